Context: an optimization exercise on an open-source flow, tuned for small area. The choices shown serve that exercise and are no tape-out recipe. Where RTL was checked, it was by simulation tests only, not by an equivalence proof against the original. Runs are listed by start time; runs that overlapped did not see each other's results, and the first one shown may already differ from the original design. The series may have gaps, and a smaller design here may also do less where the tests do not look. Only the layout flow was run in run 3; the RTL was not checked for function there. Power figures rest on the tool's default switching activity, not on a simulated workload.

`design/flow/constraint.sdc`:
```
create_clock -name core_clock -period 20.0 [get_ports {CLOCK_50}]
set_input_delay 4.0000 -clock core_clock [delete_from_list [all_inputs] [get_ports {CLOCK_50}]]
set_output_delay 4.0000 -clock core_clock [all_outputs]
set_load 0.01 [all_outputs]
```
`design/flow/run.sh`:
```
#!/bin/bash
# synth_recipe.tcl (not shown) runs the flow's synth.tcl, then flattens the netlist and writes it again
# the make line also repeats each setting of config.mk as NAME=value (left out here)
make -C /OpenROAD-flow-scripts/flow DESIGN_CONFIG=/design/flow/config.mk WORK_HOME=/design/flow/orfs CLKGATE_MAP_FILE= SYNTH_SCRIPT=/design/flow/synth_recipe.tcl finish
```
`design/flow/config.mk`:
```
export PLATFORM = sky130hd
export DESIGN_NAME = Ball_thrower
export DESIGN_NICKNAME = Ball_thrower
export VERILOG_FILES = /design/flow/design.v
export SDC_FILE = /design/flow/constraint.sdc
export NUM_CORES = 4
export LEC_CHECK = 0
export CAP_MARGIN = 20
export CORE_MARGIN = 2
export CORE_UTILIZATION = 40
export SLEW_MARGIN = 20
export SYNTH_MEMORY_MAX_BITS = 8192
```
`design/flow/design.v`:
```
module switch_clock(clk, rst, update_en, vga_en, VGA_CLK);
input clk;
input rst;
output update_en;
output vga_en;
output reg VGA_CLK;
reg update;
reg [21:0]count;	
reg i;
always@(posedge clk)
	begin
		if (rst == 1'b1)
		begin
			count <= 22'd0;
			update <= 1'b0;
		end
		else
		begin
			count <= count + 22'd1;
			if(count == 22'd2000)
			begin
				update <= ~update;
				count <= 22'd0;
			end
		end
	end
assign update_en = (count == 22'd2000) && (update == 1'b0);
always@(posedge clk)
	begin
		if (rst == 1'b1)
		begin
			i <= 1'b0;
			VGA_CLK <= 1'b0;
		end
		else
		begin
			i <= ~i; 
			VGA_CLK <= i;
		end
	end
assign vga_en = i;
endmodule
module Look_Up(Vel,Ang,Vel_x,Vel_y);
	input[2:0] Vel;
	input[4:0] Ang;
	output reg [9:0]Vel_x;
	output reg [9:0]Vel_y;
	always @(Vel,Ang)
	begin
		case ({Vel,Ang})
			8'b00000000: 
			begin
				Vel_x <= 10'd120; 
				Vel_y <= 10'd10;
			end
			8'b00000001: 
			begin 
				Vel_x <= 10'd118; 
				Vel_y <= 10'd21;
			end
			8'b00000010: 
			begin
				Vel_x <= 10'd116; 
				Vel_y <= 10'd31;
			end
			8'b00000011: 
			begin
				Vel_x <= 10'd113; 
				Vel_y <= 10'd41;
			end
			8'b00000100: 
			begin
				Vel_x <= 10'd109; 
				Vel_y <= 10'd51;
			end
			8'b00000101:
			begin	
				Vel_x <= 10'd104; 
				Vel_y <= 10'd60;
			end
			8'b00000110: 
			begin
				Vel_x <= 10'd98; 
				Vel_y <= 10'd69;
			end
			8'b00000111: 
			begin 
				Vel_x <= 10'd92; 
				Vel_y <= 10'd77;
			end
			8'b00001000: 
			begin
				Vel_x <= 10'd85; 
				Vel_y <= 10'd85;
			end
			8'b00001001: 
			begin
				Vel_x <= 10'd77; 
				Vel_y <= 10'd92;
			end
			8'b00001010: 
			begin
				Vel_x <= 10'd69; 
				Vel_y <= 10'd98;
			end
			8'b00001011: 
			begin
				Vel_x <= 10'd60; 
				Vel_y <= 10'd104;
			end
			8'b00001100: 
			begin
				Vel_x <= 10'd51; 
				Vel_y <= 10'd109;
			end
			8'b00001101: 
			begin
				Vel_x <= 10'd41; 
				Vel_y <= 10'd113;
			end
			8'b00001111: 
			begin
				Vel_x <= 10'd21; 
				Vel_y <= 10'd116;
			end
			8'b00010000: 
			begin
				Vel_x <= 10'd21; 
				Vel_y <= 10'd118;
			end
			8'b00010001: 
			begin
				Vel_x <= 10'd10; 
				Vel_y <= 10'd120;
			end
			8'b00100000: 
			begin
				Vel_x <= 10'd239; 
				Vel_y <= 10'd21;
			end
			8'b00100001: 
			begin
				Vel_x <= 10'd236; 
				Vel_y <= 10'd42;
			end
			8'b00100010: 
			begin
				Vel_x <= 10'd232; 
				Vel_y <= 10'd62;
			end
			8'b00100011: 
			begin
				Vel_x <= 10'd226; 
				Vel_y <= 10'd82;
			end
			8'b00100100: 
			begin
				Vel_x <= 10'd218; 
				Vel_y <= 10'd101;  
			end
			8'b00100101: 
			begin
				Vel_x <= 10'd208; 
				Vel_y <= 10'd120;
			end
			8'b00100110: 
			begin
				Vel_x <= 10'd197; 
				Vel_y <= 10'd138;
			end
			8'b00100111: 
			begin
				Vel_x <= 10'd184; 
				Vel_y <= 10'd154;
			end
			8'b00101000: 
			begin
				Vel_x <= 10'd170; 
				Vel_y <= 10'd170;
			end
			8'b00101001:
			begin	
				Vel_x <= 10'd154; 
				Vel_y <= 10'd184;
			end
			8'b00101010: 
			begin
				Vel_x <= 10'd138; 
				Vel_y <= 10'd197;
			end
			8'b00101011: 
			begin
				Vel_x <= 10'd120; 
				Vel_y <= 10'd208;
			end
			8'b00101100: 
			begin
				Vel_x <= 10'd101; 
				Vel_y <= 10'd218;
			end
			8'b00101101: 
			begin
				Vel_x <= 10'd82; 
				Vel_y <= 10'd226;
			end
			8'b00101111: 
			begin
				Vel_x <= 10'd62; 
				Vel_y <= 10'd232;
			end
			8'b00110000: 
			begin
				Vel_x <= 10'd42; 
				Vel_y <= 10'd236;
			end
			8'b00110001: 
			begin
				Vel_x <= 10'd21; 
				Vel_y <= 10'd239;
			end
			8'b01000000:
			begin
				Vel_x <= 10'd359; 
				Vel_y <= 10'd31;
			end
			8'b01000001: 
			begin
				Vel_x <= 10'd355; 
				Vel_y <= 10'd63;
			end
			8'b01000010: 
			begin
				Vel_x <= 10'd348; 
				Vel_y <= 10'd93;
			end
			8'b01000011: 
			begin
				Vel_x <= 10'd338; 
				Vel_y <= 10'd123;
			end
			8'b01000100: 
			begin
				Vel_x <= 10'd326; 
				Vel_y <= 10'd152;
			end
			8'b01000101: 
			begin
				Vel_x <= 10'd312; 
				Vel_y <= 10'd180;
			end
			8'b01000110: 
			begin
				Vel_x <= 10'd295; 
				Vel_y <= 10'd206;
			end
			8'b01000111: 
			begin
				Vel_x <= 10'd276; 
				Vel_y <= 10'd231;
			end
			8'b01001000: 
			begin
				Vel_x <= 10'd255; 
				Vel_y <= 10'd255;
			end
			8'b01001001: 
			begin
				Vel_x <= 10'd231; 
				Vel_y <= 10'd276;
			end
			8'b01001010: 
			begin
				Vel_x <= 10'd206; 
				Vel_y <= 10'd295;
			end
			8'b01001011: 
			begin
				Vel_x <= 10'd180; 
				Vel_y <= 10'd312;
			end
			8'b01001100: 
			begin
				Vel_x <= 10'd152; 
				Vel_y <= 10'd326;
			end
			8'b01001101: 
			begin
				Vel_x <= 10'd123; 
				Vel_y <= 10'd338;
			end
			8'b01001111: 
			begin
				Vel_x <= 10'd93; 
				Vel_y <= 10'd348;
			end
			8'b01010000: 
			begin
				Vel_x <= 10'd63; 
				Vel_y <= 10'd355;
			end
			8'b01010001: 
			begin
				Vel_x <= 10'd31; 
				Vel_y <= 10'd359;
			end
			8'b01100000: 
			begin
				Vel_x <= 10'd478; 
				Vel_y <= 10'd42;
			end
			8'b01100001: 
			begin
				Vel_x <= 10'd473; 
				Vel_y <= 10'd83;
			end
			8'b01100010: 
			begin
				Vel_x <= 10'd464; 
				Vel_y <= 10'd124;
			end
			8'b01100011: 
			begin
				Vel_x <= 10'd451; 
				Vel_y <= 10'd164;
			end
			8'b01100100: 
			begin
				Vel_x <= 10'd435; 
				Vel_y <= 10'd203;
			end
			8'b01100101: 
			begin
				Vel_x <= 10'd416; 
				Vel_y <= 10'd240;
			end
			8'b01100110: 
			begin
				Vel_x <= 10'd393; 
				Vel_y <= 10'd275;
			end
			8'b01100111: 
			begin
				Vel_x <= 10'd368; 
				Vel_y <= 10'd309;
			end
			8'b01101000: 
			begin
				Vel_x <= 10'd339; 
				Vel_y <= 10'd339;
			end
			8'b01101001: 
			begin
				Vel_x <= 10'd309; 
				Vel_y <= 10'd368;
			end
			8'b01101010: 
			begin
				Vel_x <= 10'd275; 
				Vel_y <= 10'd393;
			end
			8'b01101011: 
			begin
				Vel_x <= 10'd240; 
				Vel_y <= 10'd416;
			end
			8'b01101100: 
			begin
				Vel_x <= 10'd203; 
				Vel_y <= 10'd435;
			end
			8'b01101101: 
			begin
				Vel_x <= 10'd164; 
				Vel_y <= 10'd451;
			end
			8'b01101111: 
			begin
				Vel_x <= 10'd124; 
				Vel_y <= 10'd464;
			end
			8'b01110000: 
			begin
				Vel_x <= 10'd83; 
				Vel_y <= 10'd473;
			end
			8'b01110001: 
			begin
				Vel_x <= 10'd42; 
				Vel_y <= 10'd478;
			end
			8'b10000000: 
			begin
				Vel_x <= 10'd598; 
				Vel_y <= 10'd52;
			end
			8'b10000001: 
			begin
				Vel_x <= 10'd591; 
				Vel_y <= 10'd104;
			end
			8'b10000010: 
			begin
				Vel_x <= 10'd580; 
				Vel_y <= 10'd155;
			end
			8'b10000011: 
			begin
				Vel_x <= 10'd564; 
				Vel_y <= 10'd205;
			end
			8'b10000100: 
			begin
				Vel_x <= 10'd544; 
				Vel_y <= 10'd254;
			end
			8'b10000101: 
			begin
				Vel_x <= 10'd520; 
				Vel_y <= 10'd300;
			end
			8'b10000110: 
			begin
				Vel_x <= 10'd491; 
				Vel_y <= 10'd344;
			end
			8'b10000111: 
			begin
				Vel_x <= 10'd460; 
				Vel_y <= 10'd386;
			end
			8'b10001000: 
			begin
				Vel_x <= 10'd424; 
				Vel_y <= 10'd424;
			end
			8'b10001001: 
			begin
				Vel_x <= 10'd386; 
				Vel_y <= 10'd460;
			end
			8'b10001010: 
			begin
				Vel_x <= 10'd344; 
				Vel_y <= 10'd491;
			end
			8'b10001011: 
			begin
				Vel_x <= 10'd300; 
				Vel_y <= 10'd520;
			end
			8'b10001100: 
			begin
				Vel_x <= 10'd254; 
				Vel_y <= 10'd544;
			end
			8'b10001101: 
			begin
				Vel_x <= 10'd205; 
				Vel_y <= 10'd564;
			end
			8'b10001111: 
			begin
				Vel_x <= 10'd155; 
				Vel_y <= 10'd580;
			end
			8'b10010000: 
			begin
				Vel_x <= 10'd104; 
				Vel_y <= 10'd591;
			end
			8'b10010001: 
			begin
				Vel_x <= 10'd52; 
				Vel_y <= 10'd598;
			end
			8'b10100000: 
			begin
				Vel_x <= 10'd717; 
				Vel_y <= 10'd63;
			end
			8'b10100001: 
			begin
				Vel_x <= 10'd709; 
				Vel_y <= 10'd125;
			end
			8'b10100010: 
			begin
				Vel_x <= 10'd695; 
				Vel_y <= 10'd186;
			end
			8'b10100011: 
			begin
				Vel_x <= 10'd677; 
				Vel_y <= 10'd246;
			end
			8'b10100100: 
			begin
				Vel_x <= 10'd653; 
				Vel_y <= 10'd304;
			end
			8'b10100101: 
			begin
				Vel_x <= 10'd624; 
				Vel_y <= 10'd360;
			end
			8'b10100110: 
			begin
				Vel_x <= 10'd590; 
				Vel_y <= 10'd413;
			end
			8'b10100111: 
			begin
				Vel_x <= 10'd552; 
				Vel_y <= 10'd463;
			end
			8'b10101000: 
			begin
				Vel_x <= 10'd509; 
				Vel_y <= 10'd509;
			end
			8'b10101001: 
			begin
				Vel_x <= 10'd463; 
				Vel_y <= 10'd552;
			end
			8'b10101010: 
			begin
				Vel_x <= 10'd413; 
				Vel_y <= 10'd590;
			end
			8'b10101011: 
			begin
				Vel_x <= 10'd360; 
				Vel_y <= 10'd624;
			end
			8'b10101100: 
			begin
				Vel_x <= 10'd304; 
				Vel_y <= 10'd653;
			end
			8'b10101101: 
			begin
				Vel_x <= 10'd246; 
				Vel_y <= 10'd677;
			end
			8'b10101111: 
			begin
				Vel_x <= 10'd186; 
				Vel_y <= 10'd695;
			end
			8'b10110000: 
			begin
				Vel_x <= 10'd125; 
				Vel_y <= 10'd709;
			end
			8'b10110001: 
			begin
				Vel_x <= 10'd63; 
				Vel_y <= 10'd717;
			end
			default:
			begin
				Vel_x <= 10'd0;
				Vel_y <= 10'd0;
			end
		endcase
	end
endmodule 
module angle_power(clk, vga_en, rst, angleup, angledown, powerup, powerdown, update, xCount, yCount, arrow, Vel, Ang);
input clk, vga_en, rst, angleup, angledown, powerup, powerdown, update;
input [9:0]xCount;
input [9:0]yCount;
output arrow;
output reg[2:0]Vel;
output reg[4:0]Ang;
reg arrow;
wire rst;
always @(posedge clk)
begin
	if (rst == 1'b1)
		arrow <= 1'b0;
	else if (vga_en == 1'b1)
	arrow <= (xCount > arrowX[0] && xCount < (arrowX[0] + 10'd5)) && (yCount > arrowY[0] && yCount < (arrowY[0] + 10'd5));
end
reg[9:0] arrowX[0:9];
reg [8:0]arrowY[0:9]; 
reg [3:0]S; 
reg [3:0]NS;
localparam ANGLEUP = 4'd0, 
	ANGLEDOWN = 4'd1,
	POWERUP = 4'd2, 
	POWERDOWN = 4'd3, 
	STAY = 4'd4,
	DELAY1A = 4'd5,
	DELAY2A = 4'd6,
	DELAY3A = 4'd7,
	DELAY1P = 4'd8,
	DELAY2P = 4'd9,
	DELAY3P = 4'd10,
	DELAY4P = 4'd11,
	DELAY5P = 4'd12,
	DELAY6P = 4'd13;
	always @(posedge clk) 
	begin
		if (rst == 1'b1)
			S <= STAY;
		else if (update == 1'b1)
			S <= NS;
	end
always @(*) 
	case (S)
		ANGLEUP: NS = DELAY1A;
		ANGLEDOWN: NS = DELAY1A;
		POWERUP: NS = DELAY1P;
		POWERDOWN: NS = DELAY1P;
		DELAY1A: NS = DELAY2A;
		DELAY2A: NS = DELAY3A;
		DELAY3A: NS = STAY;
		DELAY1P: NS = DELAY2P;
		DELAY2P: NS = DELAY3P;
		DELAY3P: NS = DELAY4P;
		DELAY4P: NS = DELAY5P;
		DELAY5P: NS = DELAY6P;
		DELAY6P: NS = STAY;
		STAY: 
			begin
				if(angleup == 1'b0 && Ang < 5'd16)
					NS = ANGLEUP;
				else if (angledown == 1'b0 && Ang > 5'd0)
					NS = ANGLEDOWN;
				else if (powerup == 1'b0 && Vel < 3'd5)
					NS = POWERUP;
				else if (powerdown == 1'b0 && Vel > 3'd0)
					NS = POWERDOWN;
				else
					NS = STAY;
			end
		default: NS = STAY;
	endcase
	always @(posedge clk) 
	begin
	if (rst == 1'b1)
		begin  
			arrowX[0] <= 10'd42;
			arrowY[0] <= 9'd425;
			Vel <= 3'd0;
			Ang <= 5'd0;
		end
	else if (update == 1'b1)
		case(S)
			ANGLEUP:
				begin
					arrowX[0] <= (arrowX[0] - 10'd1);
					arrowY[0] <= (arrowY[0] - 9'd4);
					Ang <= Ang + 5'd1;
				end
			ANGLEDOWN:
				begin
					arrowX[0] <= (arrowX[0] + 10'd1);
					arrowY[0] <= (arrowY[0] + 9'd4);
					Ang <= Ang - 5'd1;
				end
			POWERUP:
				begin
					arrowX[0] <= (arrowX[0] + 10'd4);
					arrowY[0] <= (arrowY[0] - 9'd10);
					Vel <= Vel + 3'd1;
				end
			POWERDOWN:
				begin
					arrowX[0] <= (arrowX[0] - 10'd4);
					arrowY[0] <= (arrowY[0] + 9'd10);
					Vel <= Vel - 3'd1;
				end
			STAY:
				begin
					arrowX[0] <= arrowX[0];
					arrowY[0] <= arrowY[0];
					Vel <= Vel;
					Ang <= Ang;
				end
		endcase
	end
endmodule 
module ball(clk,vga_en,rst,update,go,xCount,yCount,Vel_x,Vel_y,ball);
input clk, vga_en, rst, update,go;
input [9:0]xCount;
input [9:0]yCount;
input [9:0]Vel_x;
input [9:0]Vel_y;
output ball;
reg [9:0]holdx;
reg [9:0]holdy;
reg ball;
wire rst;
reg [10:0]i;
always @(posedge clk)
begin
	if (rst == 1'b1)
		ball <= 1'b0;
	else if (vga_en == 1'b1)
	ball <= (xCount > ballX[0] && xCount < (ballX[0] + 10'd5)) && (yCount > ballY[0] && yCount < (ballY[0] + 10'd5));
end
reg[9:0] ballX [0:9];
reg [8:0]ballY [0:9]; 
reg [2:0]S; 
reg [2:0]NS;
localparam START = 3'd0, 
	Check_loop = 3'd1,
	adjust_value = 3'd2, 
	move_ball = 3'd3, 
	done = 3'd4;
	always @(posedge clk) 
	begin
		if (rst == 1'b1)
			S <= START;
		else if (update == 1'b1)
			S <= NS;
	end
always @(*) 
	case (S)
		START:
			begin
				if (go == 1'd1)
				begin
					NS=Check_loop;
				end
				else
					NS=START;
			end
		Check_loop:
			begin
				if(ballY[0]>=9'd445)
				begin
					NS=done;
				end
				else
					NS=adjust_value;
			end
		adjust_value:NS=move_ball;
		move_ball:NS=Check_loop;
		done: NS=done;
		default: NS=START;
	endcase
	always @(posedge clk) 
	begin
	if (rst == 1'b1)
		begin  
			ballX[0] <=10'd24;
			ballY[0] <=9'd435;
			i<=0;
		end
	else if (update == 1'b1)
		case(S)
			START:
				begin
					ballX[0] <=10'd24;
					ballY[0] <=9'd435;
				end
			Check_loop:;
			adjust_value:
				begin
					holdx <= (24+((Vel_x/10)*i));
					holdy <=	(435-((Vel_y/10)*i)+((981/200)*(i*i)));
				end
			move_ball: 
			begin
				ballX[0]<=holdx;
				ballY[0]<=holdy;
				i<=i+1;
			end
			done:;
		endcase
	end
endmodule 
module VGA_Controller(clk, rst, VGA_CLK, xCount, yCount, ScreenArea, hsync, vsync, blank_n);
input clk, rst;
input VGA_CLK;  
output reg [9:0]xCount, yCount; 
output reg ScreenArea;  
output hsync, vsync, blank_n;
reg p_hSync, p_vSync; 
localparam integer porchHF = 10'd640;  
localparam integer syncH = 10'd655; 
localparam integer porchHB = 10'd747;  
localparam integer maxH = 10'd793;  
localparam integer porchVF = 10'd480;  
localparam integer syncV = 10'd490;  
localparam integer porchVB = 10'd492;  
localparam integer maxV = 10'd525;  
always@(posedge clk)
	begin
		if (rst == 1'b1)
			xCount <= 10'd0;
		else if (VGA_CLK == 1'b0)
			xCount <= xCount;
		else if(xCount == maxH)
			xCount <= 10'd0;
		else
			xCount <= xCount + 10'd1;
	end
always@(posedge clk)
	begin
		if (rst == 1'b1)
			yCount <= 10'd0;
		else if(VGA_CLK == 1'b1 && xCount == maxH)
			begin
				if(yCount == maxV)
					yCount <= 10'd0;
				else
					yCount <= yCount + 10'd1;
			end
	end
always@(posedge clk)  
	begin
		if (rst == 1'b1)
			ScreenArea <= 1'b0;
		else if (VGA_CLK == 1'b1)
		ScreenArea <= ((xCount < porchHF) && (yCount < porchVF)); 
	end
always@(posedge clk)  
	begin
		if (rst == 1'b1)
		begin
			p_hSync <= 1'b0;
			p_vSync <= 1'b0;
		end
		else if (VGA_CLK == 1'b1)
		begin
		p_hSync <= ((xCount >= syncH) && (xCount < porchHB)); 
		p_vSync <= ((yCount >= syncV) && (yCount < porchVB)); 
		end
	end
assign vsync = ~p_vSync; 
assign hsync = ~p_hSync;
assign blank_n = ScreenArea;
endmodule 
module Ball_thrower(
  input         CLOCK_50,
  input  [3:0] KEY,          
  input  [17:0] SW,           
  output        VGA_CLK,      
  output        VGA_HS,       
  output        VGA_VS,       
  output        VGA_BLANK_N,  
  output        VGA_SYNC_N,   
  output reg [7:0]  VGA_R,        
  output reg [7:0]  VGA_G,        
  output reg [7:0]  VGA_B        
  );
wire clk;
wire rst;
assign clk = CLOCK_50;
assign go = SW[0];
assign rst = SW[17];
assign VGA_SYNC_N = 1'b0;
wire go;
wire [9:0] xCount; 
wire [9:0] yCount;
wire [9:0]Vel_x;
wire [9:0]Vel_y;
wire update;
wire vga_en;
switch_clock clocks(clk, rst, update, vga_en, VGA_CLK);  
wire arrow;
wire ball;
wire angleup;
wire angledown;
wire powerup;
wire powerdown;
assign angleup = KEY[0];
assign angledown = KEY[1];
assign powerup = KEY[2];
assign powerdown = KEY[3];
wire [2:0]Vel;
wire [4:0]Ang;
angle_power aandp(clk, vga_en, rst, angleup, angledown, powerup, powerdown, update, xCount, yCount, arrow, Vel, Ang);
Look_Up dataneeded(Vel,Ang,Vel_x,Vel_y);
ball paul(clk,vga_en,rst,update,go,xCount,yCount,Vel_x,Vel_y,ball);
wire ScreenArea;
reg ground;
reg target;
reg whitering;
reg center;
always @(posedge clk) 
begin
	if (rst == 1'b1)
	begin
	ground <= 1'b0;
	target <= 1'b0;
	whitering <= 1'b0;
	center <= 1'b0;
	end
	else if (vga_en == 1'b1)
	begin
	ground <= ((yCount >= 450) && (yCount < 481));
	target <= ((yCount >= 450) && (yCount < 481) && (xCount > 420) && (xCount <540));
	whitering <= ((yCount >= 458) && (yCount < 474) && (xCount > 425) && (xCount <535));
	center <= ((yCount >= 462) && (yCount < 468) && (xCount > 435) && (xCount <525));
	end
end
VGA_Controller VGA(clk, rst, vga_en, xCount, yCount, ScreenArea, VGA_HS, VGA_VS, VGA_BLANK_N);
wire R;
wire G;
wire B;
assign R = ((target && ~ball) || (arrow) || (center && ~ball));
assign G = (ground && ~target && ~ball)||(whitering && ~center && ~ball)||(ScreenArea && ~ground && ~ball && ~arrow);
assign B = (ball)||(whitering && ~center) || (ScreenArea && ~ground && ~ball && ~arrow);
always @ (posedge clk)
	begin
		if (rst == 1'b1)
		begin
			VGA_R <= 8'd0;
			VGA_G <= 8'd0;
			VGA_B <= 8'd0;
		end
		else if (vga_en == 1'b1)
		begin
		VGA_R <= {8{R}};
		VGA_G <= {8{G}};
		VGA_B <= {8{B}};
		end
	end 
endmodule 
```
==> impl_metrics.yaml, run 1 <==
run:
  maxCapViolCount: 0
routing:
  route.detailed.drc: 0
  drt_wl_total_mm: 51.4
  drt_pass1_iterations: 5
  wire_per_inst_um: 17.7
  viasPerCell: 5.88
  dr.first_iter.drc_count: 1489
  ant_nets: 0
  via_count: 17100
global_routing:
  grt_use_met2_pct: 37.5
  use_met1_pct: 28.5
  antenna_found_initial: 0
  grt_pass1_wl_mm: 85.7
  grt_usage_pct: 21.9
  grt_pass1_vias: 16500
  gr-max-usage-layer: "met2"
  grt_start_max_net_pins: 65
  overflow: 0
  met3_usage_pct: 2.96
die:
  fp.dieW_um: 217
  num_rows: 77
  core_area_um2: 44400
  dieArea_um2: 46900
  start_util_pct: 40.7
  die_y_um: 217
  io_pins: 52
worst_setup_path:
  crit_required_ps: 20180
  crit_arrival_ps: 14210
  crit_family: "compound AO/OA/AOI/OAI gates"
  cp_slowest_cell: "ha_1"
  critPathCaptureType: "flop"
  cp_slowest_stage_delay_ps: 700
  startpoint_type: "flop"
  crit_fanout: 25
  crit_buf_inv: 10
  path_common_cell: "xnor2_1"
  critical_path_class: "reg -> reg"
clocking:
  cts_setup_buffers: 0
  ctsResizeCount: 0
  cts_htree_levels: 4
  cts_buffers: 17
  cts_root_buffer: "clkbuf_16"
  cts_buffer_depth: 2
  cts.sinks: 138
  insertion_delay_ps: 440
  cts_tree: "yes"
  postCtsHoldBufs: 0
  clk_pin_slew_ps: 60
final_layout:
  diodes: 0
  fin_cells: 2900
  syn_to_final_growth_pct: 5.94
  drive_gt1_share_pct: 5.46
  final_nets: 2572
logic_synthesis:
  synth_area_per_cell_um2: 7.63
  yosysUniqueCellTypes: 114
  synthCells: 2371
  synthArstFlopShare_pct: 0
  synth_warnings: 10
  ys_ff_latch: 138
  yosysTopAreaCellShare_pct: 14.0
  netlist.top_cell.by_area: "ha_1"
  synth_commonest_cells: "226 x nor2_1, 202 x ha_1, 184 x nand2_1"
  syn_area_um2: 18100
  yosysSeqAreaShare_pct: 16.3
  synth_edf_count: 19
  post-synth-top-count-cell: "nor2_1"
  synth_flop_cell: "dfxtp_1"
  synth_area_leaders: "ha_1 14%, dfxtp_1 13%, fa_1 5.8%"
timing:
  fmax_ghz: 0.0713
  slew_viol_final: 0
  fin_skew_ps: 9.80
  fin_tns_setup_ps: 0
  finalHoldViolCount: 0
  worst_pin_slew_ps: 907
  finalCritPeriodShare_pct: 70.2
  setup_violations: 0
  min_period_ps: 14030
  slew_headroom_pct: 39.3
  rsz0062_at_grt: "false"
place:
  dp_hpwl_mm: 37.7
  place_congestion: 0.943
  portBuffers: 34
  dp_cells: 2868
worst_hold_path:
  holdCritPathClass: "reg -> reg"
outcome:
  status: "timing/DRC/antenna clean"
## area by class of cell
type / count / area, µm²
clock buffers: 22 / 507
repair buffers: 61 / 538
fillers: 4476 / 25300
inverters: 187 / 702
clock inverters: 10 / 77.6
well taps: 592 / 741
flip-flops and latches: 138 / 2960
multi-input cells: 1890 / 13600
## layout by cell type (no fill, tap or decap), types with 8 or more instances in the layout
| cell | count |
|---|---|
| nor2_1 | 226 |
| ha_1 | 202 |
| nand2_1 | 184 |
| inv_1 | 180 |
| a21oi_1 | 165 |
| dfxtp_1 | 115 |
| xnor2_1 | 114 |
| o21ai_0 | 113 |
| nand3_1 | 62 |
| nor3_1 | 62 |
| nand2b_1 | 55 |
| fa_1 | 52 |
| xor2_1 | 47 |
| nor2b_1 | 36 |
| a211oi_1 | 34 |
| and2_1 | 33 |
| a21o_1 | 33 |
| clkdlybuf4s50_1 | 33 |
| o211ai_1 | 32 |
| a31oi_1 | 28 |
| nand4_1 | 28 |
| buf_4 | 27 |
| a22oi_1 | 23 |
| and3_1 | 22 |
| clkbuf_16 | 19 |
| edfxtp_1 | 19 |
| or3_1 | 18 |
| o21a_1 | 17 |
| o21bai_1 | 17 |
| o31ai_1 | 15 |
| nor4_1 | 15 |
| o22ai_1 | 13 |
| a311oi_1 | 11 |
| or2_2 | 10 |
| mux2i_1 | 9 |
| a211o_1 | 9 |
| o32ai_1 | 8 |
| mux2_2 | 8 |
| o2111ai_1 | 8 |
| o31a_1 | 8 |
## path summary, 6_finish.rpt
check | slack (ps) | end | cells past startpoint | from
max | 5970 | paul.holdy[8]$_DFFE_PP_ | 56 | aandp.Ang[0]$_SDFFE_PP0P_
min | 440 | whitering$_SDFFE_PP0P_ | 2 | whitering$_SDFFE_PP0P_
max reg2reg | 5970 | paul.holdy[8]$_DFFE_PP_ | 56 | aandp.Ang[0]$_SDFFE_PP0P_
min reg2reg | 440 | whitering$_SDFFE_PP0P_ | 2 | whitering$_SDFFE_PP0P_
## worst min-delay path, stage by stage (launching register included)
cell and delay (ps):
dfxtp_1 310, nand2_1 50, nand2_1 40
## registers in the layout, indices dropped and copies added (netlist names), 3 cells and up
name / flops
paul.ballX: 10
aandp.Ang: 5
aandp.Vel: 3
aandp.arrowY: 8
paul.holdx: 10
paul.holdy: 9
paul.i: 10
paul.S: 3
VGA.xCount: 10
clocks.count: 22
aandp.arrowX: 10
paul.ballY: 9
VGA.yCount: 10
aandp.S: 4
## per-layer routing
metal,vias up,wire [µm]
met5,-,0
met4,0,1240
met3,82,2770
met2,531,24400
met1,8179,23000
li1,8269,-
## per-stage QoR
stage | area [µm²] | worst slack, ps | hold WS, ps | util (%)
2_1_floorplan | 18100 | 8380 | 416 | -
3_3_place_gp | 18600 | 6340 | 432 | 41.8
3_5_place_dp | 18600 | 6260 | 433 | 41.8
4_1_cts | 19200 | 6170 | 442 | 43.1
5_1_grt | 19200 | 5020 | 463 | 43.1
6_report | 19200 | 5970 | 439 | 43.1
## cell families after synthesis
group           after synthesis  synth area share (%)
other cells                   1                0.0207
mux                          19                  1.18
flops                       138                  16.3
fa+ha+maj                   255                  19.8
buf+inv                     344                  8.35
xor+xnor                    162                  7.89
simple gates                809                  22.2
compound gates              643                  24.2
Power of run 1 is not shown: the default activity estimate is doubtful for this run.
==> run 2: changes to the inputs <==
==> design/flow/design.v (replaced) <==
module Look_Up(Vel, cs, cm, q);
input [2:0] Vel;
input cs;
input [3:0] cm;
output [6:0] q;
  wire new_n16, new_n17, new_n18, new_n19, new_n20, new_n21, new_n22,
    new_n23, new_n24, new_n25, new_n26, new_n27, new_n28, new_n29, new_n30,
    new_n31, new_n32, new_n33, new_n34, new_n35, new_n36, new_n37, new_n38,
    new_n39, new_n40, new_n41, new_n42, new_n43, new_n44, new_n45, new_n46,
    new_n47, new_n48, new_n49, new_n50, new_n51, new_n52, new_n53, new_n54,
    new_n55, new_n56, new_n57, new_n59, new_n60, new_n61, new_n62, new_n63,
    new_n64, new_n65, new_n66, new_n67, new_n68, new_n69, new_n70, new_n71,
    new_n72, new_n73, new_n74, new_n75, new_n76, new_n77, new_n78, new_n79,
    new_n80, new_n81, new_n82, new_n83, new_n84, new_n85, new_n86, new_n87,
    new_n88, new_n89, new_n90, new_n91, new_n92, new_n93, new_n94, new_n95,
    new_n96, new_n97, new_n98, new_n99, new_n100, new_n101, new_n102,
    new_n103, new_n105, new_n106, new_n107, new_n108, new_n109, new_n110,
    new_n111, new_n112, new_n113, new_n114, new_n115, new_n116, new_n117,
    new_n118, new_n119, new_n120, new_n121, new_n122, new_n123, new_n124,
    new_n125, new_n126, new_n127, new_n128, new_n129, new_n130, new_n131,
    new_n132, new_n133, new_n134, new_n135, new_n136, new_n137, new_n138,
    new_n139, new_n140, new_n141, new_n142, new_n143, new_n144, new_n145,
    new_n146, new_n147, new_n148, new_n149, new_n150, new_n151, new_n153,
    new_n154, new_n155, new_n156, new_n157, new_n158, new_n159, new_n160,
    new_n161, new_n162, new_n163, new_n164, new_n165, new_n166, new_n167,
    new_n168, new_n169, new_n170, new_n171, new_n172, new_n173, new_n174,
    new_n175, new_n176, new_n177, new_n178, new_n179, new_n180, new_n181,
    new_n182, new_n183, new_n184, new_n185, new_n186, new_n187, new_n188,
    new_n190, new_n191, new_n192, new_n193, new_n194, new_n195, new_n196,
    new_n197, new_n198, new_n199, new_n200, new_n201, new_n202, new_n203,
    new_n204, new_n205, new_n206, new_n207, new_n208, new_n209, new_n210,
    new_n211, new_n212, new_n213, new_n214, new_n215, new_n216, new_n218,
    new_n219, new_n220, new_n221, new_n222, new_n223, new_n224, new_n225,
    new_n226, new_n227, new_n228;
  assign new_n16 = ~cm[0] & Vel[0];
  assign new_n17 = ~Vel[2] & new_n16;
  assign new_n18 = ~Vel[0] & Vel[1];
  assign new_n19 = ~Vel[1] & ~Vel[2];
  assign new_n20 = cm[0] & cs;
  assign new_n21 = new_n19 & new_n20;
  assign new_n22 = ~new_n18 & ~new_n21;
  assign new_n23 = ~cm[1] & ~new_n22;
  assign new_n24 = ~new_n17 & ~new_n23;
  assign new_n25 = ~cm[3] & ~new_n24;
  assign new_n26 = cm[1] & new_n16;
  assign new_n27 = ~new_n25 & ~new_n26;
  assign new_n28 = ~cm[2] & ~new_n27;
  assign new_n29 = cm[0] & ~Vel[1];
  assign new_n30 = ~cm[2] & new_n29;
  assign new_n31 = cm[0] & ~Vel[0];
  assign new_n32 = cm[2] & ~new_n19;
  assign new_n33 = ~new_n31 & new_n32;
  assign new_n34 = ~new_n30 & ~new_n33;
  assign new_n35 = cm[1] & ~new_n34;
  assign new_n36 = cm[0] & ~cm[3];
  assign new_n37 = Vel[0] & Vel[2];
  assign new_n38 = ~Vel[0] & ~Vel[2];
  assign new_n39 = ~new_n37 & ~new_n38;
  assign new_n40 = new_n36 & ~new_n39;
  assign new_n41 = ~cm[1] & ~new_n17;
  assign new_n42 = ~new_n40 & new_n41;
  assign new_n43 = ~new_n35 & ~new_n42;
  assign new_n44 = ~cm[0] & cm[3];
  assign new_n45 = ~new_n19 & new_n44;
  assign new_n46 = Vel[0] & ~Vel[1];
  assign new_n47 = ~cm[0] & ~new_n46;
  assign new_n48 = cm[2] & ~new_n29;
  assign new_n49 = ~new_n47 & new_n48;
  assign new_n50 = ~new_n45 & ~new_n49;
  assign new_n51 = ~new_n43 & new_n50;
  assign new_n52 = ~cs & ~new_n51;
  assign new_n53 = ~cm[0] & ~Vel[0];
  assign new_n54 = ~cm[2] & ~cm[3];
  assign new_n55 = cs & new_n53;
  assign new_n56 = ~new_n54 & new_n55;
  assign new_n57 = ~new_n28 & ~new_n56;
  assign q[0] = new_n52 | ~new_n57;
  assign new_n59 = cm[3] & Vel[1];
  assign new_n60 = cs & Vel[1];
  assign new_n61 = cm[1] & new_n60;
  assign new_n62 = ~cs & Vel[1];
  assign new_n63 = cs & ~Vel[1];
  assign new_n64 = cm[2] & ~new_n62;
  assign new_n65 = ~new_n63 & new_n64;
  assign new_n66 = ~new_n61 & new_n65;
  assign new_n67 = ~new_n59 & ~new_n66;
  assign new_n68 = ~Vel[0] & ~new_n67;
  assign new_n69 = ~cs & ~new_n46;
  assign new_n70 = ~new_n38 & new_n69;
  assign new_n71 = ~new_n46 & ~new_n70;
  assign new_n72 = cm[3] & ~new_n71;
  assign new_n73 = cm[1] & ~new_n63;
  assign new_n74 = ~cm[2] & ~new_n73;
  assign new_n75 = Vel[0] & ~new_n65;
  assign new_n76 = ~new_n74 & new_n75;
  assign new_n77 = ~new_n72 & ~new_n76;
  assign new_n78 = ~new_n68 & new_n77;
  assign new_n79 = ~cm[0] & ~new_n78;
  assign new_n80 = ~cm[1] & Vel[2];
  assign new_n81 = ~cm[2] & new_n80;
  assign new_n82 = ~cs & new_n37;
  assign new_n83 = ~cm[2] & new_n18;
  assign new_n84 = cm[2] & cs;
  assign new_n85 = ~cm[1] & ~new_n84;
  assign new_n86 = ~new_n69 & new_n85;
  assign new_n87 = ~new_n82 & ~new_n83;
  assign new_n88 = ~new_n86 & new_n87;
  assign new_n89 = cm[0] & ~new_n88;
  assign new_n90 = ~new_n81 & ~new_n89;
  assign new_n91 = ~cm[3] & ~new_n90;
  assign new_n92 = cm[1] & ~Vel[0];
  assign new_n93 = cm[2] & ~cs;
  assign new_n94 = ~Vel[1] & new_n93;
  assign new_n95 = ~new_n92 & ~new_n94;
  assign new_n96 = cm[0] & ~new_n95;
  assign new_n97 = cm[1] & new_n93;
  assign new_n98 = ~new_n96 & ~new_n97;
  assign new_n99 = ~Vel[2] & ~new_n98;
  assign new_n100 = ~new_n63 & ~new_n93;
  assign new_n101 = new_n92 & ~new_n100;
  assign new_n102 = ~new_n99 & ~new_n101;
  assign new_n103 = ~new_n91 & new_n102;
  assign q[1] = new_n79 | ~new_n103;
  assign new_n105 = ~Vel[0] & new_n84;
  assign new_n106 = ~cm[2] & cs;
  assign new_n107 = Vel[0] & new_n62;
  assign new_n108 = ~new_n106 & ~new_n107;
  assign new_n109 = ~cm[3] & ~new_n108;
  assign new_n110 = ~new_n105 & ~new_n109;
  assign new_n111 = cm[0] & ~new_n110;
  assign new_n112 = cs & Vel[2];
  assign new_n113 = ~Vel[0] & ~new_n112;
  assign new_n114 = ~cm[0] & Vel[2];
  assign new_n115 = ~cs & ~new_n114;
  assign new_n116 = new_n113 & ~new_n115;
  assign new_n117 = ~Vel[1] & ~new_n37;
  assign new_n118 = ~cm[0] & cs;
  assign new_n119 = ~new_n117 & new_n118;
  assign new_n120 = ~new_n116 & ~new_n119;
  assign new_n121 = cm[2] & ~new_n120;
  assign new_n122 = ~new_n111 & ~new_n121;
  assign new_n123 = ~cm[1] & ~new_n122;
  assign new_n124 = cm[2] & Vel[0];
  assign new_n125 = ~new_n44 & ~new_n124;
  assign new_n126 = ~cs & new_n19;
  assign new_n127 = ~new_n125 & new_n126;
  assign new_n128 = new_n45 & ~new_n113;
  assign new_n129 = Vel[2] & new_n54;
  assign new_n130 = cm[1] & new_n46;
  assign new_n131 = cm[2] & ~Vel[0];
  assign new_n132 = new_n60 & new_n131;
  assign new_n133 = ~new_n129 & ~new_n130;
  assign new_n134 = ~new_n132 & new_n133;
  assign new_n135 = cm[0] & ~new_n134;
  assign new_n136 = ~cm[2] & new_n19;
  assign new_n137 = new_n114 & new_n131;
  assign new_n138 = ~new_n136 & ~new_n137;
  assign new_n139 = cs & ~new_n138;
  assign new_n140 = ~new_n20 & new_n83;
  assign new_n141 = cm[2] & ~Vel[2];
  assign new_n142 = ~new_n62 & ~new_n141;
  assign new_n143 = ~cm[0] & ~new_n142;
  assign new_n144 = ~new_n93 & ~new_n143;
  assign new_n145 = Vel[0] & ~new_n144;
  assign new_n146 = ~new_n139 & ~new_n140;
  assign new_n147 = ~new_n145 & new_n146;
  assign new_n148 = cm[1] & ~new_n147;
  assign new_n149 = ~new_n127 & ~new_n128;
  assign new_n150 = ~new_n135 & new_n149;
  assign new_n151 = ~new_n148 & new_n150;
  assign q[2] = new_n123 | ~new_n151;
  assign new_n153 = new_n33 & new_n105;
  assign new_n154 = ~new_n18 & ~new_n46;
  assign new_n155 = cm[2] & ~new_n154;
  assign new_n156 = ~cm[2] & Vel[0];
  assign new_n157 = new_n36 & new_n156;
  assign new_n158 = ~new_n155 & ~new_n157;
  assign new_n159 = cs & ~new_n158;
  assign new_n160 = new_n53 & new_n54;
  assign new_n161 = ~new_n159 & ~new_n160;
  assign new_n162 = ~cm[1] & ~new_n161;
  assign new_n163 = ~cm[0] & ~cs;
  assign new_n164 = Vel[1] & ~new_n163;
  assign new_n165 = ~Vel[2] & new_n106;
  assign new_n166 = ~new_n164 & ~new_n165;
  assign new_n167 = Vel[0] & ~new_n166;
  assign new_n168 = new_n20 & ~new_n156;
  assign new_n169 = ~cm[2] & new_n16;
  assign new_n170 = ~new_n131 & ~new_n168;
  assign new_n171 = ~new_n169 & new_n170;
  assign new_n172 = Vel[2] & ~new_n171;
  assign new_n173 = ~new_n167 & ~new_n172;
  assign new_n174 = cm[1] & ~new_n173;
  assign new_n175 = ~new_n125 & new_n154;
  assign new_n176 = cm[1] & new_n37;
  assign new_n177 = ~cm[3] & ~Vel[0];
  assign new_n178 = Vel[1] & new_n177;
  assign new_n179 = ~new_n176 & ~new_n178;
  assign new_n180 = ~cm[2] & ~new_n179;
  assign new_n181 = cm[0] & new_n80;
  assign new_n182 = ~new_n19 & ~new_n181;
  assign new_n183 = new_n177 & ~new_n182;
  assign new_n184 = ~new_n175 & ~new_n180;
  assign new_n185 = ~new_n183 & new_n184;
  assign new_n186 = ~cs & ~new_n185;
  assign new_n187 = ~new_n153 & ~new_n162;
  assign new_n188 = ~new_n174 & ~new_n186;
  assign q[3] = ~new_n187 | ~new_n188;
  assign new_n190 = ~Vel[0] & Vel[2];
  assign new_n191 = cm[1] & new_n190;
  assign new_n192 = Vel[0] & Vel[1];
  assign new_n193 = new_n39 & ~new_n192;
  assign new_n194 = ~cm[0] & ~new_n177;
  assign new_n195 = new_n193 & new_n194;
  assign new_n196 = ~new_n191 & ~new_n195;
  assign new_n197 = ~cs & ~new_n196;
  assign new_n198 = ~cs & ~new_n193;
  assign new_n199 = cm[1] & ~new_n16;
  assign new_n200 = ~cm[1] & new_n192;
  assign new_n201 = ~Vel[2] & ~new_n200;
  assign new_n202 = ~new_n199 & ~new_n201;
  assign new_n203 = cs & ~new_n202;
  assign new_n204 = cm[2] & ~new_n198;
  assign new_n205 = ~new_n203 & new_n204;
  assign new_n206 = ~cm[3] & new_n60;
  assign new_n207 = ~new_n191 & ~new_n206;
  assign new_n208 = cm[0] & ~new_n207;
  assign new_n209 = ~cm[0] & ~cm[1];
  assign new_n210 = cs & ~new_n209;
  assign new_n211 = ~cm[3] & ~new_n154;
  assign new_n212 = ~new_n210 & new_n211;
  assign new_n213 = ~new_n61 & ~new_n208;
  assign new_n214 = ~new_n212 & new_n213;
  assign new_n215 = ~cm[2] & ~new_n214;
  assign new_n216 = ~new_n197 & ~new_n205;
  assign q[4] = new_n215 | ~new_n216;
  assign new_n218 = Vel[2] & ~new_n92;
  assign new_n219 = cm[0] & ~new_n218;
  assign new_n220 = ~cm[2] & ~new_n201;
  assign new_n221 = ~new_n219 & new_n220;
  assign new_n222 = ~new_n70 & ~new_n221;
  assign new_n223 = ~cm[3] & ~new_n222;
  assign new_n224 = ~new_n59 & ~new_n190;
  assign new_n225 = ~cm[0] & ~new_n224;
  assign new_n226 = cm[2] & Vel[1];
  assign new_n227 = ~new_n225 & ~new_n226;
  assign new_n228 = ~cs & ~new_n227;
  assign q[5] = new_n223 | new_n228;
  assign q[6] = new_n82 & ~new_n125;
endmodule
module Ball_thrower(
  input         CLOCK_50,
  input  [3:0] KEY,          
  input  [17:0] SW,           
  output        VGA_CLK,      
  output        VGA_HS,       
  output        VGA_VS,       
  output        VGA_BLANK_N,  
  output        VGA_SYNC_N,   
  output [7:0]  VGA_R,        
  output [7:0]  VGA_G,        
  output [7:0]  VGA_B         
  );
function [11:0] add;
	input [10:0] a;
	input [10:0] b;
	input cin;
	integer k;
	reg c;
	begin
		c = cin;
		for (k = 0; k < 11; k = k + 1) begin
			add[k] = a[k] ^ b[k] ^ c;
			c = (a[k] & b[k]) | (a[k] & c) | (b[k] & c);
		end
		add[11] = c;
	end
endfunction
function [10:0] inc;
	input [10:0] a;
	integer k;
	reg c;
	begin
		c = 1'b1;
		for (k = 0; k < 11; k = k + 1) begin
			inc[k] = a[k] ^ c;
			c = a[k] & c;
		end
	end
endfunction
function ge;
	input [10:0] a;
	input [10:0] b;
	integer k;
	reg r;
	begin
		r = 1'b1;
		for (k = 0; k < 11; k = k + 1)
			r = (a[k] & ~b[k]) | (~(a[k] ^ b[k]) & r);
		ge = r;
	end
endfunction
wire clk = CLOCK_50;
wire rst = SW[17];
wire go = SW[0];
assign VGA_SYNC_N = 1'b0;
reg [10:0] count;
reg half;
reg vga_en;
reg vga_clk_q;
assign VGA_CLK = vga_clk_q;
wire last = &count[10:6] & count[4];    
wire update = last & ~half;
always @(posedge clk)
begin
	if (rst) begin
		count <= 11'd0;
		half <= 1'b0;
	end else if (last) begin
		count <= 11'd0;
		half <= ~half;
	end else
		count <= inc(count);
end
always @(posedge clk)
begin
	if (rst) begin
		vga_en <= 1'b0;
		vga_clk_q <= 1'b0;
	end else begin
		vga_en <= ~vga_en;
		vga_clk_q <= vga_en;
	end
end
reg [9:0] xCount, yCount;
wire xmax = xCount[9] & xCount[8] & xCount[4] & xCount[3] & xCount[0];   
wire ymax = yCount[9] & yCount[3] & yCount[2] & yCount[0];               
wire x0 = ~|xCount;
wire [10:0] xinc = inc({1'b0, xCount});
wire [10:0] yinc = inc({1'b0, yCount});
always @(posedge clk)
begin
	if (rst)
		xCount <= 10'd0;
	else if (vga_en)
		xCount <= xmax ? 10'd0 : xinc[9:0];
end
always @(posedge clk)
begin
	if (rst)
		yCount <= 10'd0;
	else if (vga_en && xmax)
		yCount <= ymax ? 10'd0 : yinc[9:0];
end
wire [10:0] X = {1'b0, xCount};
wire [10:0] Y = {1'b0, yCount};
wire ScreenArea = ~x0 && ~ge(X, 11'd641) && ~ge(Y, 11'd480);
wire p_hSync = ge(X, 11'd656) && ~ge(X, 11'd748);
wire p_vSync = (yCount == 10'd491) || (x0 ? (yCount == 10'd492) : (yCount == 10'd490));
wire ground = (ge(Y, 11'd451) && ~ge(Y, 11'd481)) || (x0 ? (yCount == 10'd481) : (yCount == 10'd450));
wire target = ge(Y, 11'd450) && ~ge(Y, 11'd481) && ge(X, 11'd422) && ~ge(X, 11'd541);
wire whitering = ge(Y, 11'd458) && ~ge(Y, 11'd474) && ge(X, 11'd427) && ~ge(X, 11'd536);
wire center = ge(Y, 11'd462) && ~ge(Y, 11'd468) && ge(X, 11'd437) && ~ge(X, 11'd526);
assign VGA_HS = ~p_hSync;
assign VGA_VS = ~p_vSync;
assign VGA_BLANK_N = ScreenArea;
reg [3:0] S;
reg [3:0] NS;
reg [2:0] Vel;
reg [4:0] Ang;
localparam ANGLEUP = 4'd0,
	ANGLEDOWN = 4'd1,
	POWERUP = 4'd2,
	POWERDOWN = 4'd3,
	STAY = 4'd4,
	DELAY1A = 4'd5,
	DELAY2A = 4'd6,
	DELAY3A = 4'd7,
	DELAY1P = 4'd8,
	DELAY2P = 4'd9,
	DELAY3P = 4'd10,
	DELAY4P = 4'd11,
	DELAY5P = 4'd12,
	DELAY6P = 4'd13;
always @(*)
	case (S)
		ANGLEUP: NS = DELAY1A;
		ANGLEDOWN: NS = DELAY1A;
		POWERUP: NS = DELAY1P;
		POWERDOWN: NS = DELAY1P;
		DELAY1A: NS = DELAY2A;
		DELAY2A: NS = DELAY3A;
		DELAY3A: NS = STAY;
		DELAY1P: NS = DELAY2P;
		DELAY2P: NS = DELAY3P;
		DELAY3P: NS = DELAY4P;
		DELAY4P: NS = DELAY5P;
		DELAY5P: NS = DELAY6P;
		DELAY6P: NS = STAY;
		STAY:
			if (KEY[0] == 1'b0 && ~Ang[4])
				NS = ANGLEUP;
			else if (KEY[1] == 1'b0 && |Ang)
				NS = ANGLEDOWN;
			else if (KEY[2] == 1'b0 && ~(Vel[2] & Vel[0]))
				NS = POWERUP;
			else if (KEY[3] == 1'b0 && |Vel)
				NS = POWERDOWN;
			else
				NS = STAY;
		default: NS = STAY;
	endcase
wire [10:0] ang_up = inc({6'd0, Ang});
wire [11:0] ang_dn = add({6'd0, Ang}, 11'h7ff, 1'b0);
wire [10:0] vel_up = inc({8'd0, Vel});
wire [11:0] vel_dn = add({8'd0, Vel}, 11'h7ff, 1'b0);
always @(posedge clk)
begin
	if (rst) begin
		S <= STAY;
		Vel <= 3'd0;
		Ang <= 5'd0;
	end else if (update) begin
		S <= NS;
		case (S)
			ANGLEUP: Ang <= ang_up[4:0];
			ANGLEDOWN: Ang <= ang_dn[4:0];
			POWERUP: Vel <= vel_up[2:0];
			POWERDOWN: Vel <= vel_dn[2:0];
			default: ;
		endcase
	end
end
wire [11:0] nax0 = add({6'd0, Ang}, 11'd981, 1'b0);
wire [11:0] nax = add(nax0[10:0], {6'h3f, ~Vel, 2'b11}, 1'b1);
wire [11:0] nay0 = add({4'd0, Ang, 2'b00}, {5'd0, Vel, 3'b000}, 1'b0);
wire [11:0] nay1 = add(nay0[10:0], {7'd0, Vel, 1'b0}, 1'b0);
wire [11:0] nay = add(nay1[10:0], 11'd598, 1'b0);
wire [11:0] adx = add(X, {1'b0, nax[9:0]}, 1'b0);
wire [11:0] ady = add(Y, {1'b0, nay[9:0]}, 1'b0);
wire arrow_hit = adx[10] & ~|adx[9:2] & ady[10] & ~|ady[9:2];
reg arrow;
always @(posedge clk)
begin
	if (rst)
		arrow <= 1'b0;
	else if (vga_en)
		arrow <= arrow_hit;
end
wire ys = ~Ang[3] & ~Ang[4];
wire [3:0] cm;
assign cm[0] = (Ang[0] & ~Ang[3]) | (Ang[0] & ~Ang[2]) | Ang[4] | (Ang[0] & ~Ang[1]) | (~Ang[0] & Ang[1] & Ang[2] & Ang[3]);
assign cm[1] = (Ang[0] & ~Ang[1] & ~Ang[3]) | (~Ang[0] & Ang[1] & ~Ang[3]) | Ang[4] | (Ang[0] & Ang[1] & Ang[3]) | (Ang[1] & ~Ang[2] & Ang[3]);
assign cm[2] = (Ang[0] & ~Ang[2] & ~Ang[3]) | (Ang[1] & ~Ang[2] & ~Ang[3]) | (~Ang[0] & ~Ang[1] & Ang[2]) | Ang[4] | (Ang[0] & Ang[2] & Ang[3]);
assign cm[3] = (~Ang[0] & ~Ang[1] & ~Ang[2] & ~Ang[3] & ~Ang[4]) | (~Ang[0] & Ang[1] & Ang[2] & Ang[3]);
wire [6:0] qt;
Look_Up dataneeded(Vel, ys ^ half, cm, qt);
wire [6:0] q = {qt[6:1], qt[0] & ~(half & ~|Vel & (&Ang[3:0]))};
localparam START = 3'd0,
	Check_loop = 3'd1,
	adjust_value = 3'd2,
	move_ball = 3'd3,
	done = 3'd4;
reg [2:0] BS;
reg [9:0] ballX;
reg [8:0] ballY;
reg [9:0] i;         
reg [9:0] holdx;
reg [8:0] holdy;
wire [10:0] i_inc = inc({1'b0, i});
always @(posedge clk)
begin
	if (rst) begin
		BS <= START;
		i <= 10'd0;
	end else if (update)
		case (BS)
			START: if (go) BS <= Check_loop;
			Check_loop: BS <= ge({2'd0, ballY}, 11'd445) ? done : adjust_value;
			adjust_value: BS <= move_ball;
			move_ball: begin
				i <= i_inc[9:0];
				BS <= Check_loop;
			end
			done: ;
			default: BS <= START;
		endcase
end
always @(posedge clk)
begin
	if (BS == START || (update && BS == move_ball)) begin
		ballX <= holdx;
		ballY <= holdy;
	end
end
wire [11:0] hx_next = add({1'b0, holdx}, {4'd0, q}, 1'b0);
wire [8:0] yop = half ? {count[5:0], 3'b100} : {2'b11, ~q};
wire [11:0] hy_next = add({2'd0, holdy}, {2'd0, yop}, ~half);
wire step = (BS == adjust_value) && ~ge(count, {1'b0, i});
always @(posedge clk)
begin
	if (rst || BS[2:1] == 2'b00) begin
		holdx <= 10'd24;
		holdy <= 9'd435;
	end else if (step) begin
		if (half)
			holdx <= hx_next[9:0];
		holdy <= hy_next[8:0];
	end
end
wire [11:0] bdx = add(X, {1'b0, ~ballX}, 1'b0);
wire [11:0] bdy = add(Y, {1'b1, ~ballY}, 1'b0);
wire ball_hit = bdx[10] & ~|bdx[9:2] & bdy[10] & ~|bdy[9:2];
reg ball;
always @(posedge clk)
begin
	if (rst)
		ball <= 1'b0;
	else if (vga_en)
		ball <= ball_hit;
end
wire R = ((target && ~ball) || (arrow) || (center && ~ball));
wire G = (ground && ~target && ~ball)||(whitering && ~center && ~ball)||(ScreenArea && ~ground && ~ball && ~arrow);
wire B = (ball)||(whitering && ~center) || (ScreenArea && ~ground && ~ball && ~arrow);
reg r, g, b;
always @(posedge clk)
begin
	if (rst) begin
		r <= 1'b0;
		g <= 1'b0;
		b <= 1'b0;
	end else if (vga_en) begin
		r <= R;
		g <= G;
		b <= B;
	end
end
assign VGA_R = {8{r}};
assign VGA_G = {8{g}};
assign VGA_B = {8{b}};
endmodule
==> run 2 against run 1 <==
  * Sequential share of layout area increased by 10 points
  * Critical path depth decreased by 48
  * Utilization increased by 0.83 points
  * Wire length decreased by 65%
  * Cell count decreased by 61%
  * Clock-buffer cell count decreased by 12
  * Global-route usage decreased by 4.7 points
  * First-iteration DRC count decreased by 69%
  * Sequential cell count decreased by 36
  * Critical path type is now reg -> out
==> impl_metrics.yaml, run 2 <==
clocking:
  cts_setup_buffers: 0
  cts_root_buffer: "clkbuf_16"
  postCtsHoldBufs: 0
  cts_tree: "yes"
  cts_buffer_depth: 2
  insertion_delay_ps: 360
  cts_htree_levels: 3
  cts_buffers: 9
  cts.sinks: 102
  ctsResizeCount: 0
  clk_pin_slew_ps: 70
die:
  num_rows: 51
  dieArea_um2: 21200
  io_pins: 52
  die_y_um: 146
  start_util_pct: 40.9
  fp.dieW_um: 146
  core_area_um2: 19600
pwr:
  total_leakage_power_uw: 0.00349
  peakVddDrop_v: 0.0000368
  pwr_density_cell_nw_per_um2: 47.9
worst_setup_path:
  crit_chain: "inv_1 -> ha_1 -> nor3b_1 -> nand4_1 -> or3_1 -> a21oi_1 -> o21ai_0 -> clkdlybuf4s50_1"
  critical_path_class: "reg -> out"
  cp_slowest_cell: "clkdlybuf4s50_1"
  startpoint_type: "flop"
  crit_fanout: 4
  r2r_cells: 20
  crit_buf_inv: 2
  worstSetupPathDepth: 8
  cp_slowest_stage_delay_ps: 500
  crit_arrival_ps: 2750
  crit_required_ps: 16000
  crit_family: "simple AND/OR/NAND/NOR gates"
  critPathCaptureType: "primary output"
timing:
  finalHoldViolCount: 0
  worst_pin_slew_ps: 1020
  setup_violations: 0
  rsz0062_at_grt: "false"
  fin_tns_setup_ps: 0
  slew_headroom_pct: 31.7
  finalCritPeriodShare_pct: 33.8
  min_period_ps: 6750
  fmax_ghz: 0.148
  fin_skew_ps: 13.7
  slew_viol_final: 0
logic_synthesis:
  post-synth-top-count-cell: "inv_1"
  synth_commonest_cells: "90 x inv_1, 89 x ha_1, 83 x dfxtp_1"
  syn_area_um2: 8020
  synth_area_leaders: "dfxtp_1 21%, ha_1 14%, fa_1 12%"
  synth_edf_count: 19
  synth_flop_cell: "dfxtp_1"
  yosysSeqAreaShare_pct: 27.8
  synthCells: 887
  synthArstFlopShare_pct: 0
  yosysUniqueCellTypes: 79
  ys_ff_latch: 102
  yosysTopAreaCellShare_pct: 20.7
  synth_area_per_cell_um2: 9.04
  netlist.top_cell.by_area: "dfxtp_1"
  synth_warnings: 1
routing:
  wire_per_inst_um: 15.8
  ant_nets: 0
  route.detailed.drc: 0
  drt_pass1_iterations: 5
  via_count: 6158
  drt_wl_total_mm: 18.0
  viasPerCell: 5.40
  dr.first_iter.drc_count: 468
global_routing:
  grt_usage_pct: 17.2
  grt_pass1_vias: 5860
  overflow: 0
  grt_pass1_wl_mm: 29.9
  antenna_found_initial: 0
  grt_start_max_net_pins: 40
place:
  portBuffers: 34
  placed_area_um2: 8330
  dp_hpwl_mm: 13.5
  place_congestion: 0.883
final_layout:
  n_fill_cell: 1973
  utilization_pct: 44.0
  top_register: "count"
  final_cell_mix: "90 x inv_1, 89 x ha_1, 83 x dfxtp_1"
  diodes: 0
  final_common_cell: "inv_1"
  multi_input_area_um2: 5060
  syn_to_final_growth_pct: 7.44
  design_area_um2: 8610
  seqCellArea_um2: 2230
  largest_reg_flops: 11
  final_nets: 1030
  drive_gt1_share_pct: 5.14
run:
  maxCapViolCount: 0
outcome:
  status: "timing/DRC/antenna clean"
worst_hold_path:
  hold_path_depth: 0
  holdCritPathClass: "reg -> reg"
run 2: changes by cell type after synthesis, sizes merged, moves of 91 or more:
cell   change
inv       -91
a21oi    -121
xnor2     -98
nand2    -128
nor2     -146
ha       -113
run 2: cell families (layout without fill, tap and decap cells):
logic type | after synthesis | after routing | share of synthesized area [%]
buffers and inverters | 158 | 146 | 9.13
other | 1 | 1 | 0.0468
flip-flops | 102 | 102 | 27.8
AND/OR/NAND/NOR | 266 | 266 | 16.6
XOR/XNOR | 19 | 19 | 2.08
AO/OA/AOI/OAI | 186 | 186 | 16.0
adder cells (fa/ha/maj) | 137 | 137 | 25.9
multiplexers | 18 | 18 | 2.51
run 2: power breakdown:
part | switching (µW) | internal [µW] | total, µW
Combinational | 13.7 | 12.9 | 26.6
Sequential | 4.37 | 213 | 217
Clock | 82.8 | 85.7 | 169
Total | 101 | 311 | 412
run 2: metal layers:
metal / share of wire [%] / track usage [%] / vias up
met1: 46 / 23.0 / 2892
met5: 0 / 0 / -
li1: - / - / 3055
met2: 46 / 28.5 / 183
met3: 5.0 / 3.07 / 28
met4: 2.3 / 5.39 / 0
run 2: cell type report:
class	count	share of cell area, %
Multi-Input combinational cell	627	58.8
Sequential cell	102	25.9
Clock inverter	6	0.523
Tap cell	265	3.85
Clock buffer	10	2.66
Timing Repair Buffer	37	4.21
Inverter	93	4.05
run 2: final timing paths:
check / start / to / slack [ps]
max: xCount[0]$_SDFFE_PP0P_ / VGA_VS / 13250
max reg2reg: Ang[4]$_SDFFE_PP0P_ / holdy[8]$_SDFFE_PP1P_ / 13730
min reg2reg: holdx[2]$_SDFFE_PP0P_ / ballX[2]$_DFFE_PP_ / 460
min: holdx[2]$_SDFFE_PP0P_ / ballX[2]$_DFFE_PP_ / 460
run 2: through the flow:
step | hold WS, ps | setup WS [ps] | power [µW] | std cells
floorplan | 417 | 14410 | 240 | 887
global placement | 437 | 13650 | 248 | 1124
detailed placement | 443 | 13630 | 249 | 1124
CTS | 459 | 13220 | 419 | 1140
global route | 480 | 13080 | 429 | 1140
finish | 465 | 13250 | 412 | 1140
==> run 3: changes to the inputs <==
--- a/design/flow/design.v
+++ b/design/flow/design.v
@@ -431,14 +431,15 @@
 		endcase
 	end
 end
-wire [11:0] nax0 = add({6'd0, Ang}, 11'd981, 1'b0);
-wire [11:0] nax = add(nax0[10:0], {6'h3f, ~Vel, 2'b11}, 1'b1);
-wire [11:0] nay0 = add({4'd0, Ang, 2'b00}, {5'd0, Vel, 3'b000}, 1'b0);
-wire [11:0] nay1 = add(nay0[10:0], {7'd0, Vel, 1'b0}, 1'b0);
-wire [11:0] nay = add(nay1[10:0], 11'd598, 1'b0);
-wire [11:0] adx = add(X, {1'b0, nax[9:0]}, 1'b0);
-wire [11:0] ady = add(Y, {1'b0, nay[9:0]}, 1'b0);
-wire arrow_hit = adx[10] & ~|adx[9:2] & ady[10] & ~|ady[9:2];
+wire [11:0] v21 = add(11'd21, {8'hff, ~Vel}, 1'b1);                   
+wire [11:0] apx = add({6'd0, Ang}, {4'd0, v21[4:0], 2'b01}, 1'b0);    
+wire [11:0] apy0 = add({5'd0, Ang, 1'b0}, {6'd0, Vel, 2'b00}, 1'b0);
+wire [11:0] apy = add(apy0[10:0], {8'd0, Vel}, 1'b0);                 
+wire [11:0] apy1 = add(apy[10:0], 11'd43, 1'b0);
+wire [11:0] adx = add({4'd0, xCount[6:0]}, {4'd0, apx[6:0]}, 1'b0);
+wire [11:0] ady = add({3'd0, yCount[7:0]}, {3'd0, apy1[6:0], 1'b0}, 1'b0);
+wire arrow_hit = ~|xCount[9:7] & adx[7] & ~|adx[6:2] &
+	~yCount[9] & yCount[8] & ady[8] & ~|ady[7:2];
 reg arrow;
 always @(posedge clk)
 begin
==> design/flow/flow/run.sh (new file) <==
#!/bin/bash
set -euo pipefail
W=$(pwd)
F=$W/flow

# synth.tcl from ORFS with two changes: the abc call uses flow/area.abc, and
# extract_fa is skipped
sed -e 's|^\( *\)log_cmd abc {\*}\$abc_args$|\1log_cmd abc {*}[lreplace $abc_args 1 1 '"$F"'/area.abc]|' \
    -e 's|^\( *\)extract_fa {\*}\[dont_use_extract_fa_args\]$|\1# extract_fa skipped|' \
    "$FLOW_HOME/scripts/synth.tcl" > "$W/synth_area.tcl"
grep -q "area.abc" "$W/synth_area.tcl"
grep -q "# extract_fa skipped" "$W/synth_area.tcl"

# The standard flow's synthesis script, sourcing the changed synth.tcl
sed -e "s|\$::env(SCRIPTS_DIR)/synth.tcl|$W/synth_area.tcl|" "$W/synth_recipe.tcl" > "$W/synth_recipe_area.tcl"
grep -q "synth_area.tcl" "$W/synth_recipe_area.tcl"

# standard.sh with that synthesis script
sed -e "s|$W/synth_recipe.tcl|$W/synth_recipe_area.tcl|g" "$W/standard.sh" > "$W/standard_area.sh"
grep -q "synth_recipe_area.tcl" "$W/standard_area.sh"

bash "$W/standard_area.sh" finish > "$W/flow_make.log" 2>&1
==> design/flow/flow/area.abc (new file) <==
strash; dc2; resub -K 8; dc2; dch -f; amap -m -F 4 -A 8; topo; mfs2 -W 4 -M 5000; strash; dc2; dch -f; amap -m -F 4 -A 8; topo; mfs2; strash; dch -f; amap -m; topo
==> design/flow/standard.sh (new file) <==
#!/bin/bash
# synth_recipe.tcl (not shown) runs the flow's synth.tcl, then flattens the netlist and writes it again
# the make line also repeats each setting of config.mk as NAME=value (left out here)
make -C /OpenROAD-flow-scripts/flow DESIGN_CONFIG=/design/flow/config.mk WORK_HOME=/design/flow/orfs CLKGATE_MAP_FILE= SYNTH_SCRIPT=/design/flow/synth_recipe.tcl "${@:-finish}"
removed: design/flow/run.sh
==> run 3 against run 2 <==
  * Still clean
  * Clock-buffer cell count grew 3
  * First-iteration DRC count fell by 5.1%
  * Die area fell by 19%
  * Sequential power shrank 3%
  * Via count is 7.1% higher
  * Power fell by 1.7%
  * Maximum frequency is 3.7% lower
  * Critical path type is now reg -> reg
==> impl_metrics.yaml, run 3 <==
outcome:
  status: "timing/DRC/antenna clean"
worst_setup_path:
  startpoint_type: "flop"
  critical_path_class: "reg -> reg"
  reg2reg_slack_ps: 12990
  cp_slowest_stage_delay_ps: 610
  crit_fanout: 9
  crit_required_ps: 20240
  r2r-end: "holdy[8]$_SDFFE_PP1P_"
  crit-reg2reg-launch: "Ang[0]$_SDFFE_PP0P_"
  endpoint: "holdy[8]$_SDFFE_PP1P_"
  critPathCaptureType: "flop"
  cp_slowest_cell: "nor2_1"
  r2r_cells: 30
  crit_start: "Ang[0]$_SDFFE_PP0P_"
  crit_arrival_ps: 7250
final_layout:
  diodes: 0
  final_cell_mix: "214 x nor2_1, 103 x clkinv_1, 87 x nand2_1"
  largest_reg_flops: 11
  top_register: "count"
  final_nets: 981
  drive_gt1_share_pct: 2.18
  final_common_cell: "nor2_1"
  n_fill_cell: 1641
  syn_to_final_growth_pct: 11.9
logic_synthesis:
  yosysTopAreaCellShare_pct: 25.6
  synthCells: 933
  post-synth-top-count-cell: "nor2_1"
  synthArstFlopShare_pct: 0
  netlist.top_cell.by_area: "dfxtp_1"
  yosysSeqAreaShare_pct: 34.4
  synth_edf_count: 19
  syn_area_um2: 6490
  synth_warnings: 1
  synth_area_leaders: "dfxtp_1 26%, nor2_1 12%, edfxtp_1 8.8%"
  synth_flop_cell: "dfxtp_1"
  ys_ff_latch: 102
  synth_commonest_cells: "214 x nor2_1, 103 x clkinv_1, 87 x nand2_1"
  synth_area_per_cell_um2: 6.96
  yosysUniqueCellTypes: 50
timing:
  fin_skew_ps: 11.8
  slew_viol_final: 0
  setup_violations: 0
  min_period_ps: 7010
  fmax_ghz: 0.143
  rsz0062_at_grt: "false"
  slew_headroom_pct: 23.5
  hold_ws_ps: 420
  fin_tns_setup_ps: 0
  finalCritPeriodShare_pct: 35.1
  finalHoldViolCount: 0
  worst_pin_slew_ps: 1150
pwr:
  pwr-share-seq_pct: 52.0
  pwr_density_cell_nw_per_um2: 55.8
  intPower_uw: 316
  combPwrFrac_pct: 4.0
  peakVddDrop_v: 0.0000389
  p_switching_uw: 89.0
  total_leakage_power_uw: 0.00240
  clkPwrFrac_pct: 43.9
  swShare_pct: 22.0
clocking:
  ctsResizeCount: 0
  cts_htree_levels: 3
  insertion_delay_ps: 350
  cts_root_buffer: "clkbuf_16"
  cts_buffers: 9
  cts.sinks: 102
  postCtsHoldBufs: 0
  cts_setup_buffers: 0
  cts_tree: "yes"
  clk_pin_slew_ps: 70
  cts_buffer_depth: 2
global_routing:
  grt_start_max_net_pins: 27
  overflow: 0
  antenna_found_initial: 0
  grt_usage_pct: 20.0
  grt_pass1_vias: 5731
  grt_pass1_wl_mm: 28.3
die:
  die_y_um: 131
  fp.dieW_um: 131
  start_util_pct: 40.9
  dieArea_um2: 17300
  core_area_um2: 15900
  num_rows: 46
  io_pins: 52
routing:
  drt_wl_total_mm: 17.4
  via_count: 6596
  wire_per_inst_um: 14.7
  route.detailed.drc: 0
  viasPerCell: 5.59
  ant_nets: 0
  dr.first_iter.drc_count: 444
  drt_pass1_iterations: 5
run:
  maxCapViolCount: 0
place:
  dp_hpwl_mm: 13.1
  place_congestion: 0.938
  portBuffers: 34
worst_hold_path:
  holdCritPathClass: "reg -> reg"
run 3: layer usage:
| metal | part of all wire (%) | GRT usage, % | up-vias |
|---|---|---|---|
| met5 | 0 | 0 | - |
| met4 | 2.2 | 7.07 | 0 |
| met3 | 6.0 | 3.09 | 27 |
| met2 | 45 | 32.2 | 217 |
| met1 | 47 | 27.3 | 2921 |
| li1 | - | - | 3431 |
run 3: cell type report:
type / count / area, µm² / share of cell area [%]
timing repair buffer: 39 / 378 / 5.20
sequential: 102 / 2230 / 30.7
clock inverter: 3 / 22.5 / 0.310
inverter: 103 / 387 / 5.32
tap: 216 / 270 / 3.72
clock buffer: 13 / 282 / 3.88
multi-input combinational: 703 / 3690 / 50.8
run 3: power by group through the flow:
stage	Clock [µW]	Sequential, µW	Combinational, µW
2_1_floorplan	0	215	10.0
3_3_place_gp	0	215	16.3
3_5_place_dp	0	215	16.4
4_1_cts	183	211	16.4
5_1_grt	191	211	17.8
6_report	178	211	16.4
run 3: cells by family (layout without fill, tap and decap cells):
logic type      count (synthesis)  in the layout  synth area share (%)
compound gates                311            311                  31.3
xor+xnor                        1              1                 0.135
buf+inv                       128            158                  8.85
flops                         102            102                  34.4
other cells                     1              1                0.0578
simple gates                  390            390                  25.2
run 3: worst min-delay path by stage:
stage / start / to / slack, ps / depth (start not counted)
3_3_place_gp: count[0]$_SDFF_PP0_ / count[0]$_SDFF_PP0_ / 410 / 1
2_1_floorplan: count[0]$_SDFF_PP0_ / count[0]$_SDFF_PP0_ / 400 / 1
6_report: count[0]$_SDFF_PP0_ / count[0]$_SDFF_PP0_ / 420 / 1
3_5_place_dp: count[0]$_SDFF_PP0_ / count[0]$_SDFF_PP0_ / 410 / 1
4_1_cts: count[0]$_SDFF_PP0_ / count[0]$_SDFF_PP0_ / 420 / 1
5_1_grt: count[0]$_SDFF_PP0_ / count[0]$_SDFF_PP0_ / 440 / 1
run 3: stage by stage:
| stage | util (%) | area (µm²) | cells | total power (µW) | setup WS, ps |
|---|---|---|---|---|---|
| floorplan | - | 6490 | 933 | 225 | 14180 |
| global placement | 43.8 | 6960 | 1163 | 232 | 13000 |
| detailed placement | 43.8 | 6960 | 1163 | 232 | 12970 |
| CTS | 45.7 | 7260 | 1179 | 410 | 13260 |
| global route | 45.7 | 7260 | 1179 | 419 | 12420 |
| finish | 45.7 | 7260 | 1179 | 405 | 12990 |
run 3: worst max-delay path, delay by kind of cell (launching register included):
family | cells | cell delay, ps
compound gates | 10 | 1780
buf+inv | 4 | 1010
flops | 1 | 430
simple gates | 16 | 3680
==> run 4: changes to the inputs <==
--- a/design/flow/design.v
+++ b/design/flow/design.v
@@ -306,8 +306,8 @@
 assign VGA_SYNC_N = 1'b0;
 reg [10:0] count;
 reg half;
-reg vga_en;
 reg vga_clk_q;
+wire vga_en = count[0] ^ half;
 assign VGA_CLK = vga_clk_q;
 wire last = &count[10:6] & count[4];    
 wire update = last & ~half;
@@ -324,13 +324,10 @@
 end
 always @(posedge clk)
 begin
-	if (rst) begin
-		vga_en <= 1'b0;
+	if (rst)
 		vga_clk_q <= 1'b0;
-	end else begin
-		vga_en <= ~vga_en;
+	else
 		vga_clk_q <= vga_en;
-	end
 end
 reg [9:0] xCount, yCount;
 wire xmax = xCount[9] & xCount[8] & xCount[4] & xCount[3] & xCount[0];   
@@ -368,48 +365,22 @@
 reg [3:0] NS;
 reg [2:0] Vel;
 reg [4:0] Ang;
-localparam ANGLEUP = 4'd0,
-	ANGLEDOWN = 4'd1,
-	POWERUP = 4'd2,
-	POWERDOWN = 4'd3,
-	STAY = 4'd4,
-	DELAY1A = 4'd5,
-	DELAY2A = 4'd6,
-	DELAY3A = 4'd7,
-	DELAY1P = 4'd8,
-	DELAY2P = 4'd9,
-	DELAY3P = 4'd10,
-	DELAY4P = 4'd11,
-	DELAY5P = 4'd12,
-	DELAY6P = 4'd13;
+wire [11:0] S_dec = add({7'd0, S}, 11'h7ff, 1'b0);
 always @(*)
-	case (S)
-		ANGLEUP: NS = DELAY1A;
-		ANGLEDOWN: NS = DELAY1A;
-		POWERUP: NS = DELAY1P;
-		POWERDOWN: NS = DELAY1P;
-		DELAY1A: NS = DELAY2A;
-		DELAY2A: NS = DELAY3A;
-		DELAY3A: NS = STAY;
-		DELAY1P: NS = DELAY2P;
-		DELAY2P: NS = DELAY3P;
-		DELAY3P: NS = DELAY4P;
-		DELAY4P: NS = DELAY5P;
-		DELAY5P: NS = DELAY6P;
-		DELAY6P: NS = STAY;
-		STAY:
-			if (KEY[0] == 1'b0 && ~Ang[4])
-				NS = ANGLEUP;
-			else if (KEY[1] == 1'b0 && |Ang)
-				NS = ANGLEDOWN;
-			else if (KEY[2] == 1'b0 && ~(Vel[2] & Vel[0]))
-				NS = POWERUP;
-			else if (KEY[3] == 1'b0 && |Vel)
-				NS = POWERDOWN;
-			else
-				NS = STAY;
-		default: NS = STAY;
-	endcase
+	if (S[3])
+		NS = S[1] ? 4'd6 : 4'd3;
+	else if (S != 4'd0)
+		NS = S_dec[3:0];
+	else if (KEY[0] == 1'b0 && ~Ang[4])
+		NS = 4'b1000;
+	else if (KEY[1] == 1'b0 && |Ang)
+		NS = 4'b1001;
+	else if (KEY[2] == 1'b0 && ~(Vel[2] & Vel[0]))
+		NS = 4'b1010;
+	else if (KEY[3] == 1'b0 && |Vel)
+		NS = 4'b1011;
+	else
+		NS = 4'd0;
 wire [10:0] ang_up = inc({6'd0, Ang});
 wire [11:0] ang_dn = add({6'd0, Ang}, 11'h7ff, 1'b0);
 wire [10:0] vel_up = inc({8'd0, Vel});
@@ -417,16 +388,16 @@
 always @(posedge clk)
 begin
 	if (rst) begin
-		S <= STAY;
+		S <= 4'd0;
 		Vel <= 3'd0;
 		Ang <= 5'd0;
 	end else if (update) begin
 		S <= NS;
 		case (S)
-			ANGLEUP: Ang <= ang_up[4:0];
-			ANGLEDOWN: Ang <= ang_dn[4:0];
-			POWERUP: Vel <= vel_up[2:0];
-			POWERDOWN: Vel <= vel_dn[2:0];
+			4'b1000: Ang <= ang_up[4:0];
+			4'b1001: Ang <= ang_dn[4:0];
+			4'b1010: Vel <= vel_up[2:0];
+			4'b1011: Vel <= vel_dn[2:0];
 			default: ;
 		endcase
 	end
--- a/design/flow/flow/run.sh
+++ b/design/flow/flow/run.sh
@@ -1,4 +1,8 @@
 #!/bin/bash
+# Layout flow: the standard flow (standard.sh), with these changes:
+# * the port buffers (every input and output port still gets one) and the
+#   buffers synthesis puts on outputs driven by the same net are buf_1;
+# * the clock tree is built from clkbuf_8 without dummy loads.
 set -euo pipefail
 W=$(pwd)
 F=$W/flow
@@ -19,4 +23,8 @@
 sed -e "s|$W/synth_recipe.tcl|$W/synth_recipe_area.tcl|g" "$W/standard.sh" > "$W/standard_area.sh"
 grep -q "synth_recipe_area.tcl" "$W/standard_area.sh"
 
-bash "$W/standard_area.sh" finish > "$W/flow_make.log" 2>&1
+bash "$W/standard_area.sh" \
+    "BUFFER_PORTS_ARGS=-buffer_cell sky130_fd_sc_hd__buf_1" \
+    "MIN_BUF_CELL_AND_PORTS=sky130_fd_sc_hd__buf_1 A X" \
+    "CTS_ARGS=-sink_clustering_enable -repair_clock_nets -buf_list sky130_fd_sc_hd__clkbuf_8 -dont_use_dummy_load" \
+    finish > "$W/flow_make.log" 2>&1
==> run 4 against run 3 <==
  * Sequential share of layout area is 1.9 points higher
  * Global-route usage is 1.2 points higher
  * Critical path depth down 21
  * Die area fell by 3.2%
  * Clock-buffer cell count is 4 lower
  * Power is 19% lower
  * Register-to-register slack better by 1100 ps
  * Critical endpoint is now VGA_VS
==> impl_metrics.yaml, run 4 <==
outcome:
  status: "timing/DRC/antenna clean"
worst_setup_path:
  critical_path_class: "reg -> out"
  crit_buf_inv: 2
  startpoint_type: "flop"
  crit_required_ps: 16000
  crit_arrival_ps: 2390
  cp_slowest_stage_delay_ps: 390
  crit_chain: "nor2_1 -> clkinv_1 -> nor4_1 -> nand4_1 -> nor3_1 -> a31oi_1 -> nand2_1 -> o2111ai_1 -> buf_1"
  critPathCaptureType: "primary output"
  crit_fanout: 6
  crit_family: "simple AND/OR/NAND/NOR gates"
  cp_slowest_cell: "nor4_1"
timing:
  rsz0062_at_grt: "false"
  finalCritPeriodShare_pct: 31.9
  min_period_ps: 6390
  worst_pin_slew_ps: 1120
  slew_headroom_pct: 24.4
  finalHoldViolCount: 0
  slew_viol_final: 0
  setup_ws_ps: 13610
  fin_tns_setup_ps: 0
  hold_ws_ps: 468
  fin_skew_ps: 23.4
  setup_violations: 0
  fmax_ghz: 0.157
die:
  core_area_um2: 15300
  start_util_pct: 41.1
  dieArea_um2: 16700
  die_y_um: 129
  num_rows: 45
  fp.dieW_um: 129
  io_pins: 52
logic_synthesis:
  yosysUniqueCellTypes: 47
  synth_edf_count: 19
  netlist.top_cell.by_area: "dfxtp_1"
  synth_commonest_cells: "220 x nor2_1, 103 x clkinv_1, 89 x nand2_1"
  synth_warnings: 1
  syn_area_um2: 6270
  ys_ff_latch: 101
  post-synth-top-count-cell: "nor2_1"
  yosysTopAreaCellShare_pct: 26.2
  synthCells: 928
  synthArstFlopShare_pct: 0
  synth_flop_cell: "dfxtp_1"
  synth_area_leaders: "dfxtp_1 26%, nor2_1 13%, edfxtp_1 9.1%"
  synth_area_per_cell_um2: 6.76
  yosysSeqAreaShare_pct: 35.3
pwr:
  pwr_density_cell_nw_per_um2: 48.5
  intPower_uw: 253
  p_total_uw: 329
  clkPwrFrac_pct: 31.6
  swShare_pct: 23.1
  total_leakage_power_uw: 0.00224
  combPwrFrac_pct: 4.7
  pwr-share-seq_pct: 63.7
  p_switching_uw: 75.8
  peakVddDrop_v: 0.0000272
place:
  dp_slack_ps: 14030
  dp_hpwl_mm: 12.9
  portBuffers: 34
  place_congestion: 0.920
  placed_area_um2: 6640
routing:
  wire_per_inst_um: 14.6
  via_count: 6450
  drt_pass1_iterations: 6
  dr.first_iter.drc_count: 561
  ant_nets: 0
  route.detailed.drc: 0
  drt_wl_total_mm: 17.0
  viasPerCell: 5.53
final_layout:
  largest_reg_flops: 11
  final_common_cell: "nor2_1"
  design_area_um2: 6770
  final_cell_mix: "220 x nor2_1, 103 x clkinv_1, 89 x nand2_1"
  diodes: 0
  drive_gt1_share_pct: 1.99
  top_register: "count"
  syn_to_final_growth_pct: 7.86
  n_fill_cell: 1601
  final_nets: 980
global_routing:
  grt_pass1_wl_mm: 28.3
  antenna_found_initial: 0
  overflow: 0
  grt_usage_pct: 21.2
  grt_start_max_net_pins: 31
  grt_pass1_vias: 5775
worst_hold_path:
  holdCritPathClass: "reg -> reg"
clocking:
  ctsResizeCount: 0
  cts_root_buffer: "clkbuf_8"
  cts_setup_buffers: 0
  insertion_delay_ps: 380
  cts_buffers: 9
  clk_pin_slew_ps: 90
  cts_tree: "yes"
  cts_buffer_depth: 2
  cts.sinks: 101
  cts_htree_levels: 3
  postCtsHoldBufs: 0
run:
  maxCapViolCount: 0
-- run 4: metal layers --
layer  global-route usage, %  part of all wire (%)
met1                    27.8                    47
met2                    34.4                    44
met3                    4.91                   6.2
met4                    7.42                   3.1
met5                       0                     0
-- run 4: worst paths after layout --
check	start	endpoint	slack [ps]	depth (start not counted)
min	holdy[7]$_SDFFE_PP1P_	ballY[7]$_DFFE_PP_	470	0
min reg2reg	holdy[7]$_SDFFE_PP1P_	ballY[7]$_DFFE_PP_	470	0
max	xCount[1]$_SDFFE_PP0P_	VGA_VS	13610	9
max reg2reg	Ang[3]$_SDFFE_PP0P_	holdy[8]$_SDFFE_PP1P_	14100	29
-- run 4: stage by stage --
stage | utilization [%] | std cells
floorplan | - | 928
CTS | 44.4 | 1166
global route | 44.4 | 1166
finish | 44.4 | 1166
detailed placement | 43.5 | 1157
global placement | 43.5 | 1157
-- run 4: final cells by class --
type,count,area (µm²),area share [%]
clock buffers,9,124,1.83
well taps,211,264,3.90
flip-flops and latches,101,2210,32.7
repair buffers,43,195,2.88
multi-input cells,699,3590,53.0
inverters,103,387,5.71
-- run 4: logic make-up after synthesis --
group	synth area share (%)
flip-flops	35.3
buffers and inverters	7.66
AND/OR/NAND/NOR	26.1
other	0.0598
AO/OA/AOI/OAI	31.0
-- run 4: power by group through the flow --
stage | clock network [µW] | registers (µW) | logic (µW)
floorplan | 0 | 214 | 11.0
global placement | 0 | 214 | 15.7
detailed placement | 0 | 214 | 15.7
CTS | 110 | 209 | 15.8
global route | 116 | 210 | 17.9
finish | 104 | 209 | 15.6
==> run 5: changes to the inputs <==
--- a/design/flow/design.v
+++ b/design/flow/design.v
@@ -402,14 +402,13 @@
 		endcase
 	end
 end
-wire [11:0] v21 = add(11'd21, {8'hff, ~Vel}, 1'b1);                   
-wire [11:0] apx = add({6'd0, Ang}, {4'd0, v21[4:0], 2'b01}, 1'b0);    
+wire [11:0] asx = add({4'd0, xCount[6:0]}, {6'd0, Ang}, 1'b1);
+wire [11:0] v11 = add({8'd0, Vel}, 11'd11, 1'b0);
 wire [11:0] apy0 = add({5'd0, Ang, 1'b0}, {6'd0, Vel, 2'b00}, 1'b0);
 wire [11:0] apy = add(apy0[10:0], {8'd0, Vel}, 1'b0);                 
 wire [11:0] apy1 = add(apy[10:0], 11'd43, 1'b0);
-wire [11:0] adx = add({4'd0, xCount[6:0]}, {4'd0, apx[6:0]}, 1'b0);
 wire [11:0] ady = add({3'd0, yCount[7:0]}, {3'd0, apy1[6:0], 1'b0}, 1'b0);
-wire arrow_hit = ~|xCount[9:7] & adx[7] & ~|adx[6:2] &
+wire arrow_hit = ~|xCount[9:7] & (asx[7:2] == v11[5:0]) &
 	~yCount[9] & yCount[8] & ady[8] & ~|ady[7:2];
 reg arrow;
 always @(posedge clk)
==> design/flow/flow/area.abc (replaced) <==
strash; &get -n; &deepsyn -T 60; &put; dc2; dch -f; amap -m -F 4 -A 8; topo; mfs2 -W 4 -M 5000; strash; dc2; dch -f; amap -m -F 4 -A 8; topo; mfs2; strash; dch -f; amap -m; topo
==> run 5 against run 4 <==
  * Utilization fell by 0.80 points
  * Critical path type is now reg -> reg
  * Clock power barely moved
  * Highest routed layer unchanged
  * Sequential power rose by 2%
  * Largest power group unchanged
  * Sequential cell count did not move
==> impl_metrics.yaml, run 5 <==
routing:
  via_count: 6291
  drt_pass1_iterations: 7
  wire_per_inst_um: 15.9
  viasPerCell: 5.71
  dr.first_iter.drc_count: 564
  drt_wl_total_mm: 17.5
  route.detailed.drc: 0
  ant_nets: 0
clocking:
  cts.sinks: 101
  cts_htree_levels: 3
  ctsResizeCount: 0
  insertion_delay_ps: 380
  cts_tree: "yes"
  cts_buffers: 9
  postCtsHoldBufs: 0
  cts_buffer_depth: 2
  cts_root_buffer: "clkbuf_8"
  cts_setup_buffers: 0
  clk_pin_slew_ps: 100
logic_synthesis:
  ys_ff_latch: 101
  synthCells: 889
  synth_flop_cell: "dfxtp_1"
  synth_fa_ha_area_share_pct: 0
  yosysSeqAreaShare_pct: 36.3
  syn_area_um2: 6100
  synthSimpleGateAreaFrac_pct: 26.7
  netlist.top_cell.by_area: "dfxtp_1"
  post-synth-top-count-cell: "nor2_1"
  synthMuxAreaShare_pct: 0.185
  synth_warnings: 1
  synth_compound_gate_area_share_pct: 28.4
  synth_top_family_by_area: "compound AO/OA/AOI/OAI gates"
  synth_area_per_cell_um2: 6.86
  synth_area_leaders: "dfxtp_1 27%, nor2_1 13%, edfxtp_1 9.4%"
  synth_xor_area_share_pct: 0.144
  synth_edf_count: 19
  yosysTopAreaCellShare_pct: 26.9
  synthArstFlopShare_pct: 0
  yosysUniqueCellTypes: 49
  synth_commonest_cells: "204 x nor2_1, 109 x clkinv_1, 82 x dfxtp_1"
global_routing:
  antenna_found_initial: 0
  grt_pass1_vias: 5772
  overflow: 0
  met3_usage_pct: 4.23
  use_met1_pct: 28.7
  grt_use_met2_pct: 36.4
  grt_start_max_net_pins: 36
  grt_pass1_wl_mm: 28.9
  grt_usage_pct: 22.3
  gr-max-usage-layer: "met2"
worst_setup_path:
  crit_fanout: 13
  path_common_cell: "nor2_1"
  startpoint_type: "flop"
  critPathCaptureType: "flop"
  critical_path_class: "reg -> reg"
  cp_slowest_stage_delay_ps: 570
  crit_required_ps: 20250
  crit_arrival_ps: 7660
  cp_slowest_cell: "a2111oi_0"
pwr:
  peakVddDrop_v: 0.0000421
  total_leakage_power_uw: 0.00203
  pwr_density_cell_nw_per_um2: 51.4
  p_total_uw: 337
final_layout:
  final_nets: 938
  diodes: 0
  multi_input_area_um2: 3390
  seqCellArea_um2: 2210
  utilization_pct: 43.6
  syn_to_final_growth_pct: 7.39
  fin_cells: 1101
  drive_gt1_share_pct: 1.97
  n_fill_cell: 1577
  final_cell_mix: "204 x nor2_1, 109 x clkinv_1, 82 x dfxtp_1"
  top_register: "count"
  final_common_cell: "nor2_1"
  design_area_um2: 6550
  largest_reg_flops: 11
timing:
  fin_tns_setup_ps: 0
  slew_headroom_pct: 50.0
  slew_viol_final: 0
  finalHoldViolCount: 0
  rsz0062_at_grt: "false"
  worst_pin_slew_ps: 749
  setup_violations: 0
  fin_skew_ps: 28.0
  fmax_ghz: 0.135
  finalCritPeriodShare_pct: 37.1
  min_period_ps: 7410
place:
  dp_hpwl_mm: 13.2
  placed_area_um2: 6420
  dp_cells: 1092
  portBuffers: 34
  place_congestion: 0.937
die:
  io_pins: 52
  die_y_um: 127
  dieArea_um2: 16200
  fp.dieW_um: 127
  core_area_um2: 15000
  num_rows: 45
  start_util_pct: 40.6
worst_hold_path:
  holdCritPathClass: "reg -> reg"
outcome:
  status: "timing/DRC/antenna clean"
run:
  maxCapViolCount: 0
==> run 5: per-layer routing <==
layer	share of wire (%)	routed length, µm	vias up
li1	-	-	3220
met1	46	8090	2765
met2	44	7760	252
met3	5.5	966	54
met4	4.1	719	0
met5	0	0	-
==> run 5: power breakdown <==
| part | internal, µW | switching, µW | leakage (µW) | total [µW] |
|---|---|---|---|---|
| clock network | 40.5 | 63.5 | 0.0000647 | 104 |
| registers | 210 | 2.94 | 0.000848 | 213 |
| logic | 6.12 | 13.4 | 0.00112 | 19.5 |
| total | 257 | 79.9 | 0.00203 | 337 |
==> run 5: final timing paths <==
check / from / end / slack (ps) / cells after the start
worst max-delay path: Ang[3]$_SDFFE_PP0P_ / holdy[8]$_SDFFE_PP1P_ / 12590 / 37
worst min-delay path: holdx[3]$_SDFFE_PP1P_ / ballX[3]$_DFFE_PP_ / 460 / 0
worst max register to register: Ang[3]$_SDFFE_PP0P_ / holdy[8]$_SDFFE_PP1P_ / 12590 / 37
worst min register to register: holdx[3]$_SDFFE_PP1P_ / ballX[3]$_DFFE_PP_ / 460 / 0
==> run 5: stage by stage <==
step	hold WS [ps]	worst slack (ps)
after CTS	456	12700
after detailed placement	429	12720
after global placement	422	12760
final	456	12590
after floorplan	416	13540
after global routing	477	11880
==> run 5: critical path, delay by kind of cell, from the launching register on <==
family / cells / cell delay [ps]
buffers and inverters: 6 / 1240
and+or+nand+nor: 23 / 3800
DFF: 1 / 470
AOI/OAI and AO/OA: 8 / 1800
==> run 5: cells by family (layout without fill, tap and decap cells) <==
| kind of cell | count (synthesis) | count (layout) |
|---|---|---|
| compound gates | 272 | 272 |
| xor+xnor | 1 | 1 |
| buf+inv | 134 | 158 |
| flops | 101 | 101 |
| mux | 1 | 1 |
| other cells | 1 | 1 |
| simple gates | 379 | 379 |
==> run 5: cell type report <==
type	instances	area share, %
inverter	109	6.25
sequential	101	33.8
timing repair buffer	40	2.66
tap	188	3.59
clock buffer	9	1.89
multi-input combinational	654	51.8
==> run 6: changes to the inputs <==
--- a/design/flow/config.mk
+++ b/design/flow/config.mk
@@ -8,5 +8,6 @@
 export CAP_MARGIN = 20
 export CORE_MARGIN = 2
 export CORE_UTILIZATION = 40
+export GPL_TIMING_DRIVEN = 0
 export SLEW_MARGIN = 20
 export SYNTH_MEMORY_MAX_BITS = 8192
==> run 6 against run 5 <==
  * Power rose by 0.97%
  * Largest power group unchanged
  * Clock power barely moved
  * Synthesized area did not move
  * Critical path type unchanged
  * Setup slack got worse by 780 ps
  * Clock-buffer cell count did not move
  * Critical endpoint unchanged
  * Sequential power barely moved
  * Sequential cell count did not move
  * Still clean on timing, DRC and antenna
==> impl_metrics.yaml, run 6 <==
place:
  place_congestion: 0.981
  placed_area_um2: 6490
  dp_hpwl_mm: 13.3
  dp_cells: 1112
  portBuffers: 34
routing:
  dr.first_iter.drc_count: 602
  drt_wl_total_mm: 17.5
  ant_nets: 0
  viasPerCell: 5.59
  via_count: 6261
  drt_pass1_iterations: 7
  wire_per_inst_um: 15.6
  route.detailed.drc: 0
clocking:
  cts_setup_buffers: 0
  cts_buffers: 9
  ctsResizeCount: 0
  cts.sinks: 101
  cts_root_buffer: "clkbuf_8"
  clk_pin_slew_ps: 100
  insertion_delay_ps: 370
  cts_htree_levels: 3
  postCtsHoldBufs: 0
  cts_buffer_depth: 2
  cts_tree: "yes"
final_layout:
  top_register: "count"
  final_common_cell: "nor2_1"
  final_cell_mix: "204 x nor2_1, 109 x clkinv_1, 82 x dfxtp_1"
  largest_reg_flops: 11
  n_fill_cell: 1589
  syn_to_final_growth_pct: 8.43
  drive_gt1_share_pct: 1.29
  final_nets: 958
  design_area_um2: 6610
  diodes: 0
  fin_cells: 1121
pwr:
  pwr-share-seq_pct: 62.7
  peakVddDrop_v: 0.0000298
  pwr_density_cell_nw_per_um2: 51.4
  swShare_pct: 24.1
  total_leakage_power_uw: 0.00204
  intPower_uw: 258
  clkPwrFrac_pct: 31.1
  p_total_uw: 340
  p_switching_uw: 81.9
  combPwrFrac_pct: 6.2
worst_hold_path:
  hold_path_depth: 0
  worstHoldStart: "holdy[4]$_SDFFE_PP1P_"
  holdCritPathClass: "reg -> reg"
logic_synthesis:
  synthCells: 889
  yosysTopAreaCellShare_pct: 26.9
  synth_warnings: 1
  synth_area_per_cell_um2: 6.86
  synth_flop_cell: "dfxtp_1"
  synthArstFlopShare_pct: 0
  post-synth-top-count-cell: "nor2_1"
  yosysSeqAreaShare_pct: 36.3
  synth_area_leaders: "dfxtp_1 27%, nor2_1 13%, edfxtp_1 9.4%"
  yosysUniqueCellTypes: 49
  synthSimpleGateAreaFrac_pct: 26.7
  synthMuxAreaShare_pct: 0.185
  synth_edf_count: 19
  netlist.top_cell.by_area: "dfxtp_1"
  synth_commonest_cells: "204 x nor2_1, 109 x clkinv_1, 82 x dfxtp_1"
  syn_area_um2: 6100
  synth_top_family_by_area: "compound AO/OA/AOI/OAI gates"
  ys_ff_latch: 101
  synth_xor_area_share_pct: 0.144
  synth_compound_gate_area_share_pct: 28.4
  synth_fa_ha_area_share_pct: 0
worst_setup_path:
  path_common_cell: "nor2_1"
  crit_required_ps: 20270
  crit_start: "Ang[3]$_SDFFE_PP0P_"
  crit_fanout: 13
  cp_slowest_stage_delay_ps: 810
  startpoint_type: "flop"
  crit-reg2reg-launch: "Ang[3]$_SDFFE_PP0P_"
  critical_path_class: "reg -> reg"
  r2r_cells: 35
  crit_arrival_ps: 8460
  critPathCaptureType: "flop"
  cp_slowest_cell: "a2111oi_1"
timing:
  finalHoldViolCount: 0
  fin_tns_setup_ps: 0
  slew_viol_final: 0
  hold_ws_ps: 449
  slew_headroom_pct: 21.9
  rsz0062_at_grt: "false"
  min_period_ps: 8200
  fin_skew_ps: 27.6
  setup_violations: 0
  fmax_ghz: 0.122
  worst_pin_slew_ps: 1140
  finalCritPeriodShare_pct: 41.0
die:
  start_util_pct: 40.6
  dieArea_um2: 16200
  core_area_um2: 15000
  die_y_um: 127
  io_pins: 52
  num_rows: 45
  fp.dieW_um: 127
global_routing:
  antenna_found_initial: 0
  grt_usage_pct: 22.0
  overflow: 0
  grt_pass1_vias: 5728
  grt_pass1_wl_mm: 28.8
  grt_start_max_net_pins: 36
run:
  maxCapViolCount: 0
outcome:
  status: "timing/DRC/antenna clean"
run 6: cell count changes in the layout (fill, tap and decap cells not counted), sizes merged:
cell	change
buf	+21
clkbuf	-1
run 6: critical path: cells and delay by family (launching register included):
kind | cells | cell delay (ps)
flip-flops | 1 | 460
AND/OR/NAND/NOR | 23 | 4430
AO/OA/AOI/OAI | 8 | 2020
buffers and inverters | 4 | 1200
run 6: final cells by class:
type	instances	area [µm²]	share of cell area (%)
Tap cell	188	235	3.56
Clock buffer	9	124	1.87
Inverter	109	409	6.19
Timing Repair Buffer	35	140	2.12
Sequential cell	101	2210	33.5
Buffer	25	93.8	1.42
Multi-Input combinational cell	654	3400	51.4
run 6: power groups by stage:
stage	logic (µW)	registers, µW	clock network [µW]
6_report	21.2	213	106
5_1_grt	24.0	214	117
4_1_cts	21.3	213	109
3_5_place_dp	21.2	218	0
3_3_place_gp	20.5	218	0
2_1_floorplan	13.5	217	0
run 6: cell families after synthesis:
group                  Yosys count
AND/OR/NAND/NOR                379
AO/OA/AOI/OAI                  272
buffers and inverters          134
flip-flops                     101
XOR/XNOR                         1
multiplexers                     1
other                            1
run 6: routing by layer:
| metal | wire, µm | up-vias | GRT usage, % |
|---|---|---|---|
| met2 | 7620 | 249 | 35.4 |
| met1 | 7980 | 2713 | 29.5 |
| met4 | 741 | 0 | 9.31 |
| li1 | - | 3244 | - |
| met3 | 1190 | 55 | 3.60 |
| met5 | 0 | - | 0 |
run 6: final timing paths:
check / end / slack, ps
worst min register to register: ballY[4]$_DFFE_PP_ / 450
worst min-delay path: ballY[4]$_DFFE_PP_ / 450
worst max-delay path: holdy[8]$_SDFFE_PP1P_ / 11800
worst max register to register: holdy[8]$_SDFFE_PP1P_ / 11800
run 6: metrics by stage:
stage	utilization, %	setup slack, ps
floorplan	-	13540
global placement	43.0	11620
detailed placement	43.2	11840
CTS	44.0	11830
global route	44.0	10950
finish	44.0	11800
==> run 7: changes to the inputs <==
--- a/design/flow/design.v
+++ b/design/flow/design.v
@@ -304,23 +304,22 @@
 wire rst = SW[17];
 wire go = SW[0];
 assign VGA_SYNC_N = 1'b0;
-reg [10:0] count;
-reg half;
+reg [11:0] cnt;
 reg vga_clk_q;
-wire vga_en = count[0] ^ half;
 assign VGA_CLK = vga_clk_q;
-wire last = &count[10:6] & count[4];    
-wire update = last & ~half;
+wire vga_en = ~cnt[0];
+wire update = &cnt[11:7] & cnt[5] & cnt[0];    
+wire half = ~cnt[11];
+wire [10:0] count = cnt[10:0];
+wire [11:0] cnt_inc = add(cnt[10:0], 11'd0, 1'b1);    
 always @(posedge clk)
 begin
-	if (rst) begin
-		count <= 11'd0;
-		half <= 1'b0;
-	end else if (last) begin
-		count <= 11'd0;
-		half <= ~half;
-	end else
-		count <= inc(count);
+	if (rst)
+		cnt <= 12'd2001;
+	else if (update)
+		cnt <= 12'd0;
+	else
+		cnt <= {cnt[11] | cnt_inc[11], cnt_inc[10:0]};
 end
 always @(posedge clk)
 begin
@@ -433,11 +432,11 @@
 	move_ball = 3'd3,
 	done = 3'd4;
 reg [2:0] BS;
-reg [9:0] ballX;
-reg [8:0] ballY;
+reg [9:0] nballX;    
+reg [8:0] nballY;    
 reg [9:0] i;         
-reg [9:0] holdx;
-reg [8:0] holdy;
+reg [9:0] nholdx;    
+reg [8:0] nholdy;    
 wire [10:0] i_inc = inc({1'b0, i});
 always @(posedge clk)
 begin
@@ -447,7 +446,7 @@
 	end else if (update)
 		case (BS)
 			START: if (go) BS <= Check_loop;
-			Check_loop: BS <= ge({2'd0, ballY}, 11'd445) ? done : adjust_value;
+			Check_loop: BS <= ge(11'd66, {2'd0, nballY}) ? done : adjust_value;    
 			adjust_value: BS <= move_ball;
 			move_ball: begin
 				i <= i_inc[9:0];
@@ -460,27 +459,27 @@
 always @(posedge clk)
 begin
 	if (BS == START || (update && BS == move_ball)) begin
-		ballX <= holdx;
-		ballY <= holdy;
+		nballX <= nholdx;
+		nballY <= nholdy;
 	end
 end
-wire [11:0] hx_next = add({1'b0, holdx}, {4'd0, q}, 1'b0);
-wire [8:0] yop = half ? {count[5:0], 3'b100} : {2'b11, ~q};
-wire [11:0] hy_next = add({2'd0, holdy}, {2'd0, yop}, ~half);
+wire [11:0] hx_next = add({1'b0, nholdx}, {4'b0111, ~q}, 1'b1);
+wire [8:0] yop = half ? ~{count[5:0], 3'b100} : {2'b00, q};
+wire [11:0] hy_next = add({2'd0, nholdy}, {2'd0, yop}, half);
 wire step = (BS == adjust_value) && ~ge(count, {1'b0, i});
 always @(posedge clk)
 begin
 	if (rst || BS[2:1] == 2'b00) begin
-		holdx <= 10'd24;
-		holdy <= 9'd435;
+		nholdx <= ~10'd24;
+		nholdy <= ~9'd435;
 	end else if (step) begin
 		if (half)
-			holdx <= hx_next[9:0];
-		holdy <= hy_next[8:0];
+			nholdx <= hx_next[9:0];
+		nholdy <= hy_next[8:0];
 	end
 end
-wire [11:0] bdx = add(X, {1'b0, ~ballX}, 1'b0);
-wire [11:0] bdy = add(Y, {1'b1, ~ballY}, 1'b0);
+wire [11:0] bdx = add(X, {1'b0, nballX}, 1'b0);
+wire [11:0] bdy = add(Y, {1'b1, nballY}, 1'b0);
 wire ball_hit = bdx[10] & ~|bdx[9:2] & bdy[10] & ~|bdy[9:2];
 reg ball;
 always @(posedge clk)
--- a/design/flow/flow/run.sh
+++ b/design/flow/flow/run.sh
@@ -7,12 +7,12 @@
 W=$(pwd)
 F=$W/flow
 
-# synth.tcl from ORFS with two changes: the abc call uses flow/area.abc, and
-# extract_fa is skipped
-sed -e 's|^\( *\)log_cmd abc {\*}\$abc_args$|\1log_cmd abc {*}[lreplace $abc_args 1 1 '"$F"'/area.abc]|' \
+# synth.tcl from ORFS with two changes: the abc call is replaced by
+# flow/abc_pick.tcl, and extract_fa is skipped
+sed -e 's|^\( *\)log_cmd abc {\*}\$abc_args$|\1source '"$F"'/abc_pick.tcl|' \
     -e 's|^\( *\)extract_fa {\*}\[dont_use_extract_fa_args\]$|\1# extract_fa skipped|' \
     "$FLOW_HOME/scripts/synth.tcl" > "$W/synth_area.tcl"
-grep -q "area.abc" "$W/synth_area.tcl"
+grep -q "abc_pick.tcl" "$W/synth_area.tcl"
 grep -q "# extract_fa skipped" "$W/synth_area.tcl"
 
 # The standard flow's synthesis script, sourcing the changed synth.tcl
==> design/flow/flow/abc_1.script (new file) <==
strash; dc2; resub -K 8; dc2; dch -f; amap -m -F 4 -A 8; topo; mfs2 -W 4 -M 5000; strash; dc2; dch -f; amap -m -F 4 -A 8; topo; mfs2; strash; dch -f; amap -m; topo
==> design/flow/flow/abc_2.script (new file) <==
strash; &get -n; &deepsyn -T 60; &put; dc2; dch -f; amap -m -F 4 -A 8; topo; mfs2 -W 4 -M 5000; strash; dc2; dch -f; amap -m -F 4 -A 8; topo; mfs2; strash; dch -f; amap -m; topo
==> design/flow/flow/abc_3.script (new file) <==
strash; &get -n; &deepsyn -T 60 -S 1; &put; dc2; dch -f; amap -m -F 4 -A 8; topo; mfs2 -W 4 -M 5000; strash; dc2; dch -f; amap -m -F 4 -A 8; topo; mfs2; strash; dch -f; amap -m; topo
==> design/flow/flow/abc_4.script (new file) <==
strash; &get -n; &deepsyn -T 60 -S 2; &put; dc2; dch -f; amap -m -F 4 -A 8; topo; mfs2 -W 4 -M 5000; strash; dc2; dch -f; amap -m -F 4 -A 8; topo; mfs2; strash; dch -f; amap -m; topo
==> design/flow/flow/abc_pick.tcl (new file) <==
# Replaces the abc call of ORFS's synth.tcl: maps the combinational logic with
# each flow/abc_*.script in turn and keeps the smallest result (by the cell
# area that stat reports). $abc_args is ORFS's argument list for abc.
set pick_dir [file dirname [info script]]
set pick_best_area 1e18
set pick_best ""
design -save pick_pre_abc
foreach pick_script [lsort [glob $pick_dir/abc_*.script]] {
  design -load pick_pre_abc
  log_cmd abc {*}[lreplace $abc_args 1 1 $pick_script]
  set pick_name [file rootname [file tail $pick_script]]
  tee -q -o $::env(OBJECTS_DIR)/$pick_name.stat stat {*}$lib_args
  set fh [open $::env(OBJECTS_DIR)/$pick_name.stat r]
  set pick_text [read $fh]
  close $fh
  if { ![regexp {Chip area for module '[^']*': ([0-9.]+)} $pick_text -> pick_area] } {
    error "no area for $pick_name"
  }
  puts "abc_pick: $pick_name area $pick_area"
  design -save $pick_name
  if { $pick_area < $pick_best_area } {
    set pick_best_area $pick_area
    set pick_best $pick_name
  }
}
puts "abc_pick: using $pick_best (area $pick_best_area)"
design -load $pick_best
--- a/design/flow/config.mk
+++ b/design/flow/config.mk
@@ -8,6 +8,5 @@
 export CAP_MARGIN = 20
 export CORE_MARGIN = 2
 export CORE_UTILIZATION = 40
-export GPL_TIMING_DRIVEN = 0
 export SLEW_MARGIN = 20
 export SYNTH_MEMORY_MAX_BITS = 8192
removed: design/flow/flow/area.abc
==> run 7 against run 6 <==
  * Cell count fell by 3.0%
  * Clock skew rose by 7.2 ps
  * Die area fell by 0.78%
  * Sequential share of layout area rose by 0.69 points
  * Critical path type unchanged
  * Highest routed layer unchanged
==> impl_metrics.yaml, run 7 <==
timing:
  hold_ws_ps: 444
  rsz0062_at_grt: "false"
  worst_pin_slew_ps: 1100
  finalCritPeriodShare_pct: 34.8
  finalHoldViolCount: 0
  setup_violations: 0
  setup_ws_ps: 13040
  fin_skew_ps: 34.7
  min_period_ps: 6960
  slew_viol_final: 0
  fmax_ghz: 0.144
  fin_tns_setup_ps: 0
  slew_headroom_pct: 24.8
logic_synthesis:
  synthCells: 880
  ys_ff_latch: 101
  yosysSeqAreaShare_pct: 36.6
  yosysTopAreaCellShare_pct: 27.1
  synth_flop_cell: "dfxtp_1"
  syn_area_um2: 6050
  post-synth-top-count-cell: "nor2_1"
  yosysUniqueCellTypes: 46
  netlist.top_cell.by_area: "dfxtp_1"
  synth_area_per_cell_um2: 6.87
  synth_edf_count: 19
  synth_commonest_cells: "195 x nor2_1, 112 x clkinv_1, 82 x dfxtp_1"
  synthArstFlopShare_pct: 0
  synth_warnings: 1
  synth_area_leaders: "dfxtp_1 27%, nor2_1 12%, edfxtp_1 9.4%"
final_layout:
  largest_reg_flops: 12
  final_common_cell: "nor2_1"
  diodes: 0
  n_fill_cell: 1531
  design_area_um2: 6480
  final_nets: 928
  syn_to_final_growth_pct: 7.10
  drive_gt1_share_pct: 1.66
  final_cell_mix: "195 x nor2_1, 112 x clkinv_1, 82 x dfxtp_1"
  top_register: "cnt"
routing:
  drt_wl_total_mm: 17.2
  ant_nets: 0
  viasPerCell: 5.70
  route.detailed.drc: 0
  drt_pass1_iterations: 6
  dr.first_iter.drc_count: 479
  wire_per_inst_um: 15.8
  via_count: 6199
global_routing:
  grt_pass1_vias: 5582
  use_met1_pct: 28.4
  antenna_found_initial: 0
  grt_use_met2_pct: 36.3
  overflow: 0
  gr-max-usage-layer: "met2"
  grt_start_max_net_pins: 24
  met3_usage_pct: 4.56
  grt_pass1_wl_mm: 27.9
  grt_usage_pct: 21.8
worst_setup_path:
  critPathCaptureType: "flop"
  path_common_cell: "nor2_1"
  cp_slowest_cell: "a2111oi_0"
  crit_required_ps: 20240
  startpoint_type: "flop"
  crit_fanout: 10
  cp_slowest_stage_delay_ps: 890
  crit_arrival_ps: 7200
  critical_path_class: "reg -> reg"
clocking:
  insertion_delay_ps: 400
  cts_buffer_depth: 2
  cts.sinks: 101
  cts_tree: "yes"
  clk_pin_slew_ps: 90
  cts_buffers: 9
  cts_htree_levels: 3
  ctsResizeCount: 0
  postCtsHoldBufs: 0
  cts_root_buffer: "clkbuf_8"
  cts_setup_buffers: 0
die:
  fp.dieW_um: 127
  dieArea_um2: 16100
  core_area_um2: 14600
  num_rows: 44
  die_y_um: 127
  io_pins: 52
  start_util_pct: 41.3
place:
  portBuffers: 34
  place_congestion: 0.949
  placed_area_um2: 6350
  dp_slack_ps: 13160
  dp_hpwl_mm: 13.1
outcome:
  status: "timing/DRC/antenna clean"
pwr:
  peakVddDrop_v: 0.0000327
  clkPwrFrac_pct: 32.1
  pwr_density_cell_nw_per_um2: 51.2
  p_total_uw: 331
  combPwrFrac_pct: 4.7
  pwr-share-seq_pct: 63.2
  total_leakage_power_uw: 0.00202
  intPower_uw: 253
  p_switching_uw: 78.2
  swShare_pct: 23.6
run:
  maxCapViolCount: 0
worst_hold_path:
  holdCritPathClass: "reg -> reg"
==> run 7: cell count changes in the layout (fill, tap and decap cells not counted), moves of 8 or more <==
cell and change:
or3_1 -9, buf_1 -24, o21ai_0 +8, o22ai_1 -10, nor2_1 -9, nor3_1 -10
==> run 7: area by class of cell <==
type | instances | area (µm²) | area share (%)
Multi-Input combinational cell | 642 | 3330 | 51.3
Sequential cell | 101 | 2210 | 34.2
Inverter | 112 | 420 | 6.49
Tap cell | 184 | 230 | 3.55
Timing Repair Buffer | 39 | 165 | 2.55
Clock buffer | 9 | 124 | 1.91
==> run 7: metal layers <==
metal,wire (µm),share of wire [%]
met5,0,0
met4,360,2.1
met3,1100,6.4
met2,7940,46
met1,7810,45
==> run 7: cell families (layout without fill, tap and decap cells) <==
family                    after synthesis  after routing  share of synthesized area (%)
AOI/OAI and AO/OA                     277            277                           29.3
xor gates and xnor gates                3              3                          0.435
buffers and inverters                 137            160                           8.50
other                                   1              1                         0.0620
DFF                                   101            101                           36.6
and+or+nand+nor                       361            361                           25.2
==> run 7: critical path: cells and delay by family, from the launching register on <==
family	cells	cell delay [ps]
flip-flops	1	500
AO/OA/AOI/OAI	11	3040
buffers and inverters	3	570
AND/OR/NAND/NOR	17	2710
==> run 7: path summary, 6_finish.rpt <==
check	from	slack, ps	depth (start not counted)	end
setup / recovery	Ang[2]$_SDFFE_PP0P_	13040	31	nholdx[8]$_SDFFE_PP1P_
setup reg to reg	Ang[2]$_SDFFE_PP0P_	13040	31	nholdx[8]$_SDFFE_PP1P_
hold / removal	nholdy[4]$_SDFFE_PP0P_	440	0	nballY[4]$_DFFE_PP_
hold reg to reg	nholdy[4]$_SDFFE_PP0P_	440	0	nballY[4]$_DFFE_PP_
==> run 7: power groups by stage <==
stage          Clock (µW)  Sequential [µW]  Combinational [µW]
3_5_place_dp            0              214                15.5
6_report              106              210                15.5
5_1_grt               116              210                17.6
3_3_place_gp            0              214                15.5
4_1_cts               110              210                15.5
2_1_floorplan           0              214                11.0
==> run 7: through the flow <==
stage | cells | utilization (%)
CTS | 1087 | 44.2
floorplan | 880 | -
global route | 1087 | 44.2
finish | 1087 | 44.2
global placement | 1078 | 43.4
detailed placement | 1078 | 43.4
==> run 8: changes to the inputs <==
--- a/design/flow/config.mk
+++ b/design/flow/config.mk
@@ -7,6 +7,6 @@
 export LEC_CHECK = 0
 export CAP_MARGIN = 20
 export CORE_MARGIN = 2
-export CORE_UTILIZATION = 40
+export CORE_UTILIZATION = 65
 export SLEW_MARGIN = 20
 export SYNTH_MEMORY_MAX_BITS = 8192
==> run 8 against run 7 <==
  * Largest power group unchanged
  * Still clean on timing, DRC and antenna
  * First-iteration DRC count up 27%
  * Sequential power about the same
  * Register-to-register slack better by 100 ps
==> impl_metrics.yaml, run 8 <==
outcome:
  status: "timing/DRC/antenna clean"
timing:
  fmax_ghz: 0.146
  worst_pin_slew_ps: 862
  rsz0062_at_grt: "false"
  fin_tns_setup_ps: 0
  setup_ws_ps: 13140
  min_period_ps: 6860
  slew_viol_final: 0
  setup_violations: 0
  finalHoldViolCount: 0
  finalCritPeriodShare_pct: 34.3
  fin_skew_ps: 28.0
  hold_ws_ps: 452
  slew_headroom_pct: 42.0
clocking:
  cts.sinks: 101
  clk_pin_slew_ps: 110
  insertion_delay_ps: 370
  ctsResizeCount: 0
  postCtsHoldBufs: 0
  cts_buffers: 9
  cts_root_buffer: "clkbuf_8"
  cts_buffer_depth: 2
  cts_htree_levels: 3
  cts_setup_buffers: 0
  cts_tree: "yes"
routing:
  ant_nets: 0
  wire_per_inst_um: 17.1
  route.detailed.drc: 0
  viasPerCell: 6.48
  highest_layer: "met4"
  met1Wirelength_mm: 6.93
  drt_wl_total_mm: 17.4
  wl_met3_mm: 1.88
  dr.first_iter.drc_count: 608
  wl_met2_mm: 8.08
  via_count: 6599
  drt_pass1_iterations: 9
place:
  dp_cells: 1009
  dp_hpwl_mm: 13.3
  dp_slack_ps: 13320
  place_congestion: 0.964
  portBuffers: 34
final_layout:
  n_fill_cell: 727
  largest_reg_flops: 12
  top_register: "cnt"
  multi_input_area_um2: 3320
  final_common_cell: "nor2_1"
  drive_gt1_share_pct: 1.98
  final_nets: 932
  fin_cells: 1018
  utilization_pct: 70.1
  diodes: 0
  syn_to_final_growth_pct: 6.02
  final_cell_mix: "195 x nor2_1, 112 x clkinv_1, 82 x dfxtp_1"
  seqCellArea_um2: 2210
worst_setup_path:
  path_common_cell: "nor2_1"
  critPathCaptureType: "flop"
  crit-reg2reg-launch: "Ang[2]$_SDFFE_PP0P_"
  crit_arrival_ps: 7100
  r2r_cells: 39
  crit_fanout: 8
  r2r-end: "nholdy[8]$_SDFFE_PP0P_"
  critical_path_class: "reg -> reg"
  startpoint_type: "flop"
  crit_required_ps: 20240
  reg2reg_slack_ps: 13140
  crit_start: "Ang[2]$_SDFFE_PP0P_"
  cp_slowest_stage_delay_ps: 550
  cp_slowest_cell: "a211oi_1"
logic_synthesis:
  syn_area_um2: 6050
  synth_top_family_by_area: "compound AO/OA/AOI/OAI gates"
  synth_compound_gate_area_share_pct: 29.3
  synth_commonest_cells: "195 x nor2_1, 112 x clkinv_1, 82 x dfxtp_1"
  synthCells: 880
  synth_warnings: 1
  synth_flop_cell: "dfxtp_1"
  synth_fa_ha_area_share_pct: 0
  synth_area_per_cell_um2: 6.87
  synth_area_leaders: "dfxtp_1 27%, nor2_1 12%, edfxtp_1 9.4%"
  synthSimpleGateAreaFrac_pct: 25.2
  synthArstFlopShare_pct: 0
  ys_ff_latch: 101
  yosysSeqAreaShare_pct: 36.6
  yosysTopAreaCellShare_pct: 27.1
  post-synth-top-count-cell: "nor2_1"
  synth_edf_count: 19
  synth_xor_area_share_pct: 0.434
  netlist.top_cell.by_area: "dfxtp_1"
  yosysUniqueCellTypes: 46
  synthMuxAreaShare_pct: 0
global_routing:
  grt_usage_pct: 35.7
  grt_start_max_net_pins: 24
  grt_pass1_wl_mm: 28.6
  antenna_found_initial: 0
  grt_pass1_vias: 6058
  overflow: 0
pwr:
  peakVddDrop_v: 0.0000584
  pwr_density_cell_nw_per_um2: 51.3
  total_leakage_power_uw: 0.00204
die:
  io_pins: 52
  num_rows: 35
  core_area_um2: 9150
  start_util_pct: 66.1
  fp.dieW_um: 100
  die_y_um: 100
  dieArea_um2: 10100
worst_hold_path:
  holdCritPathClass: "reg -> reg"
  worstHoldStart: "nholdy[8]$_SDFFE_PP0P_"
  min_to: "nballY[8]$_DFFE_PP_"
  hold_path_depth: 0
run:
  maxCapViolCount: 0
run 8: cell types whose count changed in the layout (fill, tap and decap cells not counted):
cell	change
buf_4	+4
o21ai_1	+1
o21ai_2	-1
run 8: kinds of logic (layout without fill, tap and decap cells):
logic type | count (synthesis) | in the layout
other | 1 | 1
AO/OA/AOI/OAI | 277 | 277
XOR/XNOR | 3 | 3
AND/OR/NAND/NOR | 361 | 361
buffers and inverters | 137 | 164
flip-flops | 101 | 101
run 8: worst max-delay path: cells and delay by family, from the launching register on:
family | cells | cell delay (ps)
AOI/OAI and AO/OA | 13 | 2150
DFF | 1 | 520
buffers and inverters | 6 | 1260
and+or+nand+nor | 20 | 2840
run 8: worst max-delay path by stage:
stage               cells past startpoint                endpoint
floorplan                              11      arrow$_SDFFE_PP0N_
global placement                       13      arrow$_SDFFE_PP0N_
detailed placement                     39  nholdy[8]$_SDFFE_PP0P_
CTS                                    34  nholdx[8]$_SDFFE_PP1P_
global route                           39  nholdy[8]$_SDFFE_PP0P_
finish                                 39  nholdy[8]$_SDFFE_PP0P_
run 8: report_power, final:
| part | internal, µW | switching (µW) | leakage [µW] | total [µW] |
|---|---|---|---|---|
| Sequential | 208 | 2.01 | 0.000849 | 210 |
| Clock | 40.6 | 63.2 | 0.0000647 | 104 |
| Combinational | 5.06 | 10.9 | 0.00112 | 15.9 |
run 8: stage by stage:
step / total power (µW) / cell area (µm²)
after floorplan: 225 / 6050
after global placement: 229 / 6290
after detailed placement: 230 / 6290
after CTS: 328 / 6410
after global routing: 337 / 6410
final: 329 / 6410
run 8: metal layers:
metal / up-vias / GRT usage, %
met4: 0 / 12.3
met2: 387 / 59.2
met3: 57 / 7.98
met1: 2971 / 46.3
li1: 3184 / -
met5: - / 0
run 8: final cells by class:
class	count	share of cell area, %
Tap cell	111	2.17
Multi-Input combinational cell	642	51.8
Inverter	112	6.56
Sequential cell	101	34.5
Clock buffer	9	1.93
Timing Repair Buffer	43	3.04
==> run 9: changes to the inputs <==
==> design/flow/flow/abc_5.script (new file) <==
strash; &get -n; &deepsyn -T 60 -S 1; &put; dch -f; amap -m -F 4 -A 8; topo
--- a/design/flow/config.mk
+++ b/design/flow/config.mk
@@ -7,6 +7,6 @@
 export LEC_CHECK = 0
 export CAP_MARGIN = 20
 export CORE_MARGIN = 2
-export CORE_UTILIZATION = 65
+export CORE_UTILIZATION = 40
 export SLEW_MARGIN = 20
 export SYNTH_MEMORY_MAX_BITS = 8192
==> run 9 against run 8 <==
  * Clock skew shrank 2.0 ps
  * Non-clock buffer count shrank 7
  * Hold slack gained 11 ps
  * Via count shrank 6.1%
  * Synthesized cell count shrank 1.0%
  * Combinational power is essentially flat
  * Utilization shrank 26 points
  * Die area grew 59%
  * First-iteration DRC count grew 5.1%
  * Sequential cell count is the same
  * Wire length shrank 2.5%
==> impl_metrics.yaml, run 9 <==
logic_synthesis:
  netlist.top_cell.by_area: "dfxtp_1"
  synth_area_leaders: "dfxtp_1 27%, nor2_1 10%, edfxtp_1 9.5%"
  ys_ff_latch: 101
  yosysUniqueCellTypes: 43
  synth_warnings: 1
  yosysSeqAreaShare_pct: 36.7
  synthArstFlopShare_pct: 0
  yosysTopAreaCellShare_pct: 27.3
  synthCells: 871
  post-synth-top-count-cell: "nor2_1"
  synth_edf_count: 19
  syn_area_um2: 6020
  synth_flop_cell: "dfxtp_1"
  synth_area_per_cell_um2: 6.91
  synth_commonest_cells: "165 x nor2_1, 119 x clkinv_1, 88 x o21ai_0"
outcome:
  status: "timing/DRC/antenna clean"
worst_setup_path:
  startpoint_type: "flop"
  critPathCaptureType: "flop"
  path_common_cell: "o21ai_0"
  cp_slowest_cell: "nor3_1"
  crit_family: "compound AO/OA/AOI/OAI gates"
  crit_required_ps: 20270
  cp_slowest_stage_delay_ps: 690
  critical_path_class: "reg -> reg"
  crit_arrival_ps: 6950
  crit_fanout: 10
  crit_buf_inv: 2
place:
  placed_area_um2: 6300
  place_congestion: 0.965
  portBuffers: 34
  dp_hpwl_mm: 12.6
routing:
  dr.first_iter.drc_count: 639
  drt_wl_total_mm: 17.0
  wire_per_inst_um: 15.8
  viasPerCell: 5.76
  ant_nets: 0
  route.detailed.drc: 0
  drt_pass1_iterations: 5
  via_count: 6197
timing:
  fmax_ghz: 0.150
  finalHoldViolCount: 0
  fin_skew_ps: 26.0
  rsz0062_at_grt: "false"
  finalCritPeriodShare_pct: 33.4
  slew_headroom_pct: 34.8
  fin_tns_setup_ps: 0
  slew_viol_final: 0
  min_period_ps: 6680
  hold_ws_ps: 463
  worst_pin_slew_ps: 968
  setup_violations: 0
final_layout:
  design_area_um2: 6440
  final_common_cell: "nor2_1"
  final_cell_mix: "165 x nor2_1, 119 x clkinv_1, 88 x o21ai_0"
  drive_gt1_share_pct: 1.46
  diodes: 0
  final_nets: 916
  n_fill_cell: 1538
  top_register: "cnt"
  largest_reg_flops: 12
  syn_to_final_growth_pct: 6.88
clocking:
  cts.sinks: 101
  insertion_delay_ps: 380
  cts_root_buffer: "clkbuf_8"
  cts_buffer_depth: 2
  cts_buffers: 9
  cts_setup_buffers: 0
  postCtsHoldBufs: 0
  cts_tree: "yes"
  ctsResizeCount: 0
  cts_htree_levels: 3
  clk_pin_slew_ps: 100
die:
  start_util_pct: 41.1
  num_rows: 44
  dieArea_um2: 16100
  fp.dieW_um: 127
  io_pins: 52
  die_y_um: 127
  core_area_um2: 14600
pwr:
  p_switching_uw: 77.3
  p_total_uw: 331
  combPwrFrac_pct: 4.7
  peakVddDrop_v: 0.0000290
  pwr_density_cell_nw_per_um2: 51.4
  clkPwrFrac_pct: 31.6
  swShare_pct: 23.4
  intPower_uw: 253
  pwr-share-seq_pct: 63.6
  total_leakage_power_uw: 0.00202
global_routing:
  overflow: 0
  grt_usage_pct: 21.3
  grt_pass1_wl_mm: 27.4
  grt_start_max_net_pins: 25
  grt_pass1_vias: 5372
  antenna_found_initial: 0
run:
  maxCapViolCount: 0
worst_hold_path:
  holdCritPathClass: "reg -> reg"
[run 9: changes by cell type after synthesis, sizes merged, moves of 7 or more]
cell | previous run | this run
a211oi | 34 | 26
clkinv | 112 | 119
nand2 | 73 | 86
nor2 | 195 | 165
nor2b | 14 | 5
nor3 | 39 | 28
o21ai | 76 | 88
[run 9: worst reg2reg max path, delay by kind of cell, from the launching register on]
kind | cells | cell delay, ps
AO/OA/AOI/OAI | 16 | 3200
AND/OR/NAND/NOR | 10 | 2380
flip-flops | 1 | 500
buffers and inverters | 2 | 490
[run 9: logic make-up after synthesis]
kind of cell,count (synthesis),share of synthesized area [%]
buf+inv,144,8.98
simple gates,327,22.8
other cells,1,0.0623
xor+xnor,1,0.145
flops,101,36.7
compound gates,297,31.3
[run 9: final timing paths]
check | from | endpoint | slack [ps] | depth (start not counted)
max | Ang[3]$_SDFFE_PP0P_ | nholdy[8]$_SDFFE_PP0P_ | 13320 | 28
min | nholdx[9]$_SDFFE_PP1P_ | nballX[9]$_DFFE_PP_ | 460 | 0
max reg2reg | Ang[3]$_SDFFE_PP0P_ | nholdy[8]$_SDFFE_PP0P_ | 13320 | 28
min reg2reg | nholdx[9]$_SDFFE_PP1P_ | nballX[9]$_DFFE_PP_ | 460 | 0
[run 9: cell type report]
| cell class | count | area, µm² | area share [%] |
|---|---|---|---|
| multi-input cells | 626 | 3280 | 51.0 |
| flip-flops and latches | 101 | 2210 | 34.4 |
| inverters | 119 | 447 | 6.94 |
| well taps | 184 | 230 | 3.58 |
| repair buffers | 36 | 143 | 2.22 |
| clock buffers | 9 | 124 | 1.92 |
[run 9: stage by stage]
stage / setup WS [ps] / cells / util (%)
2_1_floorplan: 14080 / 871 / -
3_3_place_gp: 13050 / 1066 / 43.0
3_5_place_dp: 13130 / 1066 / 43.0
4_1_cts: 13470 / 1075 / 43.9
5_1_grt: 12480 / 1075 / 44.0
6_report: 13320 / 1075 / 44.0
[run 9: power groups by stage]
stage	registers [µW]	clock network [µW]	logic [µW]
2_1_floorplan	214	0	11.2
3_3_place_gp	215	0	15.6
3_5_place_dp	215	0	15.6
4_1_cts	210	109	15.6
5_1_grt	211	115	17.4
6_report	210	105	15.6
[run 9: per-layer routing]
| metal | vias up | share of wire (%) | GRT usage [%] |
|---|---|---|---|
| met2 | 228 | 46 | 34.5 |
| met3 | 30 | 6.8 | 4.81 |
| met1 | 2752 | 46 | 28.8 |
| met4 | 0 | 2.1 | 5.62 |
| met5 | - | 0 | 0 |
| li1 | 3187 | - | - |
==> run 10: changes to the inputs <==
--- a/design/flow/design.v
+++ b/design/flow/design.v
@@ -403,12 +403,11 @@
 end
 wire [11:0] asx = add({4'd0, xCount[6:0]}, {6'd0, Ang}, 1'b1);
 wire [11:0] v11 = add({8'd0, Vel}, 11'd11, 1'b0);
-wire [11:0] apy0 = add({5'd0, Ang, 1'b0}, {6'd0, Vel, 2'b00}, 1'b0);
-wire [11:0] apy = add(apy0[10:0], {8'd0, Vel}, 1'b0);                 
-wire [11:0] apy1 = add(apy[10:0], 11'd43, 1'b0);
-wire [11:0] ady = add({3'd0, yCount[7:0]}, {3'd0, apy1[6:0], 1'b0}, 1'b0);
+wire [11:0] v10 = add({5'd0, Vel, 3'b000}, {7'd0, Vel, 1'b1}, 1'b1);   
+wire [11:0] asy = add({3'd0, yCount[7:0]}, {5'd0, v10[5:0]}, 1'b0);    
+wire [11:0] asy2 = add({4'd0, asy[8:2]}, {6'd0, Ang}, 1'b0);
 wire arrow_hit = ~|xCount[9:7] & (asx[7:2] == v11[5:0]) &
-	~yCount[9] & yCount[8] & ady[8] & ~|ady[7:2];
+	~yCount[9] & yCount[8] & (asy2[7:0] == 8'd43);
 reg arrow;
 always @(posedge clk)
 begin
==> run 10 against run 9 <==
  * Utilization up 0.15 points
  * Cell count down 1.0%
  * Largest cell class unchanged
  * Largest power group unchanged
  * Highest routed layer unchanged
  * Die area decreased by 0.53%
  * Maximum frequency decreased by 1.3%
  * Hold slack got worse by 24 ps
  * Non-clock buffer count up 5
  * Combinational power increased by 89%
  * Setup slack got worse by 85 ps
  * Synthesized cell count decreased by 1.8%
==> impl_metrics.yaml, run 10 <==
logic_synthesis:
  post-synth-top-count-cell: "nor2_1"
  ys_ff_latch: 101
  synth_flop_cell: "dfxtp_1"
  syn_area_um2: 5990
  synth_commonest_cells: "189 x nor2_1, 101 x clkinv_1, 82 x dfxtp_1"
  synthCells: 855
  synthArstFlopShare_pct: 0
  synth_area_leaders: "dfxtp_1 27%, nor2_1 12%, edfxtp_1 9.5%"
  yosysUniqueCellTypes: 47
  synth_warnings: 1
  netlist.top_cell.by_area: "dfxtp_1"
  synth_edf_count: 19
  yosysSeqAreaShare_pct: 36.9
  yosysTopAreaCellShare_pct: 27.4
  synth_area_per_cell_um2: 7.01
pwr:
  pwr_density_cell_nw_per_um2: 54.5
  swShare_pct: 25.0
  peakVddDrop_v: 0.0000370
  p_switching_uw: 87.7
  total_leakage_power_uw: 0.00204
  intPower_uw: 263
  pwr-share-seq_pct: 62.0
  clkPwrFrac_pct: 29.5
  combPwrFrac_pct: 8.4
timing:
  setup_violations: 0
  rsz0062_at_grt: "false"
  worst_pin_slew_ps: 1180
  min_period_ps: 6770
  fin_tns_setup_ps: 0
  fin_skew_ps: 27.0
  slew_headroom_pct: 20.1
  slew_viol_final: 0
  fmax_ghz: 0.148
  finalHoldViolCount: 0
  finalCritPeriodShare_pct: 33.8
die:
  io_pins: 52
  die_y_um: 126
  fp.dieW_um: 126
  num_rows: 44
  start_util_pct: 41.1
  core_area_um2: 14600
  dieArea_um2: 16000
run:
  maxCapViolCount: 0
worst_setup_path:
  reg2reg_slack_ps: 13230
  critPathCaptureType: "flop"
  crit_fanout: 10
  path_common_cell: "nor2_1"
  crit-reg2reg-launch: "Ang[2]$_SDFFE_PP0P_"
  critical_path_class: "reg -> reg"
  r2r_cells: 30
  cp_slowest_stage_delay_ps: 780
  cp_slowest_cell: "a2111oi_0"
  startpoint_type: "flop"
  crit_required_ps: 20250
  crit_arrival_ps: 7020
  r2r-end: "nholdx[9]$_SDFFE_PP1P_"
routing:
  drt_pass1_iterations: 6
  route.detailed.drc: 0
  viasPerCell: 5.66
  via_count: 6025
  wire_per_inst_um: 16.1
  ant_nets: 0
  dr.first_iter.drc_count: 526
  drt_wl_total_mm: 17.1
place:
  placed_area_um2: 6310
  dp_hpwl_mm: 13.3
  portBuffers: 34
  place_congestion: 0.990
clocking:
  postCtsHoldBufs: 0
  cts_buffers: 9
  cts_root_buffer: "clkbuf_8"
  cts_buffer_depth: 2
  insertion_delay_ps: 370
  cts_htree_levels: 3
  cts_setup_buffers: 0
  clk_pin_slew_ps: 90
  cts_tree: "yes"
  ctsResizeCount: 0
  cts.sinks: 101
global_routing:
  grt_usage_pct: 21.3
  grt_start_max_net_pins: 26
  grt_pass1_vias: 5294
  overflow: 0
  grt_pass1_wl_mm: 27.4
  antenna_found_initial: 0
final_layout:
  diodes: 0
  largest_reg_flops: 12
  syn_to_final_growth_pct: 7.42
  top_register: "cnt"
  drive_gt1_share_pct: 1.93
  final_nets: 905
  final_cell_mix: "189 x nor2_1, 101 x clkinv_1, 82 x dfxtp_1"
  final_common_cell: "nor2_1"
  design_area_um2: 6430
worst_hold_path:
  min_to: "nballX[8]$_DFFE_PP_"
  holdCritPathClass: "reg -> reg"
  hold_path_depth: 0
  worstHoldStart: "nholdx[8]$_SDFFE_PP1P_"
outcome:
  status: "timing/DRC/antenna clean"
## run 10: worst max-delay path by stage
stage	start	end	slack [ps]	depth (start not counted)
after floorplan	SW[17]	arrow$_SDFFE_PP0N_	14100	13
after global placement	Ang[0]$_SDFFE_PP0P_	nholdx[9]$_SDFFE_PP1P_	13110	30
after detailed placement	SW[17]	arrow$_SDFFE_PP0N_	13280	15
after CTS	Ang[0]$_SDFFE_PP0P_	nholdx[9]$_SDFFE_PP1P_	13290	30
after global routing	Ang[0]$_SDFFE_PP0P_	nholdx[9]$_SDFFE_PP1P_	12260	30
final	Ang[2]$_SDFFE_PP0P_	nholdx[9]$_SDFFE_PP1P_	13230	30
## run 10: final cells by class
class / instances / area, µm²
multi-input cells: 628 / 3310
well taps: 184 / 230
repair buffers: 41 / 180
flip-flops and latches: 101 / 2210
clock buffers: 9 / 124
fillers: 1526 / 8160
inverters: 101 / 379
## run 10: power groups by stage
stage | combinational (µW) | sequential [µW] | clock [µW]
4_1_cts | 29.7 | 217 | 107
2_1_floorplan | 21.7 | 220 | 0
6_report | 29.5 | 217 | 104
3_5_place_dp | 29.6 | 222 | 0
3_3_place_gp | 29.4 | 222 | 0
5_1_grt | 32.9 | 218 | 114
## run 10: per-layer routing
layer | wire [µm] | track usage (%) | up-vias | share of wire, %
li1 | - | - | 3108 | -
met1 | 8000 | 29.5 | 2664 | 47
met2 | 7510 | 32.8 | 205 | 44
met3 | 1010 | 4.22 | 48 | 5.9
met4 | 620 | 8.66 | 0 | 3.6
met5 | 0 | 0 | - | 0
## run 10: critical path, delay by kind of cell (launching register included)
kind	cells	cell delay, ps
and+or+nand+nor	16	2920
buffers and inverters	4	1100
AOI/OAI and AO/OA	9	2080
DFF	1	440
xor gates and xnor gates	1	120
## run 10: through the flow
step	std cells	hold WS (ps)	setup WS (ps)	util, %	power, µW
floorplan	855	416	14100	-	242
global placement	1055	420	13110	43.3	252
detailed placement	1055	420	13280	43.3	252
CTS	1064	440	13290	44.1	355
global route	1064	453	12260	44.1	366
finish	1064	439	13230	44.1	350
## run 10: cell families (layout without fill, tap and decap cells)
kind of cell	count (synthesis)	in the layout	share of synthesized area (%)
AO/OA/AOI/OAI	270	270	29.6
buffers and inverters	126	151	7.90
other	1	1	0.0626
flip-flops	101	101	36.9
AND/OR/NAND/NOR	354	354	25.0
XOR/XNOR	2	2	0.293
multiplexers	1	1	0.188

re-timing with driven ports:
In the flow no input, the clock included, has a driving cell. The finished layouts below were timed again as built, in two steps. Step 1: set_driving_cell puts a clkbuf_16 on CLOCK_50 and a buf_2 on each other input, an assumption about the parent block. Step 2 times the ports against the registers' clock, not the clock port: input delays grow and output delays shrink by t, the midpoint of the rising clock arrivals with the driver on. a / b / c = no drivers / after step 1 / after step 2; a / b = the first two.
| run | t (ns) | slack for setup (ns) | worst data-port slew with drivers (ns) |
|---|---|---|---|
| run 1 | 0.481 | 5.967 / 5.967 / 5.967 | 0.03 |
| run 2 | 0.391 | 13.248 / 13.208 / 13.599 | 0.03 |
| run 3 | 0.390 | 12.985 / 12.985 / 12.921 | 0.03 |
| run 4 | 0.401 | 13.614 / 13.576 / 13.977 | 0.03 |
| run 5 | 0.397 | 12.586 / 12.586 / 12.586 | 0.03 |
| run 6 | 0.392 | 11.804 / 11.804 / 11.804 | 0.03 |
| run 7 | 0.412 | 13.041 / 13.041 / 13.041 | 0.03 |
| run 8 | 0.388 | 13.143 / 13.143 / 13.143 | 0.03 |
| run 9 | 0.401 | 13.315 / 13.315 / 13.131 | 0.03 |
| run 10 | 0.388 | 13.230 / 13.230 / 13.230 | 0.03 |
After both steps setup and hold are still met in every run listed. For run 9, which loses most, drivers alone change the setup slack by 0.000 ns; drivers and shift together by -0.184 ns.
